Source: an optimization exercise on an open RTL-to-GDS flow (aim: small area). Production flows keep margins and buffers that such runs may drop.
RTL that was checked went through simulation tests only; none was proved equivalent to the original.
Runs are listed by start time; runs that overlapped did not see each other's results, and the first one shown may already differ from the original design.
Some runs may be left out. An edit can pass the tests and still lose a function that they never use.
Function not checked in runs 2 to 4, 8 and 9: the RTL went through the layout flow alone.
Power is estimated from default activity; no workload was simulated.

$ cat design.v
module LTC1668_Driver(input Refin_Clk,
					input SYS_START,
					input [15:0]AD_AMP,
					input [15:0]AD_BIAS,
					output reg signed [15:0]Wave,
					output reg deCurrent,
					output reg deTemper,
					output reg signed [15:0]vStep
					);
localparam
          DEFAULT_AMP = 16'h902d, 
          DEFAULT_BIAS = 16'h7fff,	 
          ZERO = 16'h7fff;
localparam
          on = 1'b1,
          off = 1'b0;
wire Amp_Ctrl_Flag;
wire Bias_Ctrl_Flag;
reg [2:0] State;
reg signed [15:0] SquWave;
assign Bias_Ctrl_Flag = (AD_BIAS==ZERO)?off:on;
always@(posedge Refin_Clk)
begin
	if(!SYS_START)
	begin
		State<=3'b0;
		SquWave<= ZERO;
	end
	else
	begin
		case(State)
		3'd0:
		begin
			SquWave               <= DEFAULT_AMP;
			State                 <= State+1'b1;
			deCurrent     <= on;
			deTemper <= off;
		end
		3'd1:
		begin
			SquWave               <= DEFAULT_AMP;
			State                 <= State+1'b1;
			deCurrent     <= off;
			deTemper <= on;
		end
		3'd2:
		begin
			if(!Bias_Ctrl_Flag)
				SquWave <=DEFAULT_BIAS;
			else
				SquWave <= AD_BIAS;
			State                 <= State+1'b1;
			deCurrent     <= off;
			deTemper <= off;
		end
		3'd3:
		begin
			SquWave               <= ~DEFAULT_AMP;
			State                 <= State+1'b1;
			deCurrent     <= off;
			deTemper <= off;
		end
		3'd4:
		begin
			SquWave               <= ~DEFAULT_AMP;
			State                 <= State+1'b1;
			deCurrent     <= off;
			deTemper <= on;
		end
		3'd5:
		begin
			if(!Bias_Ctrl_Flag)
				SquWave <= DEFAULT_BIAS;
			else
				SquWave <= AD_BIAS;
			State                 <= 3'b0;
			deCurrent     <= on;
			deTemper <= off;
		end
		default:
		begin
			State<=3'b0;
		end
		endcase
	end
end
reg [31:0] cntDelay;
reg Flag;
always @ (posedge Refin_Clk)
begin
	if(!SYS_START)
		begin
		Flag <= 1'b0;
		cntDelay <= 32'd0;
		end
	else
		if(cntDelay == 32'd2999)
			Flag <=1'b1;
		else
			cntDelay <= cntDelay +1'b1;
end
reg [15:0] cnt;
localparam FRE_COMP = 16'd511;
always @ (posedge Refin_Clk)
begin
	if(!Flag)
		cnt <= 16'd0;
	else
		if(cnt==FRE_COMP)
			cnt <= 16'd0;
		else
			cnt <= cnt +1'b1;
end
reg [1:0] cnt1;
always @ (posedge Refin_Clk)
begin
	if(!Flag)
		cnt1 <= 2'd0;
	else
		if(cnt1==2'd2)
			cnt1 <= 2'd0;
		else
			cnt1 <= cnt1 +1'b1;
end
wire [15:0] maxCenter = 16'd23000;
wire [15:0] minCenter = 16'd22000;
wire [15:0] meanCenter = 16'd13960; 
wire signed [15:0]  Index = 16'd10;
reg [24:0] ad_average;
reg signed [15:0] vReal;
always @ (posedge Refin_Clk)
begin
	if(!Flag)
		begin
		vReal <= 16'b0;
		vStep <= 16'b0;
		ad_average <= AD_AMP;
		end
	else
		begin
		ad_average <= ad_average + AD_AMP;
		if(cnt == FRE_COMP)
			ad_average <= ad_average>>9;
		if(cnt == 20'd0)
			begin
			vReal <= (ad_average - meanCenter);
			vStep <= vReal/Index;
			end
		end
end
reg signed [15:0] upBoundary;
reg signed [15:0] downBoundary;
reg signed [15:0] StepWave;
reg [15:0] vReset;
reg signed [15:0] realzero;
always @ (posedge Refin_Clk)
begin
	if(!Flag)
		begin
		StepWave <= 16'd0;
		upBoundary <= 16'h6fd2; 
		downBoundary <= -16'h6fd2; 
		vReset <= 16'h8170;
		realzero <= 16'd0;
		end
	else
		if(cnt1 == 2'd2)
			begin
				if((((StepWave+vStep) >= upBoundary)&&(StepWave>realzero))
					||((StepWave>realzero)&&((StepWave+vStep)<realzero)&&(vStep>realzero)))
					StepWave <= StepWave - vReset + vStep;
				else
					if((((StepWave+vStep) <= downBoundary)&&(StepWave<realzero))
						||((StepWave<realzero)&&((StepWave+vStep)>realzero)&&(vStep<realzero)))
						StepWave <= StepWave + vReset + vStep;
					else
						StepWave <= StepWave + vStep;
			end 
		else
			StepWave <= StepWave;
end
always @ (posedge Refin_Clk)
begin
	if(!SYS_START)
		begin
		Wave <= ZERO;
		end
	else
			Wave <= SquWave + StepWave;
end
endmodule
$ cat run.sh
#!/bin/bash
# synth_recipe.tcl (not shown) runs the flow's synth.tcl, then flattens the netlist and writes it again
# the make line also repeats each setting of config.mk as NAME=value (left out here)
make -C /OpenROAD-flow-scripts/flow DESIGN_CONFIG=/design/flow/config.mk WORK_HOME=/design/flow/orfs CLKGATE_MAP_FILE= SYNTH_SCRIPT=/design/flow/synth_recipe.tcl finish
$ cat config.mk
export PLATFORM = sky130hd
export DESIGN_NAME = LTC1668_Driver
export DESIGN_NICKNAME = LTC1668_Driver
export VERILOG_FILES = /design/flow/design.v
export SDC_FILE = /design/flow/constraint.sdc
export NUM_CORES = 4
export LEC_CHECK = 0
export CAP_MARGIN = 20
export CORE_MARGIN = 2
export CORE_UTILIZATION = 40
export SLEW_MARGIN = 20
$ cat constraint.sdc
create_clock -name core_clock -period 10.0 [get_ports {Refin_Clk}]
set_input_delay 2.0000 -clock core_clock [delete_from_list [all_inputs] [get_ports {Refin_Clk}]]
set_output_delay 2.0000 -clock core_clock [all_outputs]
set_load 0.01 [all_outputs]
==> summary.txt, run 1 <==
- Status: no timing/DRC/antenna violations
- CP peak stage delay: 770 ps
- Peak supply drop: 131 uV
- Syn avg cell area: 8.00 sq um
- Post-CTS sizing: 0
- Setup TNS: 0 ps
- Number of library cell types mapped by synthesis: 97
- Area leader, netlist: dfxtp_1
- Top cells by area, synth: dfxtp_1 (25%), ha_1 (9.3%), xnor2_1 (7.0%)
- Final HPWL DP: 24.6 mm
- Port Buffer Count: 67
- RSZ-0062 raised after global routing: false
- Vias in the first global route: 10500
- Finished Layout Cells: 2011
- Largest net degree at the start of global routing: 60
- FFs w/ async S/R, synth: 0%
- Finish-stage setup viols: 0
- Cts bufs inserted: 17
- Synth cell count leaders: dfxtp_1 (159), nor2_1 (151), nand2_1 (135)
- Drt drc: 0
- Syn Inst Count: 1571
- Initial cell density of the core: 40.9%
- Clk root buf: clkbuf_16
- Achievable frequency: 0.125 GHz
- CTS H-tree depth: 4
- Pre-Repair DR Iteration Count: 5
- Min-Delay Path Class: register to register
- Routed len/inst: 16.2 um
- Die ar.: 32800 sq um
- Pins Over Slew Limit: 0
- Syn_nets: 1714
- Clk buf depth: 2
- Row cnt: 64
- Final period util: 79.7%
- Clock-pin slew on the worst setup and hold paths: 80 ps
- Routed Wire Length: 32.6 mm
- Number of antenna violations at the first check in global routing: 0
- Ratio of cells with drive above 1 in the final layout: 5.88%
- Minimum clock period: 7970 ps
- Critical path buffers and inverters: 0
- CP startpoint kind: register
- Synth Cell Area: 12600 sq um
- Post-synthesis sequential area ratio: 25.8%
- Req. time, crit path: 10360 ps
- Leak pwr: 5.93 nW
- IO Pins: 68
- Area after DPL: 13500 sq um
- Max_slew headroom: 29.0%
- N_diodes: 0
- Slowest stage cell, crit path: a211oi_2
- CTS tree: yes
- Cts hold-fix bufs: 0
- DRT iter0 DRCs: 606
- First-pass GRT wire length: 53.7 mm
- Area Overhead vs Synth: 12.5%
- Die H: 181 um
- Via count: 11200
- Top cell type's share of synthesized area: 25.3%
- Ys flop type: dfxtp_1
- Gr usage total: 19.8%
- Fill cells: 3150
- Cell family with most CP delay: compound AO/OA/AOI/OAI gates
- Chip Width: 181 um
- Core Region: 30700 sq um
- Critical Path Fanout Max: 12
- Max Clock Skew: 16.5 ps
- Post-DRT Antenna Nets: 0
- Final Instance Area: 14100 sq um
- Crit-path cells: or4_1 > or4_1 > a221o_1 > or4_4 > o311a_1 > nand2_2 > o311ai_0 > a211oi_2 > o311ai_2 > o32ai_2 > o21ai_2 > a21oi_4 > a21oi_1 > or4_4 > nand2b_4 > a21o_1 > a21o_1 > ha_1 > nand3_1 > o21ai_0 > or3_1 > a31oi_1
- DR WL met2: 15.1 mm
- Final RePlAce weighted congestion: 0.904
- Critical Path End Type: register
- Seq cells post-synth: 161
- WL met3: 1.57 mm
- Most frequent cell after synthesis: dfxtp_1
- PwrDens: 115 nW/um^2
- CP arrival: 8330 ps
- Placed Cells: 1979
- Max Cap Viol: 0
- Crit path kind: register to register
- Ys Warns: 1
- Final net count: 1745
- Post-synth EDFFs: 2
- Post-CTS setup buffers: 0
- Max Used Layer: met4
- Clock insertion delay at the later pin of the skew report: 430 ps
- Fin. Hold Viols: 0
- Vias per cell: 5.56
- CTS sink cnt: 161
- DRT met1 WL: 15.6 mm
- Measured slew at the worst slew-check pin: 1060 ps
- Grt ovf: 0
==> cell usage in the layout (no fill, tap or decap), types with 31 or more instances in the layout <==
master           count
clkdlybuf4s50_1     67
xor2_1              52
nor2_1             151
dfxtp_1            159
inv_1              109
a21oi_1            108
a21o_1              31
xnor2_1            100
mux2i_1             36
o21ai_0             67
and2_1              40
nand3_1             51
nand2_1            135
ha_1                93
==> worst reg2reg max path, delay by kind of cell, from the launching register on <==
kind / cells / cell delay, ps
flip-flops: 1 / 440
adder cells (fa/ha/maj): 1 / 240
AND/OR/NAND/NOR: 8 / 3210
AO/OA/AOI/OAI: 13 / 4030
==> cells by family after synthesis <==
logic type,share of synthesized area [%]
multiplexers,3.52
flip-flops,25.8
buffers and inverters,5.78
AO/OA/AOI/OAI,21.5
XOR/XNOR,10.7
adder cells (fa/ha/maj),11.9
AND/OR/NAND/NOR,20.7
==> final cells by class <==
class	count	area, sq um	area share, %
sequential	161	3240	22.9
clock inverter	15	178	1.26
multi-input combinational	1230	8600	60.8
timing repair buffer	83	791	5.59
clock buffer	17	425	3.01
inverter	109	409	2.89
tap	396	495	3.50
==> worst paths after layout <==
kind / startpoint / end / slack, ps / cells past startpoint
worst min-delay path: cnt1[0] / cnt1[0] / 420 / 1
worst max register to register: vReal[3] / vStep[10] / 2030 / 22
worst max-delay path: vReal[3] / vStep[10] / 2030 / 22
worst min register to register: cnt1[0] / cnt1[0] / 420 / 1
==> flip-flops by register name (all words and copies together), names as in the netlist, 16 cells and up <==
name	count
cnt	16
vStep	16
cntDelay	32
SquWave	16
ad_average	25
Wave	16
vReal	16
StepWave	16
==> per-layer routing <==
metal	GRT usage, %	up-vias
met2	32.9	292
met5	0	-
li1	-	5616
met4	3.80	0
met3	3.33	29
met1	27.0	5237
==> power breakdown <==
group | leakage, nW | total, mW | switching, mW | internal, mW
Combinational | 4.32 | 0.237 | 0.119 | 0.118
Clock | 0.298 | 0.673 | 0.313 | 0.360
Sequential | 1.31 | 0.716 | 0.0295 | 0.687
Total | 5.93 | 1.63 | 0.461 | 1.16
==> metrics by stage <==
| step | hold slack, ps | util (%) | worst slack, ps | power [mW] |
|---|---|---|---|---|
| CTS | 419 | 46.0 | 2110 | 1.65 |
| floorplan | 391 | - | 3180 | 0.884 |
| finish | 416 | 46.0 | 2030 | 1.63 |
| global route | 443 | 46.0 | 1470 | 1.71 |
| detailed placement | 409 | 44.0 | 2120 | 0.967 |
| global placement | 400 | 44.0 | 2190 | 0.961 |
==> run 2, diff against run 1 <==
==> design.v (replaced) <==
module LTC1668_Driver(input Refin_Clk,
                      input SYS_START,
                      input [15:0] AD_AMP,
                      input [15:0] AD_BIAS,
                      output reg signed [15:0] Wave,
                      output deCurrent,
                      output deTemper,
                      output signed [15:0] vStep
                      );
localparam [15:0] AMP  = 16'h902d;
localparam [15:0] ZERO = 16'h7fff;
function [16:0] radd;
    input [15:0] a, b;
    input ci;
    integer i;
    reg c;
    begin
        c = ci;
        for (i = 0; i < 16; i = i + 1) begin
            radd[i] = a[i] ^ b[i] ^ c;
            c = (a[i] & b[i]) | (c & (a[i] ^ b[i]));
        end
        radd[16] = c;
    end
endfunction
reg [2:0] J;
always @(posedge Refin_Clk)
    if (!SYS_START) J <= 3'b000;
    else            J <= {J[1:0], ~J[2]};
wire ph = J[2] ^ J[1];
assign deCurrent = ~(J[2] | J[1]);    
assign deTemper  = ph;                
reg [15:0] SquWave;
always @(posedge Refin_Clk)
    if (!SYS_START) SquWave <= ZERO;
    else if (ph)    SquWave <= AD_BIAS;
    else            SquWave <= J[2] ? ~AMP : AMP;
reg [8:0] cnt;
reg [3:0] hi;
wire Flag = hi[3];
wire wrap = &cnt;
always @(posedge Refin_Clk)
    if (!SYS_START) begin
        cnt <= 9'd72;
        hi  <= 4'd2;
    end else begin
        cnt <= cnt + 1'b1;
        if (wrap && !Flag) hi <= hi + 1'b1;
    end
wire e0 = (cnt == 9'd0);
reg [24:0] acc;
wire [16:0] lo = radd(acc[15:0], AD_AMP, 1'b0);
always @(posedge Refin_Clk)
    if (!Flag)     acc <= {9'd0, AD_AMP};
    else if (wrap) acc <= {9'd0, acc[24:9]};
    else           acc <= {acc[24:16] + lo[16], lo[15:0]};
wire [15:0] vr = radd(acc[15:0], 16'hc978, 1'b0);
reg  [15:0] R;
reg  [3:0]  rem;
wire div   = &cnt[8:4];
wire first = div & (cnt[3:0] == 4'd0);
wire [3:0] rin = first ? {1'b0, R[15], 2'b00} : rem;    
wire [4:0] t   = {rin, R[15]};
wire       qb  = (t >= 5'd10);
wire [4:0] tr  = qb ? t - 5'd10 : t;
always @(posedge Refin_Clk) begin
    rem <= tr[3:0];
    if (Flag && e0) R <= {vr[14:0], vr[15]};
    else            R <= {R[14:0], Flag & (div ? qb : R[15])};
end
wire [12:0] q    = R[12:0];
wire        inc  = q[12] & (rem != 4'd0);
wire [12:0] qn   = q + inc;
reg [12:0] vs;
always @(posedge Refin_Clk)
    if (!Flag)   vs <= 13'd0;
    else if (e0) vs <= qn;
assign vStep = {{3{vs[12]}}, vs};
reg  signed [15:0] StepWave;
wire signed [15:0] sum = radd(StepWave, vStep, 1'b0);
wire up = !sum[15] && (sum >= 16'sh6fd2);
wire dn =  sum[15] && (sum <= -16'sh6fd2);
wire [15:0] kk  = up ? 16'h7e90 : dn ? 16'h8170 : 16'h0000;
wire [15:0] nsw = radd(sum, kk, 1'b0);
always @(posedge Refin_Clk)
    if (!Flag)   StepWave <= 16'd0;
    else if (ph) StepWave <= nsw;
always @(posedge Refin_Clk)
    if (!SYS_START) Wave <= ZERO;
    else            Wave <= radd(SquWave, StepWave, 1'b0);
endmodule
--- a/config.mk
+++ b/config.mk
@@ -5,6 +5,7 @@
 export SDC_FILE = /design/flow/constraint.sdc
 export NUM_CORES = 4
 export LEC_CHECK = 0
+export ABC_AREA = 1
 export CAP_MARGIN = 20
 export CORE_MARGIN = 2
 export CORE_UTILIZATION = 40
==> summary.txt, run 2 <==
- PwrDens: 166 nW/um^2 (+44%)
- CTS H-tree depth: 4 (unchanged)
- DRT iter0 DRCs: 274 (-55%)
- Ratio of cells with drive above 1 in the final layout: 9.70% (+3.8 points)
- RSZ-0062 raised after global routing: false
- Crit path kind: register to register
- Area Overhead vs Synth: 23.1%
- CP peak stage delay: 540 ps (-230 ps)
- Clk buf depth: 2 (unchanged)
- Chip Width: 127 um (-30%)
- Final RePlAce weighted congestion: 0.810 (-10%)
- Clock insertion delay at the later pin of the skew report: 420 ps (about the same)
- Fin. Hold Viols: 0 (unchanged)
- Row cnt: 45 (-30%)
- Syn_nets: 808 (-53%)
- Grt ovf: 0 (unchanged)
- Number of antenna violations at the first check in global routing: 0 (unchanged)
- Post-synth EDFFs: 0 (-2)
- Most frequent cells in the layout: nand2_1 (131), dfxtp_1 (121), inv_1 (90)
- Pre-CTS setup slack: 314 ps (-1810 ps)
- Syn Inst Count: 696 (-56%)
- Seq cells post-synth: 122 (-24%)
- Initial cell density of the core: 40.5% (-0.32 points)
- Die H: 127 um (-30%)
- Via count: 4573 (-59%)
- Cts bufs inserted: 17 (unchanged)
- CP arrival: 9720 ps (+1390 ps)
- Port Buffer Count: 67 (unchanged)
- Die ar.: 16200 sq um (-51%)
- Worst setup path end: StepWave[14]
- Worst R2R Start: vs[0]
- Gr usage total: 17.4% (-2.3 points)
- Top cell type's share of synthesized area: 40.1% (+15 points)
- Largest net degree at the start of global routing: 42 (-30%)
- Number of library cell types mapped by synthesis: 33 (-66%)
- Worst path most repeated cell: fa_1
- Leak pwr: 3.14 nW (-47%)
- DRT met1 WL: 5.93 mm (-62%)
- Min-Delay Path Class: register to register
- Largest register FFs: 25 (-22%)
- Vias in the first global route: 4642 (-56%)
- Finished Layout Cells: 961 (-52%)
- N_diodes: 0 (unchanged)
- Achievable frequency: 0.106 GHz (-15%)
- Util after Layout: 49.9% (+3.9 points)
- WL met3: 569 um (-64%)
- CP startpoint kind: register
- Core Region: 15000 sq um (-51%)
- Slowest stage cell, crit path: fa_2
- Worst reg2reg path endpoint: StepWave[14]
- Measured slew at the worst slew-check pin: 849 ps (-213 ps)
- Final Instance Area: 7500 sq um (-47%)
- Worst r2r path cells: 41 (+86%)
- Post-CTS sizing: 0 (unchanged)
- Area after DPL: 6890 sq um (-49%)
- Syn avg cell area: 8.76 sq um (+9.5%)
- Setup TNS: 0 ps (unchanged)
- Total power: 1.24 mW (-24%)
- Placed Cells: 929 (-53%)
- Ys flop type: dfxtp_1
- Most frequent cell after synthesis: nand2_1
- Drt drc: 0 (unchanged)
- Clock-pin slew on the worst setup and hold paths: 60 ps (-20 ps)
- Post-CTS setup buffers: 0 (unchanged)
- Post-DRT Antenna Nets: 0 (unchanged)
- FFs w/ async S/R, synth: 0% (unchanged)
- R2R setup slack: 570 ps (-1460 ps)
- Clk root buf: clkbuf_16
- Synth Cell Area: 6100 sq um (-51%)
- PnR worst setup slack: 567 ps (-1460 ps)
- Fill cells: 1381 (-56%)
- Crit path launch: vs[0]
- Ys Warns: 1 (unchanged)
- Final net count: 872 (-50%)
- Most flops, register: acc
- Status: no timing/DRC/antenna violations
- First-pass GRT wire length: 22.3 mm (-58%)
- Final period util: 94.3% (+15 points)
- Routed len/inst: 13.5 um (-17%)
- Most common cell after layout, fill and taps aside: nand2_1
- Vias per cell: 4.76 (-14%)
- Critical Path End Type: register
- Area leader, netlist: dfxtp_1
- Routed Wire Length: 13.0 mm (-60%)
- Minimum clock period: 9430 ps (+1460 ps)
- Top cells by area, synth: dfxtp_1 (40%), fa_1 (17%), nand2_1 (8.1%)
- Post-synthesis sequential area ratio: 40.1% (+14 points)
- CTS sink cnt: 122 (-24%)
- Peak supply drop: 116 uV (-11%)
- Pins Over Slew Limit: 0 (unchanged)
- Max_slew headroom: 43.4% (+14 points)
- CTS tree: yes
- Max Used Layer: met4
- Hold_ws: 390 ps (-25.9 ps)
- DR WL met2: 6.35 mm (-58%)
- Max Cap Viol: 0 (unchanged)
- Max Clock Skew: 6.98 ps (-9.53 ps)
- Cts hold-fix bufs: 0 (unchanged)
- IO Pins: 68 (unchanged)
- Pre-Repair DR Iteration Count: 4 (-1)
- Req. time, crit path: 10280 ps (-80 ps)
- Critical Path Fanout Max: 3 (-9)
- Synth cell count leaders: nand2_1 (131), dfxtp_1 (122), inv_1 (91)
- Finish-stage setup viols: 0 (unchanged)
- Final HPWL DP: 9.78 mm (-60%)
## run 2: cell families after synthesis
family	share of synthesized area [%]
buffers and inverters	8.15
AND/OR/NAND/NOR	17.7
adder cells (fa/ha/maj)	22.5
AO/OA/AOI/OAI	9.81
flip-flops	40.1
XOR/XNOR	1.72
## run 2: final cells by class
type / count / area (sq um) / share of cell area, %
clock buffers: 22 / 474 / 6.32
multi-input cells: 453 / 3170 / 42.3
flip-flops and latches: 122 / 2440 / 32.6
well taps: 188 / 235 / 3.14
inverters: 96 / 365 / 4.87
clock inverters: 10 / 118 / 1.57
repair buffers: 70 / 693 / 9.24
## run 2: how the worst min path moves through the flow
stage / from / to / depth (start not counted)
CTS: R[15] / rem[0] / 0
finish: R[15] / rem[0] / 0
global route: R[15] / rem[0] / 0
floorplan: R[15] / rem[0] / 0
detailed placement: R[15] / rem[0] / 0
global placement: R[15] / rem[0] / 0
## run 2: report_power, final
group | switching, mW | leakage, nW | internal [mW]
registers | 0.0143 | 1.00 | 0.508
clock network | 0.223 | 0.267 | 0.386
logic | 0.0593 | 1.88 | 0.0525
## run 2: worst max-delay path, delay by kind of cell (launching register included)
| kind | cells | cell delay [ps] |
|---|---|---|
| AO/OA/AOI/OAI | 2 | 170 |
| XOR/XNOR | 1 | 140 |
| adder cells (fa/ha/maj) | 26 | 7810 |
| buffers and inverters | 8 | 470 |
| flip-flops | 1 | 350 |
| AND/OR/NAND/NOR | 4 | 370 |
## run 2: layer usage
layer	up-vias	global-route usage, %
met4	0	5.37
met2	104	29.1
li1	2326	-
met1	2132	22.0
met5	-	0
met3	11	5.03
==> run 3, diff against run 2 <==
--- a/config.mk
+++ b/config.mk
@@ -8,5 +8,8 @@
 export ABC_AREA = 1
 export CAP_MARGIN = 20
 export CORE_MARGIN = 2
-export CORE_UTILIZATION = 40
+export CORE_UTILIZATION = 60
+export CTS_BUF_LIST = sky130_fd_sc_hd__clkbuf_4
+export CTS_CLUSTER_DIAMETER = 100
+export CTS_CLUSTER_SIZE = 30
 export SLEW_MARGIN = 20
==> summary.txt, run 3 <==
- Clock insertion delay at the later pin of the skew report: 530 ps (+110 ps)
- FFs w/ async S/R, synth: 0% (unchanged)
- Minimum clock period: 9490 ps (+53.2 ps)
- Req. time, crit path: 10430 ps (+150 ps)
- Status: no timing/DRC/antenna violations
- Vias in the first global route: 4606 (-0.78%)
- Peak supply drop: 77.5 uV (-33%)
- Crit path kind: register to register
- Routed len/inst: 13.5 um (+0.13%)
- Finish-stage setup viols: 0 (unchanged)
- Final HPWL DP: 9.31 mm (-4.8%)
- Largest net degree at the start of global routing: 42 (unchanged)
- R2R setup slack: 510 ps (-50 ps)
- Clk root buf: clkbuf_4
- Synth Cell Area: 6100 sq um (unchanged)
- Post-synthesis sequential area ratio: 40.1% (unchanged)
- Syn_nets: 808 (unchanged)
- Post-CTS sizing: 0 (unchanged)
- Most frequent cell after synthesis: nand2_1
- Gr usage total: 24.7% (+7.3 points)
- Grt ovf: 0 (unchanged)
- Clk buf depth: 2 (unchanged)
- Vias per cell: 5.04 (+5.9%)
- Ys flop type: dfxtp_1
- Cts bufs inserted: 17 (unchanged)
- CTS tree: yes
- Drt drc: 0 (unchanged)
- Die ar.: 11000 sq um (-32%)
- Leak pwr: 3.01 nW (-4.4%)
- Slowest stage cell, crit path: fa_2
- Final net count: 872 (unchanged)
- First-pass GRT wire length: 21.6 mm (-3.0%)
- PwrDens: 134 nW/um^2 (-19%)
- Post-DRT Antenna Nets: 0 (unchanged)
- Critical Path End Type: register
- Synth cell count leaders: nand2_1 (131), dfxtp_1 (122), inv_1 (91)
- Initial cell density of the core: 62.1% (+22 points)
- DRT iter0 DRCs: 179 (-35%)
- Die H: 105 um (-18%)
- Most frequent cells in the layout: nand2_1 (131), dfxtp_1 (120), inv_1 (90)
- Final Instance Area: 7090 sq um (-5.5%)
- Area Overhead vs Synth: 16.3%
- CP peak stage delay: 440 ps (-100 ps)
- Number of library cell types mapped by synthesis: 33 (unchanged)
- Area after DPL: 6820 sq um (-1.0%)
- Flip-flop and latch area: 2440 sq um (about the same)
- Via count: 4554 (-0.42%)
- Ratio of cells with drive above 1 in the final layout: 9.21% (-0.49 points)
- Most flops, register: acc
- Final period util: 94.9% (+0.53 points)
- Area leader, netlist: dfxtp_1
- Critical Path Fanout Max: 4 (+1)
- Chip Width: 105 um (-18%)
- Final RePlAce weighted congestion: 0.892 (+10%)
- Largest register FFs: 25 (unchanged)
- Total power: 951 uW (-23%)
- CTS H-tree depth: 4 (unchanged)
- Worst path most repeated cell: fa_1
- Fin. Hold Viols: 0 (unchanged)
- Top cells by area, synth: dfxtp_1 (40%), fa_1 (17%), nand2_1 (8.1%)
- Max Cap Viol: 0 (unchanged)
- RSZ-0062 raised after global routing: false
- IO Pins: 68 (unchanged)
- Measured slew at the worst slew-check pin: 901 ps (+51.6 ps)
- Clock-pin slew on the worst setup and hold paths: 100 ps (+40 ps)
- Max_slew headroom: 40.0% (-3.4 points)
- Post-CTS setup buffers: 0 (unchanged)
- N_diodes: 0 (unchanged)
- Cts hold-fix bufs: 0 (unchanged)
- Row cnt: 36 (-20%)
- Number of antenna violations at the first check in global routing: 0 (unchanged)
- CTS sink cnt: 122 (unchanged)
- Pins Over Slew Limit: 0 (unchanged)
- Ys Warns: 1 (unchanged)
- Pre-Repair DR Iteration Count: 5 (+1)
- Multi-input logic area: 3170 sq um (unchanged)
- Syn avg cell area: 8.76 sq um (unchanged)
- Min-Delay Path Class: register to register
- Seq cells post-synth: 122 (unchanged)
- CP arrival: 9920 ps (+200 ps)
- Max Clock Skew: 13.4 ps (+6.44 ps)
- Port Buffer Count: 67 (unchanged)
- Most common cell after layout, fill and taps aside: nand2_1
- Top cell type's share of synthesized area: 40.1% (unchanged)
- CP startpoint kind: register
- Setup TNS: 0 ps (unchanged)
- Achievable frequency: 0.105 GHz (-0.56%)
- Post-synth EDFFs: 0 (unchanged)
- Fill cells: 817 (-41%)
- Core Region: 9820 sq um (-35%)
- Syn Inst Count: 696 (unchanged)
- Routed Wire Length: 12.2 mm (-5.8%)
## run 3: cell type report
| type | count | area share [%] |
|---|---|---|
| multi-input combinational | 453 | 44.7 |
| sequential | 122 | 34.5 |
| timing repair buffer | 70 | 9.78 |
| inverter | 96 | 5.15 |
| tap | 133 | 2.35 |
| clock buffer | 19 | 2.01 |
| clock inverter | 11 | 1.50 |
## run 3: final timing paths
kind | start | endpoint | cells after the start
max | vs[0] | StepWave[15] | 42
min reg2reg | R[15] | rem[0] | 0
min | R[15] | rem[0] | 0
max reg2reg | vs[0] | StepWave[15] | 42
## run 3: per-layer routing
layer,track usage (%),up-vias,routed length (um)
met3,5.36,23,544
met4,7.71,0,200
li1,-,2326,-
met5,0,-,0
met1,32.0,2106,5530
met2,41.5,99,5960
## run 3: power breakdown
group	switching [mW]	internal (mW)
Sequential	0.0135	0.507
Clock	0.174	0.146
Combinational	0.0582	0.0520
## run 3: cell families (layout without fill, tap and decap cells)
logic type	Yosys count	in the layout	share of synthesized area, %
DFF	122	122	40.1
and+or+nand+nor	248	248	17.7
xor gates and xnor gates	12	12	1.72
adders and majority gates	78	78	22.5
buffers and inverters	121	196	8.15
AOI/OAI and AO/OA	115	115	9.81
## run 3: critical path, delay by kind of cell (launching register included)
family	cells	cell delay, ps
fa+ha+maj	26	7860
simple gates	7	600
buf+inv	9	540
flops	1	350
## run 3: through the flow
stage	hold WS (ps)	cells	utilization, %	setup slack (ps)
after floorplan	365	696	-	201
after global placement	388	874	69.5	508
after detailed placement	395	874	69.5	264
after CTS	414	904	72.0	245
after global routing	421	904	72.2	19.2
final	414	904	72.2	514
==> run 4, diff against run 3 <==
--- a/config.mk
+++ b/config.mk
@@ -9,7 +9,7 @@
 export CAP_MARGIN = 20
 export CORE_MARGIN = 2
 export CORE_UTILIZATION = 60
-export CTS_BUF_LIST = sky130_fd_sc_hd__clkbuf_4
-export CTS_CLUSTER_DIAMETER = 100
-export CTS_CLUSTER_SIZE = 30
+export CTS_BUF_LIST = sky130_fd_sc_hd__clkbuf_8
+export CTS_CLUSTER_DIAMETER = 200
+export CTS_CLUSTER_SIZE = 60
 export SLEW_MARGIN = 20
==> summary.txt, run 4 <==
- Initial cell density of the core: 62.1% (unchanged)
- Hold Startpoint: R[15]
- Final net count: 872 (unchanged)
- Most flops, register: acc
- Max_slew headroom: 41.0% (+1.1 points)
- Synth Cell Area: 6100 sq um (unchanged)
- Clock-pin slew on the worst setup and hold paths: 70 ps (-30 ps)
- Syn avg cell area: 8.76 sq um (unchanged)
- Ys flop type: dfxtp_1
- Crit path kind: register to register
- Largest register FFs: 25 (unchanged)
- Achievable frequency: 0.106 GHz (+0.16%)
- Crit path launch: StepWave[0]
- CP peak stage delay: 440 ps (about the same)
- Worst reg2reg path endpoint: StepWave[15]
- Worst path most repeated cell: fa_1
- Util after Layout: 73.7% (+1.5 points)
- Total power: 1.07 mW (+12%)
- Ys Warns: 1 (unchanged)
- Synth cell count leaders: nand2_1 (131), dfxtp_1 (122), inv_1 (91)
- Final RePlAce weighted congestion: 0.892 (unchanged)
- Seq cells post-synth: 122 (unchanged)
- Most frequent cells in the layout: nand2_1 (131), dfxtp_1 (121), inv_1 (92)
- Measured slew at the worst slew-check pin: 884 ps (-16.3 ps)
- Cts bufs inserted: 17 (unchanged)
- Hold path depth: 0 (unchanged)
- N_diodes: 0 (unchanged)
- Grt ovf: 0 (unchanged)
- Post-synth EDFFs: 0 (unchanged)
- Max Cap Viol: 0 (unchanged)
- Chip Width: 105 um (unchanged)
- CTS sink cnt: 122 (unchanged)
- Minimum clock period: 9470 ps (-14.8 ps)
- Pre-CTS setup slack: 264 ps (unchanged)
- Port Buffer Count: 67 (unchanged)
- Post-synthesis sequential area ratio: 40.1% (unchanged)
- CP startpoint kind: register
- Syn_nets: 808 (unchanged)
- Finished Layout Cells: 904 (unchanged)
- Die ar.: 11000 sq um (unchanged)
- Largest net degree at the start of global routing: 42 (unchanged)
- Area Overhead vs Synth: 18.8%
- Vias per cell: 5.04 (about the same)
- Area after DPL: 6820 sq um (unchanged)
- Pre-Repair DR Iteration Count: 5 (unchanged)
- Final HPWL DP: 9.31 mm (unchanged)
- Hold_ws: 405 ps (-9.38 ps)
- Most common cell after layout, fill and taps aside: nand2_1
- FFs w/ async S/R, synth: 0% (unchanged)
- Slowest stage cell, crit path: fa_2
- Clk buf depth: 2 (unchanged)
- IO Pins: 68 (unchanged)
- Pins Over Slew Limit: 0 (unchanged)
- Max Clock Skew: 9.59 ps (-3.82 ps)
- Final Instance Area: 7240 sq um (+2.1%)
- Top cells by area, synth: dfxtp_1 (40%), fa_1 (17%), nand2_1 (8.1%)
- Number of library cell types mapped by synthesis: 33 (unchanged)
- Status: no timing/DRC/antenna violations
- PnR worst setup slack: 529 ps (+14.8 ps)
- CP arrival: 9810 ps (-110 ps)
- Post-DRT Antenna Nets: 0 (unchanged)
- Number of antenna violations at the first check in global routing: 0 (unchanged)
- Req. time, crit path: 10340 ps (-90 ps)
- CTS H-tree depth: 4 (unchanged)
- Clk root buf: clkbuf_8
- CTS tree: yes
- Routed len/inst: 13.6 um (+0.57%)
- Area leader, netlist: dfxtp_1
- Via count: 4556 (+0.044%)
- Critical Path Fanout Max: 4 (unchanged)
- Clock insertion delay at the later pin of the skew report: 440 ps (-90 ps)
- Leak pwr: 3.08 nW (+2.5%)
- RSZ-0062 raised after global routing: false
- Ratio of cells with drive above 1 in the final layout: 9.60% (+0.39 points)
- Peak supply drop: 83.5 uV (+7.8%)
- Worst R2R Start: StepWave[0]
- Fin. Hold Viols: 0 (unchanged)
- Most frequent cell after synthesis: nand2_1
- Row cnt: 36 (unchanged)
- Die H: 105 um (unchanged)
- Core Region: 9820 sq um (unchanged)
- Hold EP: rem[0]
- DRT iter0 DRCs: 189 (+5.6%)
- Top cell type's share of synthesized area: 40.1% (unchanged)
- Routed Wire Length: 12.3 mm (+0.57%)
- Final period util: 94.7% (-0.15 points)
- First-pass GRT wire length: 21.6 mm (about the same)
- Worst r2r path cells: 42 (unchanged)
- Drt drc: 0 (unchanged)
- Gr usage total: 24.8% (+0.087 points)
- Min-Delay Path Class: register to register
- Finish-stage setup viols: 0 (unchanged)
- Placed Cells: 874 (unchanged)
- Syn Inst Count: 696 (unchanged)
- Setup TNS: 0 ps (unchanged)
- Vias in the first global route: 4617 (+0.24%)
- PwrDens: 148 nW/um^2 (+10%)
- R2R setup slack: 530 ps (about the same)
- Critical Path End Type: register
[run 4: cell types whose count changed in the layout (fill, tap and decap cells not counted), sizes merged]
| cell | before | now |
|---|---|---|
| clkinv | 7 | 2 |
| clkbuf | 19 | 22 |
| inv | 95 | 97 |
[run 4: worst max-delay path by stage]
stage,to
2_1_floorplan,StepWave[15]
4_1_cts,StepWave[15]
6_report,StepWave[15]
3_5_place_dp,StepWave[15]
5_1_grt,StepWave[15]
3_3_place_gp,StepWave[15]
[run 4: final cells by class]
| class | instances | area (sq um) |
|---|---|---|
| Sequential cell | 122 | 2440 |
| Tap cell | 133 | 166 |
| Inverter | 96 | 365 |
| Multi-Input combinational cell | 453 | 3170 |
| Clock buffer | 22 | 303 |
| Timing Repair Buffer | 70 | 693 |
| Clock inverter | 8 | 95.1 |
| Fill cell | 790 | 2580 |
[run 4: cells by family after synthesis]
logic type / Yosys count / share of synthesized area, %
AOI/OAI and AO/OA: 115 / 9.81
buffers and inverters: 121 / 8.15
adders and majority gates: 78 / 22.5
xor gates and xnor gates: 12 / 1.72
and+or+nand+nor: 248 / 17.7
DFF: 122 / 40.1
[run 4: repair_timing]
item / 4_1_cts / 5_1_grt
hold buffers: 0 / 0
setup endpoints to repair: 0 / 2
gates resized for setup: 0 / 10
buffers inserted: 0 / 0
endpoints found under the hold margin: 0 / 0
[run 4: power breakdown]
| group | switching (mW) | leakage (nW) | internal [mW] | total, mW |
|---|---|---|---|---|
| Combinational | 0.0583 | 1.88 | 0.0521 | 0.110 |
| Clock | 0.188 | 0.201 | 0.250 | 0.438 |
| Sequential | 0.0136 | 1.00 | 0.508 | 0.521 |
[run 4: per-layer routing]
metal  GRT usage (%)  wire length [um]
met5               0                 0
met4            6.95               159
met3            6.49               609
met2            41.5              6040
met1            31.9              5490
[run 4: critical path, delay by kind of cell (launching register included)]
family	cells	cell delay (ps)
fa+ha+maj	26	7830
simple gates	7	610
buf+inv	9	540
flops	1	360
==> run 5, diff against run 4 <==
--- a/design.v
+++ b/design.v
@@ -77,14 +77,15 @@
     else if (e0) vs <= qn;
 assign vStep = {{3{vs[12]}}, vs};
 reg  signed [15:0] StepWave;
-wire signed [15:0] sum = radd(StepWave, vStep, 1'b0);
+wire [15:0] stp = {16{ph}} & vStep;
+wire signed [15:0] sum = radd(StepWave, stp, 1'b0);
 wire up = !sum[15] && (sum >= 16'sh6fd2);
 wire dn =  sum[15] && (sum <= -16'sh6fd2);
 wire [15:0] kk  = up ? 16'h7e90 : dn ? 16'h8170 : 16'h0000;
 wire [15:0] nsw = radd(sum, kk, 1'b0);
 always @(posedge Refin_Clk)
-    if (!Flag)   StepWave <= 16'd0;
-    else if (ph) StepWave <= nsw;
+    if (!Flag) StepWave <= 16'd0;
+    else       StepWave <= nsw;
 always @(posedge Refin_Clk)
     if (!SYS_START) Wave <= ZERO;
     else            Wave <= radd(SquWave, StepWave, 1'b0);
--- a/config.mk
+++ b/config.mk
@@ -9,7 +9,5 @@
 export CAP_MARGIN = 20
 export CORE_MARGIN = 2
 export CORE_UTILIZATION = 60
-export CTS_BUF_LIST = sky130_fd_sc_hd__clkbuf_8
-export CTS_CLUSTER_DIAMETER = 200
-export CTS_CLUSTER_SIZE = 60
+export CTS_BUF_LIST = sky130_fd_sc_hd__clkbuf_4
 export SLEW_MARGIN = 20
==> summary.txt, run 5 <==
- Status: no timing/DRC/antenna violations
- Syn_nets: 818 (+1.2%)
- Vias per cell: 5.06 (+0.40%)
- Most common cell after layout, fill and taps aside: nand2_1
- IO Pins: 68 (unchanged)
- Fin. Hold Viols: 0 (unchanged)
- Clk root buf: clkbuf_4
- Hold EP: rem[0]
- Pins Over Slew Limit: 0 (unchanged)
- R2R setup slack: 410 ps (-120 ps)
- CTS H-tree depth: 4 (unchanged)
- Clock insertion delay at the later pin of the skew report: 520 ps (+80 ps)
- Area leader, netlist: dfxtp_1
- Clock-pin slew on the worst setup and hold paths: 100 ps (+30 ps)
- Util after Layout: 73.1% (-0.65 points)
- Req. time, crit path: 10380 ps (+40 ps)
- Final HPWL DP: 9.75 mm (+4.7%)
- Final net count: 887 (+1.7%)
- Row cnt: 36 (unchanged)
- Synth cell count leaders: nand2_1 (173), dfxtp_1 (122), inv_1 (100)
- Seq cells post-synth: 122 (unchanged)
- Die ar.: 11000 sq um (-0.22%)
- Cts bufs inserted: 17 (unchanged)
- N_diodes: 0 (unchanged)
- Number of library cell types mapped by synthesis: 29 (-12%)
- Ratio of cells with drive above 1 in the final layout: 13.0% (+3.4 points)
- Hold_ws: 393 ps (-11.6 ps)
- Max_slew headroom: 37.7% (-3.3 points)
- Crit path launch: J[2]
- Vias in the first global route: 4663 (+1.0%)
- Pre-Repair DR Iteration Count: 5 (unchanged)
- CP peak stage delay: 520 ps (+80 ps)
- CP arrival: 9970 ps (+160 ps)
- Hold Startpoint: R[15]
- Leak pwr: 3.14 nW (+1.9%)
- Total power: 946 uW (-12%)
- Via count: 4655 (+2.2%)
- Initial cell density of the core: 61.9% (-0.14 points)
- Critical Path Fanout Max: 3 (-1)
- First-pass GRT wire length: 21.5 mm (-0.54%)
- Synth Cell Area: 6080 sq um (-0.23%)
- Min-Delay Path Class: register to register
- Final Instance Area: 7180 sq um (-0.88%)
- Core Region: 9820 sq um (unchanged)
- CP startpoint kind: register
- Drt drc: 0 (unchanged)
- CTS sink cnt: 122 (unchanged)
- Top cell type's share of synthesized area: 40.2% (+0.091 points)
- Ys Warns: 1 (unchanged)
- Ys flop type: dfxtp_1
- DRT iter0 DRCs: 210 (+11%)
- Most frequent cell after synthesis: nand2_1
- Port Buffer Count: 67 (unchanged)
- Max Clock Skew: 21.8 ps (+12.2 ps)
- Worst r2r path cells: 45 (+7.1%)
- Post-synthesis sequential area ratio: 40.2% (+0.091 points)
- Fill cells: 789 (-0.13%)
- Post-synth EDFFs: 0 (unchanged)
- Number of antenna violations at the first check in global routing: 0 (unchanged)
- Largest register FFs: 25 (unchanged)
- Max Cap Viol: 0 (unchanged)
- Worst R2R Start: J[2]
- Achievable frequency: 0.104 GHz (-1.2%)
- Chip Width: 105 um (-0.11%)
- Critical Path End Type: register
- Finish-stage setup viols: 0 (unchanged)
- FFs w/ async S/R, synth: 0% (unchanged)
- Post-DRT Antenna Nets: 0 (unchanged)
- Routed len/inst: 13.7 um (+0.39%)
- Area Overhead vs Synth: 18.0%
- Largest net degree at the start of global routing: 29 (-31%)
- Worst path most repeated cell: fa_2
- CTS tree: yes
- Hold path depth: 0 (unchanged)
- Crit path kind: register to register
- Syn Inst Count: 706 (+1.4%)
- Syn avg cell area: 8.61 sq um (-1.6%)
- Most frequent cells in the layout: nand2_1 (171), dfxtp_1 (121), inv_1 (96)
- Clk buf depth: 2 (unchanged)
- Gr usage total: 24.8% (about the same)
- Routed Wire Length: 12.6 mm (+2.2%)
- Minimum clock period: 9590 ps (+119 ps)
- Peak supply drop: 76.0 uV (-9.0%)
- Final period util: 95.9% (+1.2 points)
- Grt ovf: 0 (unchanged)
- Measured slew at the worst slew-check pin: 933 ps (+48.6 ps)
- Top cells by area, synth: dfxtp_1 (40%), fa_1 (17%), nand2_1 (11%)
- Final RePlAce weighted congestion: 0.969 (+8.6%)
- Slowest stage cell, crit path: fa_2
- Worst reg2reg path endpoint: StepWave[14]
- Area after DPL: 6840 sq um (+0.29%)
- Most flops, register: acc
- Die H: 105 um (-0.11%)
- PwrDens: 132 nW/um^2 (-11%)
-- run 5: cell count changes in the layout (fill, tap and decap cells not counted), moves of 4 or more --
cell      change
o21ai_2      +10
fa_1         -13
clkbuf_8     -22
fa_2         +13
inv_1         +4
nand2_1      +40
o22ai_1       -5
clkbuf_4     +20
a21oi_1      -11
clkinv_1      +4
o21ai_0      -22
-- run 5: area by class of cell --
class / instances / area (sq um) / area share, %
Tap cell: 133 / 166 / 2.32
Clock buffer: 20 / 150 / 2.09
Sequential cell: 122 / 2440 / 34.0
Timing Repair Buffer: 73 / 716 / 9.97
Inverter: 104 / 390 / 5.44
Multi-Input combinational cell: 457 / 3210 / 44.7
Clock inverter: 11 / 105 / 1.46
-- run 5: repair_timing --
item / CTS / global route
setup buffers: 1 / 1
resized for setup: 3 / 26
pin swaps: 1 / 2
hold buffers: 0 / 0
endpoints found under the setup margin: 2 / 3
-- run 5: stage by stage --
stage                     setup slack [ps]  instances  TNS (ps)
final                                  409        920         0
after floorplan                       35.7        706         0
after CTS                             2.80        919         0
after global placement                 165        887         0
after global routing                 -18.0        920     -32.7
after detailed placement             -91.9        887      -120
-- run 5: worst max-delay path, delay by kind of cell (launching register included) --
family | cells | cell delay (ps)
compound gates | 1 | 80
fa+ha+maj | 27 | 7800
buf+inv | 9 | 540
flops | 1 | 360
simple gates | 8 | 690
-- run 5: kinds of logic after synthesis --
group	count (synthesis)	share of synthesized area (%)
xor gates and xnor gates	11	1.58
DFF	122	40.2
adders and majority gates	78	22.6
buffers and inverters	127	8.50
AOI/OAI and AO/OA	85	7.78
and+or+nand+nor	283	19.4
-- run 5: worst max path at each step --
stage | endpoint | slack (ps) | cells past startpoint
after floorplan | StepWave[15] | 40 | 50
after global placement | StepWave[15] | 170 | 46
after detailed placement | StepWave[15] | -90 | 46
after CTS | StepWave[15] | 3 | 46
after global routing | StepWave[15] | -20 | 48
final | StepWave[14] | 410 | 45
-- run 5: where the power goes --
part / total, mW / leakage, nW / switching, mW / internal (mW)
Clock: 0.323 / 0.139 / 0.173 / 0.151
Sequential: 0.520 / 1.00 / 0.0126 / 0.507
Combinational: 0.103 / 2.00 / 0.0542 / 0.0490
Total: 0.946 / 3.14 / 0.240 / 0.707
-- run 5: routing by layer --
layer | GRT usage, % | up-vias | wire, um
li1 | - | 2312 | -
met1 | 30.4 | 2210 | 5370
met2 | 43.6 | 104 | 6480
met3 | 4.74 | 29 | 439
met4 | 8.95 | 0 | 282
met5 | 0 | - | 0
==> run 6, diff against run 5 <==
==> flow/run.sh (new file) <==
#!/bin/bash
set -euo pipefail
export BUFFER_PORTS_ARGS="-buffer_cell sky130_fd_sc_hd__buf_1"
export CTS_ARGS="-sink_clustering_enable -repair_clock_nets -dont_use_dummy_load -buf_list sky130_fd_sc_hd__clkbuf_4"
bash standard.sh finish > make.log 2>&1
==> standard.sh (new file) <==
#!/bin/bash
# synth_recipe.tcl (not shown) runs the flow's synth.tcl, then flattens the netlist and writes it again
# the make line also repeats each setting of config.mk as NAME=value (left out here)
make -C /OpenROAD-flow-scripts/flow DESIGN_CONFIG=/design/flow/config.mk WORK_HOME=/design/flow/orfs CLKGATE_MAP_FILE= SYNTH_SCRIPT=/design/flow/synth_recipe.tcl "${@:-finish}"
--- a/config.mk
+++ b/config.mk
@@ -9,5 +9,4 @@
 export CAP_MARGIN = 20
 export CORE_MARGIN = 2
 export CORE_UTILIZATION = 60
-export CTS_BUF_LIST = sky130_fd_sc_hd__clkbuf_4
 export SLEW_MARGIN = 20
removed: run.sh
==> summary.txt, run 6 <==
- Largest family of logic cells by synthesized area: adder cells
- Routed len/inst: 13.3 um (-2.5%)
- Max Cap Viol: 0 (unchanged)
- Synth cell count leaders: nand2_1 (173), dfxtp_1 (122), inv_1 (100)
- Critical path buffers and inverters: 11 (+2)
- Achievable frequency: 0.104 GHz (about the same)
- Port Buffer Count: 67 (unchanged)
- GR Layer Usage met1: 29.3% (-1.1 points)
- Ratio of cells with drive above 1 in the final layout: 11.5% (-1.4 points)
- Final Instance Area: 6630 sq um (-7.6%)
- Clock insertion delay at the later pin of the skew report: 510 ps (about the same)
- Syn Inst Count: 706 (unchanged)
- Most flops, register: acc
- Top cells by area, synth: dfxtp_1 (40%), fa_1 (17%), nand2_1 (11%)
- RSZ-0062 raised after global routing: false
- Area leader, netlist: dfxtp_1
- CP peak stage delay: 430 ps (-90 ps)
- Flip-flop and latch area: 2440 sq um (unchanged)
- Measured slew at the worst slew-check pin: 956 ps (+23.2 ps)
- Finished Layout Cells: 906 (-1.5%)
- Layer with the highest usage: met2
- PwrDens: 125 nW/um^2 (-4.8%)
- Top cell type's share of synthesized area: 40.2% (unchanged)
- CP arrival: 9990 ps (+20 ps)
- Met2 Use GR: 42.3% (-1.3 points)
- Slowest stage cell, crit path: fa_2
- Fill cells: 922 (+17%)
- Area after DPL: 6420 sq um (-6.1%)
- Pre-Repair DR Iteration Count: 6 (+1)
- Number of library cell types mapped by synthesis: 29 (unchanged)
- Die H: 105 um (unchanged)
- Clk buf depth: 2 (unchanged)
- Register share of total power: 62.4% (+7.5 points)
- Syn_nets: 818 (unchanged)
- Post-Synth Adder-Cell Area: 22.6% (unchanged)
- Die ar.: 11000 sq um (unchanged)
- Multi-input logic area: 3210 sq um (about the same)
- Critical Path End Type: register
- FFs w/ async S/R, synth: 0% (unchanged)
- Synth Area in Simple Gates: 19.4% (unchanged)
- Area Overhead vs Synth: 9.05%
- CTS H-tree depth: 4 (unchanged)
- Req. time, crit path: 10400 ps (+20 ps)
- Min-Delay Path Class: register to register
- CTS sink cnt: 122 (unchanged)
- CTS tree: yes
- Max_slew headroom: 36.2% (-1.5 points)
- N_diodes: 0 (unchanged)
- Final net count: 887 (unchanged)
- Final RePlAce weighted congestion: 0.931 (-3.9%)
- Pins Over Slew Limit: 0 (unchanged)
- Number of antenna violations at the first check in global routing: 0 (unchanged)
- Vias per cell: 4.94 (-2.3%)
- Ys flop type: dfxtp_1
- Ys Warns: 1 (unchanged)
- Row cnt: 36 (unchanged)
- Cts bufs inserted: 17 (unchanged)
- Crit path kind: register to register
- Final period util: 95.9% (about the same)
- First-pass GRT wire length: 20.8 mm (-3.5%)
- Placed Cells: 887 (unchanged)
- Clk network pwr share: 27.3% (-6.9 points)
- Initial cell density of the core: 61.9% (unchanged)
- Post-DRT Antenna Nets: 0 (unchanged)
- Internal Dissipation: 619 uW (-12%)
- Syn avg cell area: 8.61 sq um (unchanged)
- Clock-pin slew on the worst setup and hold paths: 100 ps (about the same)
- Synth Cell Area: 6080 sq um (unchanged)
- Minimum clock period: 9590 ps (-1.70 ps)
- IO Pins: 68 (unchanged)
- Gr usage total: 23.9% (-0.84 points)
- Cts hold-fix bufs: 0 (unchanged)
- Clk root buf: clkbuf_4
- Most frequent cell after synthesis: nand2_1
- Post-synthesis sequential area ratio: 40.2% (unchanged)
- CP startpoint kind: register
- Status: no timing/DRC/antenna violations
- Via count: 4477 (-3.8%)
- Critical Path Fanout Max: 3 (unchanged)
- Most frequent cells in the layout: nand2_1 (170), dfxtp_1 (121), inv_1 (99)
- Cell family with most CP delay: adder cells
- Grt ovf: 0 (unchanged)
- Finish-stage setup viols: 0 (unchanged)
- Area share of xor/xnor cells in the synthesized design: 1.58% (unchanged)
- Post-synth EDFFs: 0 (unchanged)
- Peak supply drop: 59.4 uV (-22%)
- Fin. Hold Viols: 0 (unchanged)
- Max Clock Skew: 30.1 ps (+8.34 ps)
- Most common cell after layout, fill and taps aside: nand2_1
- Routed Wire Length: 12.1 mm (-4.0%)
- Leak pwr: 2.90 nW (-7.4%)
- Vias in the first global route: 4592 (-1.5%)
- Drt drc: 0 (unchanged)
- Chip Width: 105 um (unchanged)
- Total power: 832 uW (-12%)
- Core Region: 9820 sq um (unchanged)
- Worst path most repeated cell: fa_2
- Mux cell area share after synthesis: 0% (unchanged)
- Seq cells post-synth: 122 (unchanged)
- Met3 usage: 5.12% (+0.37 points)
- Largest register FFs: 25 (unchanged)
- Largest net degree at the start of global routing: 29 (unchanged)
- Synth Area in Compound Gates: 7.78% (unchanged)
- Final HPWL DP: 9.27 mm (-4.9%)
- DRT iter0 DRCs: 220 (+4.8%)
- Comb power frac: 10.3% (-0.6 points)
- Switching Fraction: 25.6% (+0.25 points)
- Psw: 213 uW (-11%)
-- run 6: cell counts after synthesis --
Identical to the previous run, type by type.
-- run 6: path summary, 6_finish.rpt --
kind / start / end / slack [ps] / cells after the start
hold reg to reg: R[15] / rem[0] / 390 / 0
setup / recovery: J[2] / StepWave[15] / 410 / 46
hold / removal: R[15] / rem[0] / 390 / 0
setup reg to reg: J[2] / StepWave[15] / 410 / 46
-- run 6: cell families (layout without fill, tap and decap cells) --
group	count (synthesis)	in the layout
and+or+nand+nor	283	283
xor gates and xnor gates	11	11
DFF	122	122
adders and majority gates	78	78
buffers and inverters	127	194
AOI/OAI and AO/OA	85	85
-- run 6: power groups by stage --
stage	combinational (mW)	sequential, mW	clock, mW
after floorplan	0.0593	0.530	0
after global placement	0.0829	0.530	0
after detailed placement	0.0869	0.531	0
after CTS	0.0874	0.520	0.233
after global routing	0.104	0.523	0.251
final	0.0859	0.519	0.227
-- run 6: per-stage QoR --
| step | setup WS [ps] | hold WS [ps] | setup TNS (ps) | util, % |
|---|---|---|---|---|
| after floorplan | 35.7 | 365 | 0 | - |
| after global placement | 145 | 379 | 0 | 65.4 |
| after detailed placement | -84.7 | 381 | -93.9 | 65.4 |
| after CTS | 37.2 | 392 | 0 | 66.9 |
| after global routing | 29.5 | 410 | 0 | 67.5 |
| final | 411 | 392 | 0 | 67.5 |
-- run 6: what timing repair did --
action / CTS / global route
gates resized for setup: 3 / 23
setup buffers: 1 / 1
endpoints found under the hold margin: 0 / 0
setup endpoints to repair: 2 / 3
pin swaps: 1 / 2
-- run 6: area by class of cell --
cell class | count | share of cell area [%]
multi-input combinational | 457 | 48.4
inverter | 104 | 5.89
timing repair buffer | 73 | 4.47
tap | 133 | 2.51
clock buffer | 17 | 1.92
sequential | 122 | 36.8
-- run 6: worst register-to-register path, delay by kind of cell (launching register included) --
kind | cells | cell delay, ps
buffers and inverters | 11 | 710
AOI/OAI and AO/OA | 1 | 130
adders and majority gates | 27 | 7850
DFF | 1 | 340
and+or+nand+nor | 7 | 470
-- run 6: layer usage --
| metal | up-vias | routed length (um) |
|---|---|---|
| met4 | 0 | 157 |
| met1 | 2067 | 5260 |
| met3 | 15 | 499 |
| li1 | 2299 | - |
| met5 | - | 0 |
| met2 | 96 | 6150 |
==> run 7, diff against run 6 <==
==> flow/run.sh (replaced) <==
#!/bin/bash
set -euo pipefail
export BUFFER_PORTS_ARGS="-buffer_cell sky130_fd_sc_hd__buf_1"
export CTS_ARGS="-sink_clustering_enable -repair_clock_nets -dont_use_dummy_load -buf_list sky130_fd_sc_hd__clkbuf_8 -sink_clustering_size 30 -sink_clustering_max_diameter 150"
bash standard.sh finish > make.log 2>&1
==> summary.txt, run 7 <==
- Seq cells post-synth: 122 (unchanged)
- Psw: 222 uW (+4.2%)
- Final Instance Area: 6730 sq um (+1.5%)
- Synth Cell Area: 6080 sq um (unchanged)
- Slowest stage cell, crit path: fa_2
- Vias per cell: 4.96 (+0.45%)
- Post-DRT Antenna Nets: 0 (unchanged)
- RSZ-0062 raised after global routing: false
- Number of antenna violations at the first check in global routing: 0 (unchanged)
- Setup TNS: 0 ps (unchanged)
- Final period util: 96.2% (+0.33 points)
- Port Buffer Count: 67 (unchanged)
- Clk network pwr share: 33.6% (+6.3 points)
- Drt drc: 0 (unchanged)
- Critical Path Fanout Max: 3 (unchanged)
- Critical Path End Type: register
- Vias in the first global route: 4611 (+0.41%)
- Min-Delay Path Class: register to register
- CTS sink cnt: 122 (unchanged)
- Final RePlAce weighted congestion: 0.931 (unchanged)
- Initial cell density of the core: 61.9% (unchanged)
- Most flops, register: acc
- IO Pins: 68 (unchanged)
- Fill cells: 901 (-2.3%)
- Clk root buf: clkbuf_8
- Ys flop type: dfxtp_1
- Top cell type's share of synthesized area: 40.2% (unchanged)
- Internal Dissipation: 692 uW (+12%)
- Hold_ws: 390 ps (-2.21 ps)
- Most frequent cell after synthesis: nand2_1
- Post-synthesis sequential area ratio: 40.2% (unchanged)
- Comb power frac: 9.4% (-0.9 points)
- Ratio of cells with drive above 1 in the final layout: 11.3% (-0.24 points)
- Status: no timing/DRC/antenna violations
- Largest net degree at the start of global routing: 29 (unchanged)
- Register share of total power: 57.0% (-5.4 points)
- First-pass GRT wire length: 20.9 mm (+0.46%)
- Measured slew at the worst slew-check pin: 923 ps (-32.9 ps)
- CP startpoint kind: register
- Critical path buffers and inverters: 11 (unchanged)
- Pins Over Slew Limit: 0 (unchanged)
- Ys Warns: 1 (unchanged)
- Synth cell count leaders: nand2_1 (173), dfxtp_1 (122), inv_1 (100)
- Final net count: 886 (-0.11%)
- Largest register FFs: 25 (unchanged)
- Number of library cell types mapped by synthesis: 29 (unchanged)
- Syn avg cell area: 8.61 sq um (unchanged)
- Chip Width: 105 um (unchanged)
- N_diodes: 0 (unchanged)
- CP peak stage delay: 420 ps (about the same)
- FFs w/ async S/R, synth: 0% (unchanged)
- Finish-stage setup viols: 0 (unchanged)
- Most common cell after layout, fill and taps aside: nand2_1
- Fin. Hold Viols: 0 (unchanged)
- Worst path most repeated cell: fa_2
- Core Region: 9820 sq um (unchanged)
- Via count: 4492 (+0.34%)
- Achievable frequency: 0.104 GHz (-0.34%)
- CTS H-tree depth: 4 (unchanged)
- Crit path kind: register to register
- Cell family with most CP delay: adder cells
- CTS tree: yes
- Max Clock Skew: 19.6 ps (-10.5 ps)
- Peak supply drop: 68.6 uV (+16%)
- Area after DPL: 6420 sq um (unchanged)
- Placed Cells: 887 (unchanged)
- Top cells by area, synth: dfxtp_1 (40%), fa_1 (17%), nand2_1 (11%)
- Final HPWL DP: 9.27 mm (unchanged)
- Minimum clock period: 9620 ps (+32.8 ps)
- Gr usage total: 24.0% (+0.050 points)
- Cts bufs inserted: 17 (unchanged)
- Clock insertion delay at the later pin of the skew report: 420 ps (-90 ps)
- Routed Wire Length: 12.1 mm (+0.35%)
- Max_slew headroom: 38.4% (+2.2 points)
- Leak pwr: 2.94 nW (+1.3%)
- Row cnt: 36 (unchanged)
- Switching Fraction: 24.3% (-1.3 points)
- Pre-Repair DR Iteration Count: 5 (-1)
- Most frequent cells in the layout: nand2_1 (171), dfxtp_1 (121), inv_1 (99)
- Die H: 105 um (unchanged)
- Flip-flop and latch area: 2440 sq um (unchanged)
- Clock-pin slew on the worst setup and hold paths: 60 ps (-40 ps)
- Post-synth EDFFs: 0 (unchanged)
- Finished Layout Cells: 905 (-0.11%)
- Area leader, netlist: dfxtp_1
- Die ar.: 11000 sq um (unchanged)
- Req. time, crit path: 10310 ps (-90 ps)
- Max Cap Viol: 0 (unchanged)
- Cts hold-fix bufs: 0 (unchanged)
- Grt ovf: 0 (unchanged)
- CP arrival: 9930 ps (-60 ps)
- Syn_nets: 818 (unchanged)
- Clk buf depth: 2 (unchanged)
- DRT iter0 DRCs: 224 (+1.8%)
- Area Overhead vs Synth: 10.6%
- Syn Inst Count: 706 (unchanged)
- PwrDens: 136 nW/um^2 (+8.2%)
- Routed len/inst: 13.4 um (+0.46%)
- Multi-input logic area: 3210 sq um (about the same)
[run 7: cell counts after synthesis]
No cell type changed its count.
[run 7: path summary, 6_finish.rpt]
kind,end,cells after the start,slack (ps),from
hold / removal,rem[0],0,390,R[15]
setup reg to reg,StepWave[15],46,380,J[2]
hold reg to reg,rem[0],0,390,R[15]
setup / recovery,StepWave[15],46,380,J[2]
[run 7: kinds of logic after synthesis]
kind of cell             Yosys count  share of synthesized area, %
AND/OR/NAND/NOR                  283                          19.4
flip-flops                       122                          40.2
XOR/XNOR                          11                          1.58
buffers and inverters            127                          8.50
AO/OA/AOI/OAI                     85                          7.78
adder cells (fa/ha/maj)           78                          22.6
[run 7: timing repair]
| item | 4_1_cts | 5_1_grt |
|---|---|---|
| endpoints found under the setup margin | 2 | 3 |
| pin swaps | 1 | 2 |
| setup buffers | 1 | 0 |
| endpoints found under the hold margin | 0 | 0 |
| resized for setup | 2 | 23 |
[run 7: power by group through the flow]
stage / combinational [mW] / clock [mW] / sequential (mW)
2_1_floorplan: 0.0593 / 0 / 0.530
3_3_place_gp: 0.0829 / 0 / 0.530
3_5_place_dp: 0.0869 / 0 / 0.531
4_1_cts: 0.0874 / 0.316 / 0.520
5_1_grt: 0.104 / 0.332 / 0.523
6_report: 0.0857 / 0.307 / 0.521
[run 7: area by class of cell]
class | count | share of cell area [%]
clock buffers | 17 | 3.48
flip-flops and latches | 122 | 36.3
inverters | 104 | 5.80
well taps | 133 | 2.47
repair buffers | 72 | 4.30
multi-input cells | 457 | 47.6
[run 7: stage by stage]
stage / setup WS, ps / util (%) / power [mW]
2_1_floorplan: 35.7 / - / 0.589
3_3_place_gp: 145 / 65.4 / 0.613
3_5_place_dp: -84.7 / 65.4 / 0.618
4_1_cts: 3.28 / 67.9 / 0.924
5_1_grt: 14.4 / 68.5 / 0.959
6_report: 378 / 68.5 / 0.913
[run 7: routing by layer]
layer / wire [um] / vias up / global-route usage [%] / part of all wire, %
li1: - / 2293 / - / -
met1: 5270 / 2098 / 29.3 / 43
met2: 6260 / 86 / 42.5 / 52
met3: 427 / 15 / 4.93 / 3.5
met4: 163 / 0 / 7.71 / 1.3
met5: 0 / - / 0 / 0
[run 7: worst reg2reg max path: cells and delay by family (launching register included)]
kind | cells | cell delay, ps
AOI/OAI and AO/OA | 1 | 130
and+or+nand+nor | 7 | 510
adders and majority gates | 27 | 7850
DFF | 1 | 340
buffers and inverters | 11 | 710
==> run 8, diff against run 7 <==
--- a/design.v
+++ b/design.v
@@ -23,18 +23,24 @@
         radd[16] = c;
     end
 endfunction
-reg [2:0] J;
+reg [1:0] m;
+reg       h;
 always @(posedge Refin_Clk)
-    if (!SYS_START) J <= 3'b000;
-    else            J <= {J[1:0], ~J[2]};
-wire ph = J[2] ^ J[1];
-assign deCurrent = ~(J[2] | J[1]);    
-assign deTemper  = ph;                
+    if (!SYS_START) begin
+        m <= 2'b00;
+        h <= 1'b0;
+    end else begin
+        m <= {m[0], ~(m[0] | m[1])};
+        h <= h ^ m[1];
+    end
+wire ph = m[1];
+assign deCurrent = ~(h | m[1]);    
+assign deTemper  = ph;             
 reg [15:0] SquWave;
 always @(posedge Refin_Clk)
     if (!SYS_START) SquWave <= ZERO;
     else if (ph)    SquWave <= AD_BIAS;
-    else            SquWave <= J[2] ? ~AMP : AMP;
+    else            SquWave <= h ? ~AMP : AMP;
 reg [8:0] cnt;
 reg [3:0] hi;
 wire Flag = hi[3];
==> flow/run.sh (replaced) <==
#!/bin/bash
set -euo pipefail
export BUFFER_PORTS_ARGS="-buffer_cell sky130_fd_sc_hd__buf_1"
export CTS_ARGS="-sink_clustering_enable -repair_clock_nets -dont_use_dummy_load -buf_list sky130_fd_sc_hd__clkbuf_4"
bash standard.sh finish > make.log 2>&1
==> summary.txt, run 8 <==
- Status: no timing/DRC/antenna violations
- Most frequent cell after synthesis: nand2_1
- Worst setup path end: StepWave[15]
- Ratio of cells with drive above 1 in the final layout: 10.5% (-0.76 points)
- Routed Wire Length: 12.2 mm (+0.89%)
- CP startpoint kind: register
- Max Cap Viol: 0 (unchanged)
- Final Instance Area: 6620 sq um (-1.6%)
- Peak supply drop: 70.5 uV (+2.8%)
- Most common cell after layout, fill and taps aside: nand2_1
- RSZ-0062 raised after global routing: false
- Syn_nets: 819 (+0.12%)
- Leak pwr: 2.88 nW (-2.2%)
- Post-DRT Antenna Nets: 0 (unchanged)
- Via count: 4517 (+0.56%)
- Die ar.: 11100 sq um (+1.4%)
- Ys Warns: 1 (unchanged)
- Cts hold-fix bufs: 0 (unchanged)
- Post-synthesis sequential area ratio: 39.6% (-0.57 points)
- Worst r2r path cells: 44 (-4.3%)
- Pins Over Slew Limit: 0 (unchanged)
- Hold Startpoint: R[15]
- Crit path kind: register to register
- Achievable frequency: 0.104 GHz (+0.32%)
- Post-synth EDFFs: 0 (unchanged)
- Register share of total power: 61.7% (+4.7 points)
- PwrDens: 127 nW/um^2 (-6.1%)
- Chip Width: 105 um (+0.69%)
- Critical Path End Type: register
- Clk buf depth: 2 (unchanged)
- CTS tree: yes
- Final RePlAce weighted congestion: 0.947 (+1.8%)
- Most flops, register: acc
- Worst R2R Start: m[1]
- Syn Inst Count: 707 (+0.14%)
- CP arrival: 9960 ps (+30 ps)
- Measured slew at the worst slew-check pin: 964 ps (+40.8 ps)
- Minimum clock period: 9590 ps (-30.8 ps)
- Largest net degree at the start of global routing: 29 (unchanged)
- Ys flop type: dfxtp_1
- PnR worst setup slack: 409 ps (+30.8 ps)
- Number of library cell types mapped by synthesis: 34 (+17%)
- Seq cells post-synth: 122 (unchanged)
- Clk network pwr share: 26.9% (-6.7 points)
- Initial cell density of the core: 60.9% (-1.1 points)
- CTS H-tree depth: 4 (unchanged)
- Largest register FFs: 25 (unchanged)
- N_diodes: 0 (unchanged)
- Comb power frac: 11.4% (+2.0 points)
- Crit path launch: m[1]
- Max_slew headroom: 35.6% (-2.7 points)
- R2R setup slack: 410 ps (+30 ps)
- Final period util: 95.9% (-0.31 points)
- Pre-Repair DR Iteration Count: 4 (-1)
- Fin. Hold Viols: 0 (unchanged)
- Psw: 219 uW (-1.1%)
- Internal Dissipation: 625 uW (-9.6%)
- Min-Delay Path Class: register to register
- Synth cell count leaders: nand2_1 (163), dfxtp_1 (122), inv_1 (102)
- Die H: 105 um (+0.69%)
- Vias in the first global route: 4573 (-0.82%)
- Core Region: 10100 sq um (+3.2%)
- CP peak stage delay: 430 ps (about the same)
- Pre-CTS setup slack: 148 ps (+232 ps)
- Top cells by area, synth: dfxtp_1 (40%), fa_1 (17%), nand2_1 (9.9%)
- Worst reg2reg path endpoint: StepWave[15]
- Finished Layout Cells: 907 (+0.22%)
- FFs w/ async S/R, synth: 0% (unchanged)
- Req. time, crit path: 10370 ps (+60 ps)
- First-pass GRT wire length: 20.9 mm (+0.13%)
- Grt ovf: 0 (unchanged)
- Worst path most repeated cell: fa_1
- Finish-stage setup viols: 0 (unchanged)
- Total power: 844 uW (-7.5%)
- Vias per cell: 4.98 (+0.33%)
- Final net count: 885 (-0.11%)
- Clock-pin slew on the worst setup and hold paths: 80 ps (+20 ps)
- Area Overhead vs Synth: 7.36%
- Area leader, netlist: dfxtp_1
- Hold path depth: 0 (unchanged)
- Synth Cell Area: 6170 sq um (+1.4%)
- Switching Fraction: 26.0% (+1.7 points)
- Number of antenna violations at the first check in global routing: 0 (unchanged)
- Clk root buf: clkbuf_4
- Max Clock Skew: 29.8 ps (+10.2 ps)
- Final HPWL DP: 9.46 mm (+2.0%)
- Slowest stage cell, crit path: fa_1
- Clock insertion delay at the later pin of the skew report: 500 ps (+80 ps)
- CTS sink cnt: 122 (unchanged)
- Syn avg cell area: 8.73 sq um (+1.3%)
- Setup TNS: 0 ps (unchanged)
- Cts bufs inserted: 17 (unchanged)
- Port Buffer Count: 67 (unchanged)
- Top cell type's share of synthesized area: 39.6% (-0.57 points)
- Drt drc: 0 (unchanged)
- Most frequent cells in the layout: nand2_1 (162), dfxtp_1 (120), inv_1 (101)
- Placed Cells: 889 (+0.23%)
- Routed len/inst: 13.5 um (+0.67%)
- DRT iter0 DRCs: 190 (-15%)
- Row cnt: 37 (+2.8%)
- Gr usage total: 24.2% (+0.20 points)
- Critical Path Fanout Max: 4 (+1)
- IO Pins: 68 (unchanged)
- Area after DPL: 6470 sq um (+0.72%)
run 8: worst max-delay path: cells and delay by family, from the launching register on:
kind / cells / cell delay (ps)
DFF: 1 / 360
adders and majority gates: 26 / 7820
buffers and inverters: 10 / 630
and+or+nand+nor: 7 / 560
AOI/OAI and AO/OA: 1 / 120
run 8: worst min-delay path by stage:
stage	slack, ps	end
after floorplan	350	rem[0]
after global placement	370	rem[0]
after detailed placement	370	rem[0]
after CTS	380	rem[0]
after global routing	390	rem[0]
final	370	rem[0]
run 8: logic make-up (layout without fill, tap and decap cells):
logic type      Yosys count  after routing  share of synthesized area [%]
flops                   122            122                           39.6
compound gates           86             86                           8.07
fa+ha+maj                78             78                           22.3
simple gates            282            282                           20.0
buf+inv                 130            194                           8.78
xor+xnor                  9              9                           1.28
run 8: layout make-up:
class	instances	area, sq um
tap	136	170
clock buffer	17	128
sequential	122	2440
fill	905	3510
timing repair buffer	70	274
multi-input combinational	455	3200
inverter	107	404
run 8: stage by stage:
stage	hold WS (ps)	utilization (%)
finish	374	65.3
global route	392	65.3
floorplan	351	-
global placement	371	63.8
CTS	376	65.1
detailed placement	367	63.8
run 8: routing by layer:
metal | wire length [um] | track usage (%)
met1 | 5400 | 30.1
met2 | 6040 | 40.8
met3 | 594 | 6.37
met4 | 197 | 8.29
met5 | 0 | 0
run 8: power groups by stage:
stage	logic, mW	registers (mW)	clock network [mW]
2_1_floorplan	0.0681	0.531	0
3_3_place_gp	0.0909	0.532	0
3_5_place_dp	0.0972	0.532	0
4_1_cts	0.0973	0.521	0.234
5_1_grt	0.113	0.524	0.255
6_report	0.0966	0.521	0.227
run 8: repair_timing:
action | in CTS | in global routing
setup buffers | 0 | 1
resized for setup | 0 | 9
endpoints found under the setup margin | 0 | 2
==> run 9, diff against run 8 <==
--- a/design.v
+++ b/design.v
@@ -36,19 +36,23 @@
 wire ph = m[1];
 assign deCurrent = ~(h | m[1]);    
 assign deTemper  = ph;             
+localparam [15:0] RST_NEG = ZERO ^ AMP;     
+wire hp = h | ~SYS_START;                   
+wire hn = h & SYS_START;                    
+wire pb = ph & SYS_START;
 reg [15:0] SquWave;
+integer k;
 always @(posedge Refin_Clk)
-    if (!SYS_START) SquWave <= ZERO;
-    else if (ph)    SquWave <= AD_BIAS;
-    else            SquWave <= h ? ~AMP : AMP;
+    for (k = 0; k < 16; k = k + 1)
+        SquWave[k] <= pb ? AD_BIAS[k] : ((RST_NEG[k] ? hp : hn) ^ AMP[k]);
 reg [8:0] cnt;
-reg [3:0] hi;
-wire Flag = hi[3];
+reg [2:0] hi;
+wire Flag = &hi;
 wire wrap = &cnt;
 always @(posedge Refin_Clk)
     if (!SYS_START) begin
         cnt <= 9'd72;
-        hi  <= 4'd2;
+        hi  <= 3'd1;
     end else begin
         cnt <= cnt + 1'b1;
         if (wrap && !Flag) hi <= hi + 1'b1;
@@ -88,7 +92,8 @@
 wire up = !sum[15] && (sum >= 16'sh6fd2);
 wire dn =  sum[15] && (sum <= -16'sh6fd2);
 wire [15:0] kk  = up ? 16'h7e90 : dn ? 16'h8170 : 16'h0000;
-wire [15:0] nsw = radd(sum, kk, 1'b0);
+wire [15:0] cs  = radd(sum, kk, 1'b0);
+wire [15:0] nsw = {(up | dn) ? {3{up}} : sum[15:13], cs[12:0]};
 always @(posedge Refin_Clk)
     if (!Flag) StepWave <= 16'd0;
     else       StepWave <= nsw;
==> summary.txt, run 9 <==
- Finish-stage setup viols: 0 (unchanged)
- Clk buf depth: 2 (unchanged)
- Largest register FFs: 25 (unchanged)
- Vias per cell: 5.00 (+0.31%)
- Critical Path End Type: register
- Clk root buf: clkbuf_4
- Vias in the first global route: 4602 (+0.63%)
- Area leader, netlist: dfxtp_1
- Slowest stage cell, crit path: fa_1
- Crit path kind: register to register
- Pins Over Slew Limit: 0 (unchanged)
- Port Buffer Count: 67 (unchanged)
- CP peak stage delay: 400 ps (-30 ps)
- Clock-pin slew on the worst setup and hold paths: 90 ps (about the same)
- Drt drc: 0 (unchanged)
- Die H: 105 um (-0.61%)
- Routed Wire Length: 12.1 mm (-1.3%)
- Most frequent cell after synthesis: nand2_1
- Status: no timing/DRC/antenna violations
- Top cell type's share of synthesized area: 39.8% (+0.18 points)
- PnR worst setup slack: 504 ps (+95.0 ps)
- CP arrival: 9890 ps (-70 ps)
- Pre-CTS setup slack: 275 ps (+127 ps)
- Util after Layout: 67.0% (+1.7 points)
- Ratio of cells with drive above 1 in the final layout: 9.52% (-0.99 points)
- Leak pwr: 2.86 nW (-0.56%)
- Max_slew headroom: 46.4% (+11 points)
- CP startpoint kind: register
- Core Region: 9820 sq um (-3.1%)
- RSZ-0062 raised after global routing: false
- Number of library cell types mapped by synthesis: 38 (+12%)
- Min-Delay Path Class: register to register
- Critical Path Fanout Max: 3 (-1)
- Peak supply drop: 62.0 uV (-12%)
- Final Instance Area: 6580 sq um (-0.64%)
- Clock insertion delay at the later pin of the skew report: 510 ps (about the same)
- CTS sink cnt: 121 (-0.82%)
- Cts hold-fix bufs: 0 (unchanged)
- Critical path buffers and inverters: 7 (-3)
- Setup TNS: 0 ps (unchanged)
- Synth Cell Area: 6090 sq um (-1.3%)
- Final net count: 879 (-0.68%)
- Area Overhead vs Synth: 8.03%
- Worst path most repeated cell: fa_1
- Routed len/inst: 13.4 um (-0.57%)
- Initial cell density of the core: 62.0% (+1.2 points)
- Pre-Repair DR Iteration Count: 4 (unchanged)
- Achievable frequency: 0.105 GHz (+1.0%)
- Grt ovf: 0 (unchanged)
- PwrDens: 120 nW/um^2 (-6.1%)
- Fin. Hold Viols: 0 (unchanged)
- Cell family with most CP delay: adder cells
- Post-DRT Antenna Nets: 0 (unchanged)
- Max Clock Skew: 30.3 ps (+0.507 ps)
- Synth cell count leaders: nand2_1 (150), dfxtp_1 (121), inv_1 (89)
- Largest net degree at the start of global routing: 40 (+38%)
- Ys flop type: dfxtp_1
- Post-synth EDFFs: 0 (unchanged)
- N_diodes: 0 (unchanged)
- Final HPWL DP: 9.26 mm (-2.2%)
- Post-synthesis sequential area ratio: 39.8% (+0.18 points)
- Cts bufs inserted: 17 (unchanged)
- Syn avg cell area: 8.70 sq um (-0.27%)
- Top cells by area, synth: dfxtp_1 (40%), fa_1 (16%), nand2_1 (9.2%)
- FFs w/ async S/R, synth: 0% (unchanged)
- Minimum clock period: 9500 ps (-95.0 ps)
- Most flops, register: acc
- Gr usage total: 24.2% (-0.044 points)
- CTS tree: yes
- Final period util: 95.0% (-0.95 points)
- Area after DPL: 6420 sq um (-0.72%)
- Row cnt: 36 (-2.7%)
- Seq cells post-synth: 121 (-0.82%)
- CTS H-tree depth: 4 (unchanged)
- Via count: 4496 (-0.46%)
- First-pass GRT wire length: 21.1 mm (+0.99%)
- Die ar.: 11000 sq um (-1.2%)
- IO Pins: 68 (unchanged)
- Most frequent cells in the layout: nand2_1 (150), dfxtp_1 (119), inv_1 (89)
- DRT iter0 DRCs: 192 (+1.1%)
- Measured slew at the worst slew-check pin: 804 ps (-160 ps)
- Most common cell after layout, fill and taps aside: nand2_1
- Req. time, crit path: 10390 ps (+20 ps)
- Max Cap Viol: 0 (unchanged)
- Syn Inst Count: 700 (-0.99%)
- Chip Width: 105 um (-0.61%)
- Final RePlAce weighted congestion: 0.900 (-5.0%)
- Number of antenna violations at the first check in global routing: 0 (unchanged)
- Ys Warns: 1 (unchanged)
- Syn_nets: 810 (-1.1%)
run 9: where the power goes:
part | internal, mW | switching (mW)
registers | 0.497 | 0.00917
clock network | 0.0776 | 0.149
logic | 0.0232 | 0.0318
total | 0.598 | 0.190
run 9: per-stage QoR:
step	hold WS, ps	cells	power, mW
floorplan	364	700	0.551
global placement	382	882	0.570
detailed placement	386	882	0.574
CTS	395	899	0.797
global route	410	900	0.827
finish	396	900	0.787
run 9: path summary, 6_finish.rpt:
path | start | end | slack, ps | cells past startpoint
worst max register to register | vs[0] | StepWave[12] | 500 | 41
worst min-delay path | R[15] | rem[0] | 400 | 0
worst min register to register | R[15] | rem[0] | 400 | 0
worst max-delay path | vs[0] | StepWave[12] | 500 | 41
run 9: logic make-up after synthesis:
logic type / Yosys count / share of synthesized area [%]
simple gates: 286 / 20.8
flops: 121 / 39.8
buf+inv: 116 / 7.72
compound gates: 89 / 8.17
fa+ha+maj: 76 / 21.8
xor+xnor: 12 / 1.73
run 9: layout make-up:
cell class	count	area, sq um
Sequential cell	121	2420
Clock buffer	17	128
Multi-Input combinational cell	463	3220
Timing Repair Buffer	72	289
Tap cell	133	166
Inverter	94	355
Fill cell	853	3240
run 9: routing by layer:
| layer | routed length (um) | up-vias | GRT usage [%] |
|---|---|---|---|
| met5 | 0 | - | 0 |
| met4 | 210 | 0 | 7.43 |
| met3 | 487 | 18 | 6.18 |
| met2 | 5980 | 92 | 41.0 |
| met1 | 5380 | 2076 | 30.4 |
| li1 | - | 2310 | - |
run 9: worst reg2reg max path: cells and delay by family, from the launching register on:
family        cells  cell delay, ps
flops             1             350
fa+ha+maj        23            7550
simple gates      9             760
xor+xnor          2             340
buf+inv           7             380
run 9: timing repair:
item | 4_1_cts | 5_1_grt
endpoints found under the setup margin | 0 | 2
resized for setup | 0 | 8
buffers inserted | 0 | 1

afterwards: timing with drivers on the ports:
In the flow no input, the clock included, has a driving cell. The finished layouts below were timed again as built, in two steps. Step 1 assumes that a clkbuf_16 drives the clock port and a buf_2 every other input. Step 2 times the ports against the registers' clock, not the clock port: input delays grow and output delays shrink by t, the midpoint of the rising clock arrivals with the driver on. a / b / c = ideal / step 1 / step 2; a / b = the first two.
| run | t, ns | setup WS [ns] | worst register clock-pin slew, ns |
|---|---|---|---|
| run 1 | 0.475 | 2.028 / 2.028 / 2.028 | 0.08 / 0.08 |
| run 2 | 0.453 | 0.567 / 0.567 / 0.418 | 0.06 / 0.06 |
| run 3 | 0.556 | 0.514 / 0.514 / 0.412 | 0.11 / 0.11 |
| run 4 | 0.466 | 0.529 / 0.529 / 0.411 | 0.07 / 0.07 |
| run 5 | 0.540 | 0.409 / 0.409 / 0.409 | 0.12 / 0.12 |
| run 6 | 0.532 | 0.411 / 0.411 / 0.411 | 0.11 / 0.11 |
| run 7 | 0.448 | 0.378 / 0.378 / 0.378 | 0.07 / 0.07 |
| run 8 | 0.522 | 0.409 / 0.409 / 0.409 | 0.11 / 0.11 |
| run 9 | 0.532 | 0.504 / 0.504 / 0.504 | 0.10 / 0.10 |
After both steps setup and hold are still met in every run listed. The setup slack of run 2, which loses most, moves by 0.000 ns with the drivers and by -0.149 ns with both steps.
